Context: an optimization exercise on an open-source flow, tuned for small area. The choices shown serve that exercise and are no tape-out recipe. RTL that was checked went through simulation tests only; none was proved equivalent to the original. Runs are listed by start time; runs that overlapped did not see each other's results, and the first one shown may already differ from the original design. Not every run is shown, and edits may drop behaviour that the tests do not exercise. The RTL of runs 2 to 5 was laid out without a check of its function. The clock port is modelled as an ideal driver, which makes a skipped or thinned clock tree look cheaper than it is; a real chip needs a root buffer or a tree.

--- flow/run.sh ---
#!/bin/bash
# synth_recipe.tcl (not shown) runs the flow's synth.tcl, then flattens the netlist and writes it again
# the make line also repeats each setting of config.mk as NAME=value (left out here)
make -C /OpenROAD-flow-scripts/flow DESIGN_CONFIG=/design/flow/config.mk WORK_HOME=/design/flow/orfs CLKGATE_MAP_FILE= SYNTH_SCRIPT=/design/flow/synth_recipe.tcl finish
--- flow/config.mk ---
export PLATFORM = sky130hd
export DESIGN_NAME = ad7606_drive
export DESIGN_NICKNAME = ad7606_drive
export VERILOG_FILES = /design/flow/design.v
export SDC_FILE = /design/flow/constraint.sdc
export NUM_CORES = 4
export LEC_CHECK = 0
export CAP_MARGIN = 20
export CORE_MARGIN = 2
export CORE_UTILIZATION = 40
export SLEW_MARGIN = 20
--- flow/constraint.sdc ---
create_clock -name core_clock -period 20.0 [get_ports {i_clk}]
set_input_delay 4.0000 -clock core_clock [delete_from_list [all_inputs] [get_ports {i_clk}]]
set_output_delay 4.0000 -clock core_clock [all_outputs]
set_load 0.01 [all_outputs]
--- flow/design.v ---
module ad7606_drive#(
    parameter           P_RANGE = 0     
)(
    input               i_clk           ,
    input               i_rst           ,
    input               i_user_ctrl     ,        
    output [15:0]       o_user_data_1   ,
    output              o_user_valid_1  ,
    output [15:0]       o_user_data_2   ,
    output              o_user_valid_2  ,
    output [15:0]       o_user_data_3   ,
    output              o_user_valid_3  ,
    output [15:0]       o_user_data_4   ,
    output              o_user_valid_4  ,
    output [15:0]       o_user_data_5   ,
    output              o_user_valid_5  ,
    output [15:0]       o_user_data_6   ,
    output              o_user_valid_6  ,
    output [15:0]       o_user_data_7   ,
    output              o_user_valid_7  ,
    output [15:0]       o_user_data_8   ,
    output              o_user_valid_8  ,
    output              o_ad_psb_sel    ,        
    output              o_ad_stby       ,        
    output              o_ad_convstA    ,        
    output              o_ad_convstB    ,        
    output              o_ad_reset      ,        
    output              o_ad_cs         ,        
    output              o_ad_rd         ,        
    output [2:0]        o_ad_osc        ,        
    output              o_ad_range      ,        
    input               i_ad_busy       ,
    input  [15:0]       i_ad_data       
);
reg                     ro_ad_psb_sel                                           ;
reg                     ro_ad_stby                                              ;
reg                     ro_ad_convstA                                           ;
reg                     ro_ad_convstB                                           ;
reg                     ro_ad_reset                                             ;
reg                     ro_ad_cs                                                ;
reg                     ro_ad_rd                                                ;
reg                     ro_ad_osc                                               ;
reg [15:0]              ro_user_data_1                                          ;
reg                     ro_user_valid_1                                         ;
reg [15:0]              ro_user_data_2                                          ;
reg                     ro_user_valid_2                                         ;
reg [15:0]              ro_user_data_3                                          ;
reg                     ro_user_valid_3                                         ;
reg [15:0]              ro_user_data_4                                          ;
reg                     ro_user_valid_4                                         ;
reg [15:0]              ro_user_data_5                                          ;
reg                     ro_user_valid_5                                         ;
reg [15:0]              ro_user_data_6                                          ;
reg                     ro_user_valid_6                                         ;
reg [15:0]              ro_user_data_7                                          ;
reg                     ro_user_valid_7                                         ;
reg [15:0]              ro_user_data_8                                          ;
reg                     ro_user_valid_8                                         ;
assign                  o_ad_range     = P_RANGE                                ;
assign                  o_ad_psb_sel   = ro_ad_psb_sel                          ;
assign                  o_ad_stby      = ro_ad_stby                             ;
assign                  o_ad_convstA   = ro_ad_convstA                          ;
assign                  o_ad_convstB   = ro_ad_convstB                          ;
assign                  o_ad_reset     = ro_ad_reset                            ;
assign                  o_ad_cs        = ro_ad_cs                               ;
assign                  o_ad_rd        = ro_ad_rd                               ;
assign                  o_ad_osc       = ro_ad_osc                              ;
assign                  o_user_data_1  = ro_user_data_1                         ;
assign                  o_user_valid_1 = ro_user_valid_1                        ;
assign                  o_user_data_2  = ro_user_data_2                         ;
assign                  o_user_valid_2 = ro_user_valid_2                        ;
assign                  o_user_data_3  = ro_user_data_3                         ;
assign                  o_user_valid_3 = ro_user_valid_3                        ;
assign                  o_user_data_4  = ro_user_data_4                         ;
assign                  o_user_valid_4 = ro_user_valid_4                        ;
assign                  o_user_data_5  = ro_user_data_5                         ;
assign                  o_user_valid_5 = ro_user_valid_5                        ;
assign                  o_user_data_6  = ro_user_data_6                         ;
assign                  o_user_valid_6 = ro_user_valid_6                        ;
assign                  o_user_data_7  = ro_user_data_7                         ;
assign                  o_user_valid_7 = ro_user_valid_7                        ;
assign                  o_user_data_8  = ro_user_data_8                         ;
assign                  o_user_valid_8 = ro_user_valid_8                        ;
localparam              P_ST_IDLE       =   0                                   ,
                        P_ST_RESET      =   1                                   ,
                        P_ST_CONVST     =   2                                   ,
                        P_ST_BUSY       =   3                                   ,
                        P_ST_READ       =   4                                   ,
                        P_ST_WAIT       =   5                                   ;
reg [7:0]               r_st_current                                            ;
reg [7:0]               r_st_next                                               ;
always@(posedge i_clk or posedge i_rst)
begin
    if (i_rst)
        r_st_current <= P_ST_IDLE;
    else
        r_st_current <= r_st_next;
end
always@(*)
begin
    case(r_st_current)
        P_ST_IDLE   : r_st_next = ri_user_ctrl  ? P_ST_RESET    : P_ST_IDLE     ;
        P_ST_RESET  : r_st_next = r_st_cnt == 2 ? P_ST_CONVST   : P_ST_RESET    ;
        P_ST_CONVST : r_st_next = P_ST_BUSY     ;
        P_ST_BUSY   : r_st_next = r_st_cnt >= 10 & !ri_ad_busy  ? P_ST_READ     : P_ST_BUSY     ;
        P_ST_READ   : r_st_next = r_st_cnt == 16 -1             ? P_ST_WAIT     : P_ST_READ     ;
        P_ST_WAIT   : r_st_next = r_st_cnt == 60                ? P_ST_CONVST   : P_ST_WAIT     ;        
        default     : r_st_next = P_ST_IDLE     ; 
    endcase
end
reg [15:0]              r_st_cnt                                                ;
always@(posedge i_clk or posedge i_rst)
begin
    if (i_rst)
        r_st_cnt <= 'd0;
    else if (r_st_current != r_st_next || r_st_current == P_ST_IDLE)
        r_st_cnt <= 'd0;
    else
        r_st_cnt <= r_st_cnt + 1;
end
reg                     ri_ad_busy                                              ;
reg                     ri_user_ctrl                                            ;
always@(posedge i_clk or posedge i_rst)
begin
    if (i_rst) begin
        ri_ad_busy   <= 'd0;
        ri_user_ctrl <= 'd0;
    end else begin
        ri_ad_busy   <= i_ad_busy;
        ri_user_ctrl <= i_user_ctrl;
    end
end
always@(posedge i_clk or posedge i_rst)
begin
    if (i_rst)
        ro_ad_psb_sel <= 'd0;
    else
        ro_ad_psb_sel <= 'd0;
end
always@(posedge i_clk or posedge i_rst)
begin
    if (i_rst)
        ro_ad_stby <= 'd0;
    else
        ro_ad_stby <= 'd0;
end
always@(posedge i_clk or posedge i_rst)
begin
    if (i_rst)
        ro_ad_convstA <= 'd1;
    else if (r_st_current == P_ST_CONVST)
        ro_ad_convstA <= 'd0;
    else 
        ro_ad_convstA <= 'd1;
end
always@(posedge i_clk or posedge i_rst)
begin
    if (i_rst)
        ro_ad_convstB <= 'd1;
    else if (r_st_current == P_ST_CONVST)
        ro_ad_convstB <= 'd0;
    else 
        ro_ad_convstB <= 'd1;
end
always@(posedge i_clk or posedge i_rst)
begin
    if (i_rst)
        ro_ad_reset <= 'd0;
    else if (r_st_current == P_ST_RESET && r_st_cnt == 2)
        ro_ad_reset <= 'd0;
    else if (ri_user_ctrl && r_st_current == P_ST_IDLE)
        ro_ad_reset <= 'd1;
    else 
        ro_ad_reset <= ro_ad_reset;
end
always@(posedge i_clk or posedge i_rst)
begin
    if (i_rst)
        ro_ad_cs <= 'd1;
    else if (r_st_current != P_ST_READ)
        ro_ad_cs <= 'd1;
    else if (r_st_current == P_ST_READ)
        ro_ad_cs <= 'd0;
    else 
        ro_ad_cs <= ro_ad_cs;
end
always@(posedge i_clk or posedge i_rst)
begin
    if (i_rst)
        ro_ad_rd <= 'd1;
    else if (r_st_current != P_ST_READ)
        ro_ad_rd <= 'd1;
    else if (r_st_current == P_ST_READ)
        ro_ad_rd <= ~ro_ad_rd;
    else 
        ro_ad_rd <= ro_ad_rd;
end
always@(posedge i_clk or posedge i_rst)
begin
    if (i_rst)
        ro_ad_osc <= 'd0;
    else 
        ro_ad_osc <= 'd0;
end
reg [7:0]               r_ad_channel                                            ;
always@(posedge i_clk or posedge i_rst)
begin
    if (i_rst)
        r_ad_channel <= 'd0;
    else if (r_st_cnt == 0 && r_ad_channel == 8)
        r_ad_channel <= 'd0;
    else if (r_st_current == P_ST_READ && ro_ad_rd)
        r_ad_channel <= r_ad_channel + 1;
    else
        r_ad_channel <= r_ad_channel;
end
always@(posedge i_clk or posedge i_rst)
begin
    if (i_rst) begin
        ro_user_data_1  <= 'd0;
        ro_user_valid_1 <= 'd0;
    end else if (r_ad_channel == 1 && ro_ad_rd) begin
        ro_user_data_1  <= i_ad_data;
        ro_user_valid_1 <= 'd1;
    end else begin
        ro_user_data_1  <= 'd0;
        ro_user_valid_1 <= 'd0;
    end
end
always@(posedge i_clk or posedge i_rst)
begin
    if (i_rst) begin
        ro_user_data_2  <= 'd0;
        ro_user_valid_2 <= 'd0;
    end else if (r_ad_channel == 2 && ro_ad_rd) begin
        ro_user_data_2  <= i_ad_data;
        ro_user_valid_2 <= 'd1;
    end else begin
        ro_user_data_2  <= 'd0;
        ro_user_valid_2 <= 'd0;
    end
end
always@(posedge i_clk or posedge i_rst)
begin
    if (i_rst) begin
        ro_user_data_3  <= 'd0;
        ro_user_valid_3 <= 'd0;
    end else if (r_ad_channel == 3 && ro_ad_rd) begin
        ro_user_data_3  <= i_ad_data;
        ro_user_valid_3 <= 'd1;
    end else begin
        ro_user_data_3  <= 'd0;
        ro_user_valid_3 <= 'd0;
    end
end
always@(posedge i_clk or posedge i_rst)
begin
    if (i_rst) begin
        ro_user_data_4  <= 'd0;
        ro_user_valid_4 <= 'd0;
    end else if (r_ad_channel == 4 && ro_ad_rd) begin
        ro_user_data_4  <= i_ad_data;
        ro_user_valid_4 <= 'd1;
    end else begin
        ro_user_data_4  <= 'd0;
        ro_user_valid_4 <= 'd0;
    end
end
always@(posedge i_clk or posedge i_rst)
begin
    if (i_rst) begin
        ro_user_data_5  <= 'd0;
        ro_user_valid_5 <= 'd0;
    end else if (r_ad_channel == 5 && ro_ad_rd) begin
        ro_user_data_5  <= i_ad_data;
        ro_user_valid_5 <= 'd1;
    end else begin
        ro_user_data_5  <= 'd0;
        ro_user_valid_5 <= 'd0;
    end
end
always@(posedge i_clk or posedge i_rst)
begin
    if (i_rst) begin
        ro_user_data_6  <= 'd0;
        ro_user_valid_6 <= 'd0;
    end else if (r_ad_channel == 6 && ro_ad_rd) begin
        ro_user_data_6  <= i_ad_data;
        ro_user_valid_6 <= 'd1;
    end else begin
        ro_user_data_6  <= 'd0;
        ro_user_valid_6 <= 'd0;
    end
end
always@(posedge i_clk or posedge i_rst)
begin
    if (i_rst) begin
        ro_user_data_7  <= 'd0;
        ro_user_valid_7 <= 'd0;
    end else if (r_ad_channel == 7 && ro_ad_rd) begin
        ro_user_data_7  <= i_ad_data;
        ro_user_valid_7 <= 'd1;
    end else begin
        ro_user_data_7  <= 'd0;
        ro_user_valid_7 <= 'd0;
    end
end
always@(posedge i_clk or posedge i_rst)
begin
    if (i_rst) begin
        ro_user_data_8  <= 'd0;
        ro_user_valid_8 <= 'd0;
    end else if (r_ad_channel == 8 && ro_ad_rd) begin
        ro_user_data_8  <= i_ad_data;
        ro_user_valid_8 <= 'd1;
    end else begin
        ro_user_data_8  <= 'd0;
        ro_user_valid_8 <= 'd0;
    end
end
endmodule
==> flow_summary.toml, run 1 <==
[global_routing]
grt_pass1_vias = 3942
grtUsageTotal_pct = 17.59
grt_overflow = 0
grt_pass1_wl_um = 22400
grt_max_degree = 86
antenna_found_initial = 0

[cells_and_area]
layout_common_cells = "dfrtp_1, clkdlybuf4s50_1, and2_1"
antenna_cells = 0
layout_commonest_cell = "dfrtp_1"
fillers = 1304
final_cells = 865
area_delta_synth_final_pct = 35.12
layout.nets = 664
drive_gt1_share_pct = 10.79

[cts]
ctsResizeCount = 0
root_buffer = "clkbuf_16"
clkLatencyLatePin_ps = 420
htreeDepth = 4
cts_tree = "done"
cts_hold_buf = 0
postCtsSetupRepairBufs = 0
cts_num_sinks = 169
clk_pin_slew_worst_paths_ps = 60
clockBufferDepth = 2
cts_buffers = 17

[floorplanning]
initial_core_util_pct = 40.78
die_area_um2 = 17170
io_pins = 167
die_w_um = 131.0
coreArea_um2 = 15830
dieHeight_um = 131.0
rows = 46

[run_status]
status = "no timing/DRC/antenna violations"

[setup_path]
crit_type = "reg -> out"
cp_max_fo = 23
start_kind = "flop"
required_ps = 16000
slowest_stage = "dfstp_2"
arrival_ps = 1830
slowest_delay_ps = 780
cp_cell_sequence = "clkdlybuf4s50_1"
crit_path_end_kind = "output pin"
critPathTopFamily = "flip-flops"
cp_num_buf_inv = 1

[synth]
netlist_instances = 475
syn_area_um2 = 6455
ys_seq_elements = 169
synth_edf_count = 0
ys_warn_count = 1
synth-main-ff-cell = "dfrtp_1"
synthArstFlopShare_pct = 100.0
yosysUniqueCellTypes = 45
syn_area_per_cell_um2 = 13.59
synth-seq-area-share_pct = 65.57

[drt]
dr.pass1.iters = 4
vias = 4008
first_iter_violations = 236
via_per_inst = 4.634
drc_errors = 0
wl_um = 14610
ant_nets = 0
wl_per_cell_um = 16.89

[placed_design]
dpl.hpwl_um = 10220
io_buffer_count = 160
dp.cells = 832
gp_congestion = 0.8200

[timing]
post-route-period-util_pct = 29.15
max_freq_mhz = 171.6
drv_slew = 0
fin_skew_ps = 11.30
worstMarginPinSlew_ps = 1030
setup_violations = 0
rsz0062_at_grt = "no"
slew_headroom_pct = 30.80
finalSetupTns_ps = 0
final-hold-violation-count = 0
fin_crit_ps = 5829

[run]
cap_violations = 0

[worst_hold_path]
hold_path_class = "reg -> reg"
## cell families (layout without fill, tap and decap cells)
group,Yosys count,after routing,synth area share [%]
and+or+nand+nor,214,214,21.81
DFF,169,169,65.57
buffers and inverters,34,203,3.877
AOI/OAI and AO/OA,29,29,4.478
xor gates and xnor gates,21,21,2.849
adders and majority gates,7,7,1.357
other,1,6,0.05810
## final cells by class
class / count / area, um2 / share of cell area, %
inverters: 8 / 35.03 / 0.4017
clock inverters: 14 / 125.1 / 1.435
multi-input cells: 277 / 1991 / 22.82
well taps: 216 / 270.3 / 3.099
clock buffers: 17 / 425.4 / 4.877
repair buffers: 164 / 1643 / 18.84
flip-flops and latches: 169 / 4233 / 48.53
## state kept, by name (all words and copies together) (netlist names), 8 cells and up
register,count
r_st_cnt,16
ro_user_data_1,16
ro_user_data_2,16
ro_user_data_3,16
ro_user_data_4,16
ro_user_data_5,16
ro_user_data_6,16
ro_user_data_7,16
ro_user_data_8,16
r_ad_channel,8
## stage by stage
step	hold WS [ps]	utilization, %	instance area [um2]	setup WS, ps
2_1_floorplan	446.5	-	6474	11430
3_3_place_gp	462.5	51.46	8145	13880
3_5_place_dp	464.8	51.46	8145	13820
4_1_cts	477.1	54.94	8696	14130
5_1_grt	497.6	55.11	8722	14080
6_report	474.3	55.11	8722	14170
## metal layers
| metal | track usage [%] | wire [um] |
|---|---|---|
| met1 | 23.18 | 6241 |
| met2 | 28.89 | 7417 |
| met3 | 4.194 | 864 |
| met4 | 5.695 | 90 |
| met5 | 0 | 0 |
## synthesized netlist by cell type, types with 5 or more instances
cell | n | share of area [%]
xor2_1 | 11 | 1.5
nand3_1 | 10 | 0.78
nand4_1 | 7 | 0.68
nor4_4 | 5 | 1.6
ha_1 | 7 | 1.4
dfrtp_1 | 166 | 64
and2_1 | 115 | 11
buf_6 | 9 | 1.6
a211oi_2 | 10 | 1.9
a211oi_1 | 6 | 0.70
nand2_1 | 19 | 1.1
xnor2_1 | 10 | 1.4
nor2_1 | 16 | 0.93
and3_1 | 19 | 1.8
buf_4 | 9 | 1.0
inv_1 | 8 | 0.47
## final timing paths
kind	depth (start not counted)	to	startpoint	slack, ps
worst max-delay path	1	o_ad_rd	ro_ad_rd	14170
worst min-delay path	1	r_ad_channel[7]	r_ad_channel[7]	470
worst max register to register	3	ro_user_data_1[1]	r_ad_channel[5]	17740
worst min register to register	1	r_ad_channel[7]	r_ad_channel[7]	470
max in group asynchronous	3	r_ad_channel[7]	i_rst	14690
min in group asynchronous	2	ro_user_data_5[10]	i_rst	4070
Power of run 1 is not shown: the default activity estimate is doubtful for this run.
==> run 2, diff against run 1 <==
==> flow/design.v (replaced) <==
module ad7606_drive#(
    parameter           P_RANGE = 0
)(
    input               i_clk           ,
    input               i_rst           ,
    input               i_user_ctrl     ,
    output [15:0]       o_user_data_1   ,
    output              o_user_valid_1  ,
    output [15:0]       o_user_data_2   ,
    output              o_user_valid_2  ,
    output [15:0]       o_user_data_3   ,
    output              o_user_valid_3  ,
    output [15:0]       o_user_data_4   ,
    output              o_user_valid_4  ,
    output [15:0]       o_user_data_5   ,
    output              o_user_valid_5  ,
    output [15:0]       o_user_data_6   ,
    output              o_user_valid_6  ,
    output [15:0]       o_user_data_7   ,
    output              o_user_valid_7  ,
    output [15:0]       o_user_data_8   ,
    output              o_user_valid_8  ,
    output              o_ad_psb_sel    ,
    output              o_ad_stby       ,
    output              o_ad_convstA    ,
    output              o_ad_convstB    ,
    output              o_ad_reset      ,
    output              o_ad_cs         ,
    output              o_ad_rd         ,
    output [2:0]        o_ad_osc        ,
    output              o_ad_range      ,
    input               i_ad_busy       ,
    input  [15:0]       i_ad_data
);
localparam [6:0] S_IDLE0  = 7'd124,   
                 S_IDLE1  = 7'd125,   
                 S_RESET0 = 7'd126,
                 S_CONVST = 7'd1,
                 S_BUSY10 = 7'd12,
                 S_READ0  = 7'd13,
                 S_WAIT60 = 7'd89;
reg  [6:0]  r_st;
reg         ri_ad_busy;
reg  [15:0] r_data;
wire w_hold = (r_st == S_IDLE0 && !i_user_ctrl) || (r_st == S_BUSY10 && ri_ad_busy);
always @(posedge i_clk or posedge i_rst)
begin
    if (i_rst)
        r_st <= S_IDLE0;
    else if (r_st == S_WAIT60)
        r_st <= S_CONVST;
    else if (!w_hold)
        r_st <= r_st + 7'd1;
end
always @(posedge i_clk)
begin
    ri_ad_busy <= i_ad_busy;
    r_data     <= i_ad_data;
end
wire [6:0] w_rd = r_st - S_READ0;    
assign o_ad_reset   = (r_st == S_RESET0) || (r_st == S_RESET0 + 7'd1) || (r_st == S_RESET0 + 7'd2);
assign o_ad_convstA = !(r_st == S_CONVST + 7'd1);
assign o_ad_convstB = o_ad_convstA;
assign o_ad_cs      = !(w_rd >= 7'd1 && w_rd <= 7'd16);
assign o_ad_rd      = !(w_rd >= 7'd1 && w_rd <= 7'd15 && w_rd[0]);
wire [8:1] w_valid;
genvar k;
generate for (k = 1; k <= 8; k = k + 1) begin : g_ch
    assign w_valid[k] = (w_rd == 2*k + 1);
end endgenerate
assign o_user_valid_1 = w_valid[1];
assign o_user_valid_2 = w_valid[2];
assign o_user_valid_3 = w_valid[3];
assign o_user_valid_4 = w_valid[4];
assign o_user_valid_5 = w_valid[5];
assign o_user_valid_6 = w_valid[6];
assign o_user_valid_7 = w_valid[7];
assign o_user_valid_8 = w_valid[8];
assign o_user_data_1  = r_data & {16{w_valid[1]}};
assign o_user_data_2  = r_data & {16{w_valid[2]}};
assign o_user_data_3  = r_data & {16{w_valid[3]}};
assign o_user_data_4  = r_data & {16{w_valid[4]}};
assign o_user_data_5  = r_data & {16{w_valid[5]}};
assign o_user_data_6  = r_data & {16{w_valid[6]}};
assign o_user_data_7  = r_data & {16{w_valid[7]}};
assign o_user_data_8  = r_data & {16{w_valid[8]}};
assign o_ad_psb_sel = 1'b0;
assign o_ad_stby    = 1'b0;
assign o_ad_osc     = 3'd0;
assign o_ad_range   = P_RANGE;
endmodule
--- a/flow/config.mk
+++ b/flow/config.mk
@@ -5,6 +5,7 @@
 export SDC_FILE = /design/flow/constraint.sdc
 export NUM_CORES = 4
 export LEC_CHECK = 0
+export ABC_AREA = 1
 export CAP_MARGIN = 20
 export CORE_MARGIN = 2
 export CORE_UTILIZATION = 40
==> flow_summary.toml, run 2 <==
[synth]
ys_warn_count = 1
synthArstFlopShare_pct = 29.17
synth-simple-area-share_pct = 48.57
synth_compound_area_share_pct = 2.208
synthAdderAreaFrac_pct = 3.896
synth_edf_count = 0
netlist_instances = 313
syn_area_per_cell_um2 = 6.156
synth_top_area_cell = "nor2_1"
synthMuxAreaShare_pct = 0
synth_xor_area_share_pct = 1.818
synth_top_area_share_pct = 27.86
syn_area_um2 = 1927
yosysMostFrequentCell = "nor2_1"
yosysUniqueCellTypes = 27
ys_seq_elements = 24
synth_common_cells = "nor2_1, inv_1, nand2_1, dfxtp_1"
synth_top_family_by_area = "simple AND/OR/NAND/NOR gates"
synth-seq-area-share_pct = 27.08
synth.area.top_cells = "nor2_1, dfxtp_1, inv_1, dfstp_2, nand2_1"
synth-main-ff-cell = "dfxtp_1"

[placed_design]
dpl.hpwl_um = 5770
gp_congestion = 0.9885
io_buffer_count = 160
post_dp_cell_area_um2 = 3466

[cells_and_area]
layout_commonest_cell = "clkdlybuf4s50_1"
top_register = "r_data"
postLayoutCellArea_um2 = 3537
area_delta_synth_final_pct = 83.57
layout_common_cells = "clkdlybuf4s50_1, nor2_1, inv_1"
drive_gt1_share_pct = 6.452
reg_top3 = "r_data x16, r_st x7, ri_ad_busy x1"
layout.nets = 492
largest_register_ffs = 16
final_util_pct = 75.39
antenna_cells = 0
fillers = 414

[timing]
final-hold-violation-count = 0
fin_skew_ps = 6.131
setup_violations = 0
fin_crit_ps = 6836
finalSetupTns_ps = 0
drv_slew = 0
rsz0062_at_grt = "no"
post-route-period-util_pct = 34.18
max_freq_mhz = 146.3

[cts]
clkLatencyLatePin_ps = 270
cts_tree = "done"
htreeDepth = 1
postCtsSetupRepairBufs = 0
root_buffer = "clkbuf_8"
clockBufferDepth = 2
cts_hold_buf = 0
cts_buffers = 3
clk_pin_slew_worst_paths_ps = 80
ctsResizeCount = 0
cts_num_sinks = 24

[global_routing]
grt_max_degree = 18
grt_pass1_vias = 2016
antenna_found_initial = 0
grtUsageTotal_pct = 26.06
grt_pass1_wl_um = 10890
grt_overflow = 0

[setup_path]
cp_max_fo = 17
slowest_stage = "clkdlybuf4s50_1"
crit_path_end_kind = "output pin"
r2r_cells = 7
cp_cell_sequence = "inv_2 -> ha_1 -> inv_1 -> nand3_1 -> nand3_1 -> nand2_2 -> nor2_1 -> nand3_2 -> nor2_1 -> clkdlybuf4s50_1"
start_kind = "flop"
critPathTopFamily = "simple AND/OR/NAND/NOR gates"
required_ps = 16000
arrival_ps = 2840
cp_num_cells = 10
crit_type = "reg -> out"
cp_num_buf_inv = 3
slowest_delay_ps = 570

[floorplanning]
die_area_um2 = 5388
initial_core_util_pct = 41.07
die_w_um = 73.41
rows = 25
io_pins = 167
coreArea_um2 = 4692
dieHeight_um = 73.41

[worst_hold_path]
whs_path_depth = 2
hold_path_class = "reg -> reg"

[drt]
wl_um = 7426
ant_nets = 0
wl_per_cell_um = 14.31
first_iter_violations = 111
drc_errors = 0
via_per_inst = 4.626
dr.pass1.iters = 4
vias = 2401

[run]
cap_violations = 0

[run_status]
status = "no timing/DRC/antenna violations"
## run 2: cell types whose count changed after synthesis, sizes merged, moves of 5 or more
cell | before | now
buf | 23 | 17
dfrtp | 166 | 2
a211oi | 16 | 0
nand2 | 21 | 42
nor4 | 5 | 0
nor2 | 22 | 145
xor2 | 11 | 3
inv | 8 | 43
and3 | 19 | 0
and2 | 115 | 0
dfxtp | 0 | 17
xnor2 | 10 | 1
## run 2: logic make-up after synthesis
group,after synthesis
and+or+nand+nor,210
buffers and inverters,60
DFF,24
AOI/OAI and AO/OA,8
adders and majority gates,6
xor gates and xnor gates,4
other,1
## run 2: worst paths after layout
kind | start | endpoint | slack, ps
setup / recovery | r_st[0] | o_user_data_8[6] | 13160
min in group asynchronous | i_rst | r_st[1] | 3960
setup reg to reg | r_st[0] | r_st[0] | 18360
hold reg to reg | r_st[1] | r_st[1] | 610
max in group asynchronous | i_rst | r_st[3] | 15780
hold / removal | r_st[1] | r_st[1] | 610
## run 2: worst min-delay path: stages, from the launching register on
cell,delay [ps]
dfrtp_1,430
nand2_1,70
o21ai_0,80
## run 2: stage by stage
step | hold slack, ps | std cells | setup slack, ps
after global routing | 653.6 | 519 | 12940
after detailed placement | 591.4 | 515 | 13470
final | 614.2 | 519 | 13160
after CTS | 611.7 | 519 | 13170
after global placement | 592.4 | 515 | 13550
after floorplan | 538.6 | 318 | 14190
## run 2: final cells by class
cell class	instances	area [um2]	area share (%)
Sequential cell	24	521.8	14.75
Inverter	43	163.9	4.634
Timing Repair Buffer	160	1602	45.28
Multi-Input combinational cell	234	1111	31.41
Clock buffer	3	41.29	1.167
Clock inverter	1	30.03	0.8490
Tap cell	54	67.56	1.910
## run 2: metal layers
metal	part of all wire (%)	routed length [um]	GRT usage [%]
met1	40	3007	31.18
met5	0	0	0
met4	2.2	163	7.879
met2	51	3790	47.05
met3	6.2	464	4.801
Power of run 2 is not shown: the default activity estimate is doubtful for this run.
==> run 3, diff against run 2 <==
==> flow/flow/run.sh (new file) <==
#!/bin/bash
# Standard ORFS layout, with minimum-size port buffers and power (size) recovery.
set -euo pipefail
export BUFFER_PORTS_ARGS="-buffer_cell sky130_fd_sc_hd__buf_1"
export RECOVER_POWER=100
bash standard.sh > standard_flow.log 2>&1
==> flow/standard.sh (new file) <==
#!/bin/bash
# synth_recipe.tcl (not shown) runs the flow's synth.tcl, then flattens the netlist and writes it again
# the make line also repeats each setting of config.mk as NAME=value (left out here)
make -C /OpenROAD-flow-scripts/flow DESIGN_CONFIG=/design/flow/config.mk WORK_HOME=/design/flow/orfs CLKGATE_MAP_FILE= SYNTH_SCRIPT=/design/flow/synth_recipe.tcl "${@:-finish}"
removed: flow/run.sh
==> flow_summary.toml, run 3 <==
[worst_hold_path]
hold_start = "r_st[3]"
hold_path_class = "reg -> reg"

[timing]
final-hold-violation-count = 0
rsz0062_at_grt = "no"
finalSetupTns_ps = 0
worstMarginPinSlew_ps = 719.5
fin_skew_ps = 2.804
fin_crit_ps = 7025
slew_headroom_pct = 51.90
max_freq_mhz = 142.4
drv_slew = 0
post-route-period-util_pct = 35.12
setup_violations = 0

[synth]
synth_top_area_cell = "nor2_1"
synth_top_area_share_pct = 27.86
synth.area.top_cells = "nor2_1, dfxtp_1, inv_1, dfstp_2, nand2_1"
netlist_instances = 313
synth_edf_count = 0
ys_warn_count = 1
syn_area_per_cell_um2 = 6.156
synthArstFlopShare_pct = 29.17
synth_common_cells = "nor2_1, inv_1, nand2_1, dfxtp_1"
ys_seq_elements = 24
synth-main-ff-cell = "dfxtp_1"
yosysMostFrequentCell = "nor2_1"
synth-seq-area-share_pct = 27.08
syn_area_um2 = 1927
yosysUniqueCellTypes = 27

[setup_path]
required_ps = 16000
crit_start = "r_st[0]"
crit_path_end_kind = "output pin"
cp_max_fo = 17
crit_type = "reg -> out"
r2r_start = "r_st[0]"
arrival_ps = 3020
start_kind = "flop"

[cts]
postCtsSetupRepairBufs = 0
clockBufferDepth = 2
cts_tree = "done"
clk_pin_slew_worst_paths_ps = 80
cts_buffers = 3
ctsResizeCount = 0
cts_num_sinks = 24
root_buffer = "clkbuf_8"
clkLatencyLatePin_ps = 270
cts_hold_buf = 0
htreeDepth = 1

[run_status]
status = "no timing/DRC/antenna violations"

[run]
cap_violations = 0

[drt]
via_per_inst = 4.655
drc_errors = 0
wl_per_cell_um = 12.22
ant_nets = 0
dr.pass1.iters = 5
first_iter_violations = 115
wl_um = 6341
vias = 2416

[floorplanning]
coreArea_um2 = 4692
rows = 25
die_area_um2 = 5388
io_pins = 167
dieHeight_um = 73.41
die_w_um = 73.41
initial_core_util_pct = 41.07

[cells_and_area]
top_register = "r_data"
layout_commonest_cell = "buf_1"
layout_common_cells = "buf_1, nor2_1, inv_1"
final_util_pct = 52.37
area_delta_synth_final_pct = 27.53
postLayoutCellArea_um2 = 2457
largest_register_ffs = 16
drive_gt1_share_pct = 3.871
final_cells = 519
layout.nets = 492
antenna_cells = 0
reg_top3 = "r_data x16, r_st x7, ri_ad_busy x1"

[placed_design]
io_buffer_count = 160
dp.cells = 515
dpl.hpwl_um = 4923
gp_congestion = 0.9767
post_dp_cell_area_um2 = 2465

[global_routing]
grt_pass1_wl_um = 9190
grt_overflow = 0
grt_pass1_vias = 1808
grt_max_degree = 18
antenna_found_initial = 0
grtUsageTotal_pct = 21.90
## run 3: cell counts after synthesis
No cell type changed its count.
## run 3: area by class of cell
| class | instances | area, um2 |
|---|---|---|
| Clock buffer | 3 | 41.29 |
| Clock inverter | 1 | 30.03 |
| Fill cell | 534 | 2235 |
| Inverter | 43 | 163.9 |
| Multi-Input combinational cell | 234 | 1032 |
| Sequential cell | 24 | 521.8 |
| Tap cell | 54 | 67.56 |
| Timing Repair Buffer | 160 | 600.6 |
## run 3: cell families (layout without fill, tap and decap cells)
family,Yosys count,in the layout,synth area share (%)
xor+xnor,4,4,1.819
other cells,1,6,0.1946
simple gates,210,210,48.57
flops,24,24,27.08
compound gates,8,8,2.208
buf+inv,60,207,16.23
fa+ha+maj,6,6,3.896
## run 3: final timing paths
check	slack, ps	end	cells past startpoint
max	12980	o_user_data_6[5]	11
min	610	r_st[3]	2
max reg2reg	18230	r_st[0]	7
min reg2reg	610	r_st[3]	2
max in group asynchronous	16120	r_st[3]	2
min in group asynchronous	3620	r_st[1]	2
## run 3: critical path, cell delays in order, from the launching register on
cell and delay [ps]:
dfrtp_1 460, inv_1 240, ha_1 220, inv_1 60
nand3_1 120, nand2_1 70, nand2_1 160, nand3_4 80
nor2_1 380, nand2_1 540, nor2_1 250, buf_1 170
## run 3: stage by stage
| step | hold WS (ps) | setup WS [ps] |
|---|---|---|
| global placement | 593.5 | 13920 |
| CTS | 616.7 | 13570 |
| global route | 678.9 | 12660 |
| finish | 614.5 | 12980 |
| detailed placement | 601.1 | 13880 |
| floorplan | 538.6 | 14190 |
## run 3: routing by layer
metal	GRT usage (%)	wire length, um
met5	0	0
met4	6.667	47
met3	2.881	342
met2	37.54	3197
met1	28.60	2754
Power of run 3 is not shown: the default activity estimate is doubtful for this run.
==> run 4, diff against run 3 <==
--- a/flow/design.v
+++ b/flow/design.v
@@ -32,42 +32,44 @@
     input               i_ad_busy       ,
     input  [15:0]       i_ad_data
 );
-localparam [6:0] S_IDLE0  = 7'd124,   
-                 S_IDLE1  = 7'd125,   
-                 S_RESET0 = 7'd126,
-                 S_CONVST = 7'd1,
-                 S_BUSY10 = 7'd12,
-                 S_READ0  = 7'd13,
-                 S_WAIT60 = 7'd89;
 reg  [6:0]  r_st;
-reg         ri_ad_busy;
+wire [6:0]  w_nst;
 reg  [15:0] r_data;
-wire w_hold = (r_st == S_IDLE0 && !i_user_ctrl) || (r_st == S_BUSY10 && ri_ad_busy);
+wire        w_convst_n, w_cs_n, w_rd_n;
+wire [8:1]  w_valid;
+reg ri_ad_busy;
+always @(posedge i_clk) ri_ad_busy <= i_ad_busy;
 always @(posedge i_clk or posedge i_rst)
 begin
     if (i_rst)
-        r_st <= S_IDLE0;
-    else if (r_st == S_WAIT60)
-        r_st <= S_CONVST;
-    else if (!w_hold)
-        r_st <= r_st + 7'd1;
+        r_st <= 7'd34;
+    else
+        r_st <= w_nst;
 end
 always @(posedge i_clk)
-begin
-    ri_ad_busy <= i_ad_busy;
-    r_data     <= i_ad_data;
-end
-wire [6:0] w_rd = r_st - S_READ0;    
-assign o_ad_reset   = (r_st == S_RESET0) || (r_st == S_RESET0 + 7'd1) || (r_st == S_RESET0 + 7'd2);
-assign o_ad_convstA = !(r_st == S_CONVST + 7'd1);
-assign o_ad_convstB = o_ad_convstA;
-assign o_ad_cs      = !(w_rd >= 7'd1 && w_rd <= 7'd16);
-assign o_ad_rd      = !(w_rd >= 7'd1 && w_rd <= 7'd15 && w_rd[0]);
-wire [8:1] w_valid;
-genvar k;
-generate for (k = 1; k <= 8; k = k + 1) begin : g_ch
-    assign w_valid[k] = (w_rd == 2*k + 1);
-end endgenerate
+    r_data <= i_ad_data;
+assign o_ad_reset = ~((~r_st[2]) | (r_st[0] & r_st[1]) | (r_st[3]) | (r_st[4]) | (r_st[6]));
+assign w_convst_n = (~r_st[0] & ~r_st[1] & ~r_st[2] & ~r_st[4] & ~r_st[6]);
+assign w_cs_n = (~r_st[2] & ~r_st[3] & ~r_st[4] & ~r_st[5]) | (r_st[2] & r_st[4] & ~r_st[6]) | (r_st[3] & r_st[4] & ~r_st[6]);
+assign w_rd_n = (~r_st[0] & ~r_st[2] & ~r_st[3] & ~r_st[4] & ~r_st[5]) | (~r_st[0] & r_st[2] & r_st[4] & ~r_st[6]) | (~r_st[0] & r_st[3] & r_st[4] & ~r_st[6]);
+assign w_valid[1] = (~r_st[0] & r_st[1] & r_st[2] & ~r_st[3] & r_st[4] & ~r_st[6]);
+assign w_valid[2] = (~r_st[0] & ~r_st[1] & ~r_st[2] & r_st[3] & r_st[4] & ~r_st[6]);
+assign w_valid[3] = (~r_st[0] & r_st[1] & ~r_st[2] & r_st[3] & r_st[4] & ~r_st[6]);
+assign w_valid[4] = (~r_st[0] & ~r_st[1] & r_st[2] & r_st[3] & r_st[4] & ~r_st[6]);
+assign w_valid[5] = (~r_st[0] & r_st[1] & r_st[2] & r_st[3] & r_st[4] & ~r_st[6]);
+assign w_valid[6] = (~r_st[0] & ~r_st[1] & ~r_st[2] & ~r_st[3] & ~r_st[4] & ~r_st[5]);
+assign w_valid[7] = (~r_st[0] & r_st[1] & ~r_st[2] & ~r_st[3] & ~r_st[4] & ~r_st[5]);
+assign w_valid[8] = (~r_st[0] & ~r_st[1] & r_st[2] & ~r_st[3] & ~r_st[4] & ~r_st[5]);
+assign w_hold_i = (~r_st[0] & ~r_st[2] & ~r_st[3] & ~r_st[4] & ~r_st[6]);
+assign w_hold_b = (~r_st[0] & r_st[1] & ~r_st[2] & ~r_st[3] & r_st[4] & ~r_st[6]);
+wire       w_en  = ~(w_hold_i & ~i_user_ctrl) & ~(w_hold_b & ri_ad_busy);
+wire [7:0] w_inc = {1'b0, r_st} + {7'd0, w_en};
+assign w_nst = w_inc[6:0] | {1'b0, w_inc[7], 2'b00, {3{w_inc[7]}}};
+wire w_hold_i, w_hold_b;
+assign o_ad_convstA   = ~w_convst_n;
+assign o_ad_convstB   = ~w_convst_n;
+assign o_ad_cs        = ~w_cs_n;
+assign o_ad_rd        = ~w_rd_n;
 assign o_user_valid_1 = w_valid[1];
 assign o_user_valid_2 = w_valid[2];
 assign o_user_valid_3 = w_valid[3];
@@ -84,8 +86,8 @@
 assign o_user_data_6  = r_data & {16{w_valid[6]}};
 assign o_user_data_7  = r_data & {16{w_valid[7]}};
 assign o_user_data_8  = r_data & {16{w_valid[8]}};
-assign o_ad_psb_sel = 1'b0;
-assign o_ad_stby    = 1'b0;
-assign o_ad_osc     = 3'd0;
-assign o_ad_range   = P_RANGE;
+assign o_ad_psb_sel   = 1'b0;
+assign o_ad_stby      = 1'b0;
+assign o_ad_osc       = 3'd0;
+assign o_ad_range     = P_RANGE;
 endmodule
==> flow/flow/run.sh (replaced) <==
#!/bin/bash
# The standard ORFS layout (standard.sh), with three changes that only
# affect cell sizes: ports get the smallest buffer (buf_1), every logic cell
# starts at its smallest size before repair_design, and power recovery
# downsizes cells with slack after global routing.
set -euo pipefail
HERE=$(pwd)
export BUFFER_PORTS_ARGS="-buffer_cell sky130_fd_sc_hd__buf_1"
export PRE_RESIZE_TCL="$HERE/flow/downsize.tcl"
export RECOVER_POWER=100
export SKIP_REPAIR_TIE_FANOUT=1
bash standard.sh > "$HERE/standard_flow.log" 2>&1
==> flow/flow/downsize.tcl (new file) <==
# Set every logic cell to the smallest cell of its own family (same function and
# pins, lower drive); repair_design, which runs next, sizes up whatever then needs it.
set db [ord::get_db]
set smallest [dict create]
foreach lib [$db getLibs] {
  foreach m [$lib getMasters] {
    set n [$m getName]
    if { ![regexp {^sky130_fd_sc_hd__(.+)_(\d+)$} $n -> fam drv] } { continue }
    if { [regexp {^(df|sdf|edf|dl|tap|fill|decap|conb|diode|probe|lpflow|clk)} $fam] } { continue }
    set lc [get_lib_cells -quiet */$n]
    if { $lc == "" || [get_property $lc dont_use] } { continue }
    set a [expr { [$m getWidth] * [$m getHeight] }]
    if { ![dict exists $smallest $fam] || $a < [lindex [dict get $smallest $fam] 1] } {
      dict set smallest $fam [list $n $a]
    }
  }
}
set count 0
foreach inst [[ord::get_db_block] getInsts] {
  set n [[$inst getMaster] getName]
  if { ![regexp {^sky130_fd_sc_hd__(.+)_(\d+)$} $n -> fam drv] } { continue }
  if { ![dict exists $smallest $fam] } { continue }
  set target [lindex [dict get $smallest $fam] 0]
  if { $target == $n } { continue }
  if { [$inst isFixed] || [$inst getPlacementStatus] == "FIRM" } { continue }
  replace_cell [get_cells [$inst getName]] [get_lib_cells */$target]
  incr count
}
puts "downsize: resized $count instances"
--- a/flow/config.mk
+++ b/flow/config.mk
@@ -8,5 +8,6 @@
 export ABC_AREA = 1
 export CAP_MARGIN = 20
 export CORE_MARGIN = 2
-export CORE_UTILIZATION = 40
+export CORE_UTILIZATION = 60
+export CTS_BUF_LIST = sky130_fd_sc_hd__clkbuf_8
 export SLEW_MARGIN = 20
==> flow_summary.toml, run 4 <==
[timing]
final-hold-violation-count = 0
fin_skew_ps = 2.220
drv_slew = 0
max_freq_mhz = 160.8
finalSetupTns_ps = 0
slew_headroom_pct = 49.24
rsz0062_at_grt = "no"
worstMarginPinSlew_ps = 759.3
fin_ws_ps = 13780
post-route-period-util_pct = 31.10
fin_crit_ps = 6219
setup_violations = 0

[cells_and_area]
final_util_pct = 78.25
reg_top3 = "r_data x16, r_st x7, ri_ad_busy x1"
multi_input_area_um2 = 753.2
layout.nets = 435
layout_commonest_cell = "buf_1"
ff_latch_area_um2 = 518.0
area_delta_synth_final_pct = 27.06
final_cells = 443
largest_register_ffs = 16
antenna_cells = 0
fillers = 248
layout_common_cells = "buf_1, nor2_1, inv_1"
drive_gt1_share_pct = 1.456
top_register = "r_data"

[run]
cap_violations = 0

[synth]
yosysMostFrequentCell = "nor2_1"
ys_warn_count = 1
syn_area_per_cell_um2 = 6.298
netlist_instances = 265
yosysUniqueCellTypes = 23
synth.area.top_cells = "nor2_1, dfxtp_1, inv_1, dfrtp_1, buf_6"
ys_seq_elements = 24
synth_top_area_cell = "nor2_1"
synth_common_cells = "nor2_1, inv_1, dfxtp_1, nand2_1, nor3_1"
syn_area_um2 = 1669
synthArstFlopShare_pct = 29.17
synth-seq-area-share_pct = 31.03
synth-main-ff-cell = "dfxtp_1"
synth_top_area_share_pct = 26.54
synth_edf_count = 0

[cts]
cts_tree = "done"
cts_buffers = 3
clkLatencyLatePin_ps = 260
cts_num_sinks = 24
postCtsSetupRepairBufs = 0
clk_pin_slew_worst_paths_ps = 80
ctsResizeCount = 0
cts_hold_buf = 0
htreeDepth = 1
clockBufferDepth = 2
root_buffer = "clkbuf_8"

[global_routing]
grt_pass1_wl_um = 7879
grtUsageTotal_pct = 31.34
antenna_found_initial = 0
grt_pass1_vias = 1572
grt_overflow = 0
grt_max_degree = 19

[drt]
drc_errors = 0
wl_um = 5454
via_per_inst = 4.772
dr.pass1.iters = 5
ant_nets = 0
wl_per_cell_um = 12.31
vias = 2114
first_iter_violations = 166

[floorplanning]
initial_core_util_pct = 61.59
die_w_um = 56.75
dieHeight_um = 56.75
coreArea_um2 = 2710
rows = 19
io_pins = 167
die_area_um2 = 3220

[setup_path]
r2r_start = "r_st[1]"
reg2reg_to = "r_st[4]"
r2r_cells = 11
rrSetupSlack_ps = 18050
start_kind = "flop"
arrival_ps = 2220
cp_max_fo = 17
crit_type = "reg -> out"
required_ps = 16000
crit_path_end_kind = "output pin"

[worst_hold_path]
whs_path_depth = 2
hold_path_class = "reg -> reg"
hold_start = "r_st[5]"
worstHoldEndpoint = "r_st[5]"

[placed_design]
dp.cells = 439
pre_cts_ws_ps = 14180
gp_congestion = 0.9947
io_buffer_count = 160
dpl.hpwl_um = 3997

[run_status]
status = "no timing/DRC/antenna violations"
run 4: metrics by stage:
step           hold WS [ps]  instance area, um2
2_1_floorplan         455.5                1669
3_3_place_gp          465.4                2151
3_5_place_dp          470.3                2066
4_1_cts               479.2                2121
5_1_grt               525.9                2121
6_report              475.2                2121
run 4: layer usage:
metal  routed length (um)  track usage (%)
met1                 2139            39.63
met2                 2673            51.99
met3                  589            7.834
met4                   51            10.63
met5                    0                0
run 4: critical path, cell delays in order (launching register included):
cell and delay (ps):
dfstp_1 600, inv_1 60, nor2_1 240, nand3_1 600
nor2_1 280, buf_1 180
run 4: worst max path at each step:
| stage | cells past startpoint | from | slack (ps) | endpoint |
|---|---|---|---|---|
| final | 5 | r_st[1] | 13780 | o_user_data_3[15] |
| after global routing | 5 | r_st[1] | 13620 | o_user_data_1[6] |
| after CTS | 5 | r_st[1] | 13850 | o_user_data_3[15] |
| after detailed placement | 5 | r_st[1] | 14180 | o_user_data_1[2] |
| after global placement | 5 | r_st[1] | 14510 | o_user_data_1[2] |
| after floorplan | 5 | r_st[1] | 14660 | o_user_data_7[10] |
run 4: area by class of cell:
class,instances,area share [%]
repair buffers,160,28.32
flip-flops and latches,24,24.42
multi-input cells,183,35.52
well taps,31,1.829
clock buffers,4,2.596
inverters,41,7.316
run 4: kinds of logic (layout without fill, tap and decap cells):
kind of cell,count (synthesis),count (layout),share of synthesized area (%)
AND/OR/NAND/NOR,176,176,46.85
other,1,1,0.2247
AO/OA/AOI/OAI,2,2,0.5991
XOR/XNOR,2,2,1.050
buffers and inverters,58,205,18.74
flip-flops,24,24,31.03
adder cells (fa/ha/maj),2,2,1.499
Power of run 4 is not shown: the default activity estimate is doubtful for this run.
==> run 5, diff against run 4 <==
--- a/flow/config.mk
+++ b/flow/config.mk
@@ -9,5 +9,6 @@
 export CAP_MARGIN = 20
 export CORE_MARGIN = 2
 export CORE_UTILIZATION = 60
-export CTS_BUF_LIST = sky130_fd_sc_hd__clkbuf_8
+export CTS_BUF_LIST = sky130_fd_sc_hd__clkbuf_4
+export CTS_CLUSTER_SIZE = 8
 export SLEW_MARGIN = 20
==> flow_summary.toml, run 5 <==
[cts]
ctsResizeCount = 0
cts_tree = "done"
postCtsSetupRepairBufs = 0
clkLatencyLatePin_ps = 300
root_buffer = "clkbuf_4"
cts_hold_buf = 0
cts_buffers = 3
clockBufferDepth = 2
htreeDepth = 1
clk_pin_slew_worst_paths_ps = 120
cts_num_sinks = 24

[synth]
netlist_instances = 265
syn_area_um2 = 1669
synth.area.top_cells = "nor2_1, dfxtp_1, inv_1, dfrtp_1, buf_6"
synth_top_area_share_pct = 26.54
synth_common_cells = "nor2_1, inv_1, dfxtp_1, nand2_1, nor3_1"
synthArstFlopShare_pct = 29.17
ys_seq_elements = 24
yosysUniqueCellTypes = 23
ys_warn_count = 1
synth_edf_count = 0
synth-main-ff-cell = "dfxtp_1"
yosysMostFrequentCell = "nor2_1"
synth_top_area_cell = "nor2_1"
synth-seq-area-share_pct = 31.03
syn_area_per_cell_um2 = 6.298

[timing]
final-hold-violation-count = 0
slew_headroom_pct = 48.55
setup_violations = 0
rsz0062_at_grt = "no"
drv_slew = 0
worstMarginPinSlew_ps = 769.6
finalSetupTns_ps = 0
fin_crit_ps = 6284
max_freq_mhz = 159.1
post-route-period-util_pct = 31.42
fin_skew_ps = 2.448

[drt]
wl_um = 5415
first_iter_violations = 169
vias = 2116
ant_nets = 0
dr.pass1.iters = 4
drc_errors = 0
wl_per_cell_um = 12.22
via_per_inst = 4.777

[floorplanning]
die_area_um2 = 3220
initial_core_util_pct = 61.59
rows = 19
die_w_um = 56.75
dieHeight_um = 56.75
io_pins = 167
coreArea_um2 = 2710

[cells_and_area]
reg_top3 = "r_data x16, r_st x7, ri_ad_busy x1"
top_register = "r_data"
multi_input_area_um2 = 753.2
layout_commonest_cell = "buf_1"
ff_latch_area_um2 = 518.0
layout.nets = 435
antenna_cells = 0
fillers = 254
largest_register_ffs = 16
area_delta_synth_final_pct = 25.34
layout_common_cells = "buf_1, nor2_1, inv_1"
drive_gt1_share_pct = 1.214

[setup_path]
slowest_stage = "dfstp_1"
arrival_ps = 2280
cp_cell_sequence = "inv_1 -> nor2_1 -> nand3_1 -> nor2_1 -> buf_1"
critPathTopFamily = "simple AND/OR/NAND/NOR gates"
crit_path_end_kind = "output pin"
start_kind = "flop"
required_ps = 16000
crit_path_frequent_cell = "nor2_1"
cp_max_fo = 17
slowest_delay_ps = 620
cp_num_buf_inv = 2
crit_type = "reg -> out"

[placed_design]
dpl.hpwl_um = 3997
gp_congestion = 0.9947
io_buffer_count = 160

[global_routing]
grt_max_degree = 19
grt_pass1_vias = 1581
grt_pass1_wl_um = 7893
grtUsageTotal_pct = 31.19
grt_overflow = 0
antenna_found_initial = 0

[worst_hold_path]
hold_path_class = "reg -> reg"

[run]
cap_violations = 0

[run_status]
status = "no timing/DRC/antenna violations"
-- run 5: cell counts after synthesis --
No cell type changed its count.
-- run 5: final timing paths --
| path | start | endpoint | slack [ps] | depth (start not counted) |
|---|---|---|---|---|
| setup / recovery | r_st[1] | o_user_data_3[15] | 13720 | 5 |
| hold / removal | r_st[5] | r_st[5] | 480 | 2 |
| setup reg to reg | r_st[1] | r_st[4] | 18040 | 11 |
| hold reg to reg | r_st[5] | r_st[5] | 480 | 2 |
| max in group asynchronous | i_rst | r_st[5] | 16150 | 2 |
| min in group asynchronous | i_rst | r_st[4] | 3580 | 2 |
-- run 5: worst min-delay path, cell delays in order, from the launching register on --
cell	delay (ps)
dfstp_2	390
nand2_1	60
nand2_1	40
-- run 5: logic make-up after synthesis --
kind of cell               after synthesis  synth area share [%]
DFF                                     24                 31.03
AOI/OAI and AO/OA                        2                0.5991
buffers and inverters                   58                 18.74
xor gates and xnor gates                 2                 1.050
adders and majority gates                2                 1.499
other                                    1                0.2247
and+or+nand+nor                        176                 46.85
-- run 5: area by class of cell --
cell class / count / area share (%)
inverter: 41 / 7.416
multi-input combinational: 183 / 36.00
clock inverter: 1 / 0.1794
sequential: 24 / 24.76
clock buffer: 3 / 1.077
timing repair buffer: 160 / 28.71
tap: 31 / 1.854
-- run 5: through the flow --
stage / util [%] / instance area [um2] / instances / setup slack [ps] / hold slack, ps
after global routing: 77.19 / 2092 / 443 / 13560 / 531.8
final: 77.19 / 2092 / 443 / 13720 / 482.1
after global placement: 79.36 / 2151 / 439 / 14510 / 465.4
after CTS: 77.19 / 2092 / 443 / 13790 / 485.5
after detailed placement: 76.22 / 2066 / 439 / 14180 / 470.3
after floorplan: - / 1669 / 265 / 14660 / 455.5
-- run 5: per-layer routing --
| metal | up-vias | global-route usage (%) | part of all wire [%] |
|---|---|---|---|
| li1 | 1063 | - | - |
| met1 | 939 | 39.34 | 40 |
| met2 | 112 | 52.33 | 50 |
| met3 | 2 | 7.834 | 10 |
| met4 | 0 | 9.635 | 0.092 |
| met5 | - | 0 | 0 |
Power of run 5 is not shown: the default activity estimate is doubtful for this run.
==> run 6, diff against run 5 <==
--- a/flow/design.v
+++ b/flow/design.v
@@ -37,35 +37,35 @@
 reg  [15:0] r_data;
 wire        w_convst_n, w_cs_n, w_rd_n;
 wire [8:1]  w_valid;
-reg ri_ad_busy;
-always @(posedge i_clk) ri_ad_busy <= i_ad_busy;
+wire        w_hold_i, w_hold_b, w_jmp, w_skip;
 always @(posedge i_clk or posedge i_rst)
 begin
     if (i_rst)
-        r_st <= 7'd34;
+        r_st <= 7'd90;
     else
         r_st <= w_nst;
 end
 always @(posedge i_clk)
     r_data <= i_ad_data;
-assign o_ad_reset = ~((~r_st[2]) | (r_st[0] & r_st[1]) | (r_st[3]) | (r_st[4]) | (r_st[6]));
-assign w_convst_n = (~r_st[0] & ~r_st[1] & ~r_st[2] & ~r_st[4] & ~r_st[6]);
-assign w_cs_n = (~r_st[2] & ~r_st[3] & ~r_st[4] & ~r_st[5]) | (r_st[2] & r_st[4] & ~r_st[6]) | (r_st[3] & r_st[4] & ~r_st[6]);
-assign w_rd_n = (~r_st[0] & ~r_st[2] & ~r_st[3] & ~r_st[4] & ~r_st[5]) | (~r_st[0] & r_st[2] & r_st[4] & ~r_st[6]) | (~r_st[0] & r_st[3] & r_st[4] & ~r_st[6]);
-assign w_valid[1] = (~r_st[0] & r_st[1] & r_st[2] & ~r_st[3] & r_st[4] & ~r_st[6]);
-assign w_valid[2] = (~r_st[0] & ~r_st[1] & ~r_st[2] & r_st[3] & r_st[4] & ~r_st[6]);
-assign w_valid[3] = (~r_st[0] & r_st[1] & ~r_st[2] & r_st[3] & r_st[4] & ~r_st[6]);
-assign w_valid[4] = (~r_st[0] & ~r_st[1] & r_st[2] & r_st[3] & r_st[4] & ~r_st[6]);
-assign w_valid[5] = (~r_st[0] & r_st[1] & r_st[2] & r_st[3] & r_st[4] & ~r_st[6]);
-assign w_valid[6] = (~r_st[0] & ~r_st[1] & ~r_st[2] & ~r_st[3] & ~r_st[4] & ~r_st[5]);
-assign w_valid[7] = (~r_st[0] & r_st[1] & ~r_st[2] & ~r_st[3] & ~r_st[4] & ~r_st[5]);
-assign w_valid[8] = (~r_st[0] & ~r_st[1] & r_st[2] & ~r_st[3] & ~r_st[4] & ~r_st[5]);
-assign w_hold_i = (~r_st[0] & ~r_st[2] & ~r_st[3] & ~r_st[4] & ~r_st[6]);
-assign w_hold_b = (~r_st[0] & r_st[1] & ~r_st[2] & ~r_st[3] & r_st[4] & ~r_st[6]);
-wire       w_en  = ~(w_hold_i & ~i_user_ctrl) & ~(w_hold_b & ri_ad_busy);
-wire [7:0] w_inc = {1'b0, r_st} + {7'd0, w_en};
-assign w_nst = w_inc[6:0] | {1'b0, w_inc[7], 2'b00, {3{w_inc[7]}}};
-wire w_hold_i, w_hold_b;
+assign o_ad_reset = ~((~r_st[6]) | (~r_st[2]) | (r_st[0] & r_st[1]) | (r_st[5]));
+assign w_convst_n = (~r_st[0] & ~r_st[1] & ~r_st[2] & ~r_st[3] & ~r_st[4] & r_st[6]);
+assign w_cs_n = ~((~r_st[6]) | (~r_st[5]) | (~r_st[3] & ~r_st[4]) | (~r_st[2] & ~r_st[4]) | (~r_st[0] & ~r_st[1] & ~r_st[4]) | (r_st[0] & r_st[2] & r_st[3] & r_st[4]) | (r_st[1] & r_st[2] & r_st[3] & r_st[4]));
+assign w_rd_n = ~((~r_st[6]) | (~r_st[5]) | (~r_st[3] & ~r_st[4]) | (~r_st[2] & ~r_st[4]) | (~r_st[0]) | (r_st[2] & r_st[3] & r_st[4]));
+assign w_valid[1] = (r_st[0] & r_st[1] & r_st[2] & r_st[3] & ~r_st[4] & r_st[6]);
+assign w_valid[2] = (r_st[0] & ~r_st[1] & ~r_st[2] & ~r_st[3] & r_st[4] & r_st[6]);
+assign w_valid[3] = (r_st[0] & r_st[1] & ~r_st[2] & ~r_st[3] & r_st[4] & r_st[6]);
+assign w_valid[4] = (r_st[0] & ~r_st[1] & r_st[2] & ~r_st[3] & r_st[4] & r_st[6]);
+assign w_valid[5] = (r_st[0] & r_st[1] & r_st[2] & ~r_st[3] & r_st[4] & r_st[6]);
+assign w_valid[6] = (r_st[0] & ~r_st[1] & ~r_st[2] & r_st[3] & r_st[4] & r_st[5]);
+assign w_valid[7] = (r_st[0] & r_st[1] & ~r_st[2] & r_st[3] & r_st[4] & r_st[5]);
+assign w_valid[8] = (r_st[0] & ~r_st[1] & r_st[2] & r_st[3] & r_st[4] & r_st[5]);
+assign w_hold_i = (~r_st[0] & ~r_st[2] & ~r_st[5] & r_st[6]);
+assign w_hold_b = (~r_st[0] & r_st[1] & ~r_st[2] & r_st[3] & ~r_st[4] & r_st[6]);
+assign w_skip = (r_st[0] & ~r_st[1] & ~r_st[2] & r_st[3] & ~r_st[4] & r_st[6]);
+assign w_jmp = (r_st[3] & r_st[4] & r_st[5] & ~r_st[6]);
+wire       w_en  = ~(w_hold_i & ~i_user_ctrl) & ~(w_hold_b & i_ad_busy);
+wire [6:0] w_inc = (r_st + {6'd0, w_en}) | {6'd0, w_skip & ~i_ad_busy};
+assign w_nst = (w_inc & ~({7{w_jmp}} & 7'd32)) | ({7{w_jmp}} & 7'd70);
 assign o_ad_convstA   = ~w_convst_n;
 assign o_ad_convstB   = ~w_convst_n;
 assign o_ad_cs        = ~w_cs_n;
==> flow/flow/run.sh (replaced) <==
#!/bin/bash
# The standard ORFS layout (standard.sh, standard synthesis unchanged), with
# changes that only affect cell choice and sizes:
#  - ports get the smallest buffer (buf_1) instead of clkdlybuf4s50_1,
#  - every logic cell starts at its smallest size before repair_design
#    (downsize.tcl), which then sizes up what it needs,
#  - power recovery downsizes cells with slack after global routing,
#  - the constant outputs share the one tie cell synthesis made,
#  - clock-tree leaf buffers that drive 9+ flip-flops become clkbuf_8
#    (post_cts.tcl), so flip-flop clock pins keep a fast edge.
set -euo pipefail
HERE=$(pwd)
export BUFFER_PORTS_ARGS="-buffer_cell sky130_fd_sc_hd__buf_1"
export PRE_RESIZE_TCL="$HERE/flow/downsize.tcl"
export RECOVER_POWER=100
export SKIP_REPAIR_TIE_FANOUT=1
export POST_CTS_TCL="$HERE/flow/post_cts.tcl"
bash standard.sh > "$HERE/standard_flow.log" 2>&1
==> flow/flow/post_cts.tcl (new file) <==
# Clock-tree leaf buffers that drive many flip-flops get a stronger cell, so
# every flip-flop clock pin keeps a sharp edge; the tree's shape is unchanged.
set count 0
foreach inst [[ord::get_db_block] getInsts] {
  if { [[$inst getMaster] getName] != "sky130_fd_sc_hd__clkbuf_4" } { continue }
  set sinks 0
  foreach it [$inst getITerms] {
    if { ![$it isOutputSignal] } { continue }
    set net [$it getNet]
    if { $net == "NULL" } { continue }
    foreach load [$net getITerms] {
      if { [string match "sky130_fd_sc_hd__df*" [[[$load getInst] getMaster] getName]] } { incr sinks }
    }
  }
  if { $sinks >= 9 } {
    replace_cell [get_cells [$inst getName]] [get_lib_cells */sky130_fd_sc_hd__clkbuf_8]
    incr count
  }
}
puts "post_cts: upsized $count clock leaf buffers"
if { $count > 0 } {
  detailed_placement
  check_placement -verbose
  estimate_parasitics -placement
}
--- a/flow/config.mk
+++ b/flow/config.mk
@@ -7,8 +7,7 @@
 export LEC_CHECK = 0
 export ABC_AREA = 1
 export CAP_MARGIN = 20
-export CORE_MARGIN = 2
-export CORE_UTILIZATION = 60
+export CORE_AREA = 2.3 2.72 63.7 63.28
 export CTS_BUF_LIST = sky130_fd_sc_hd__clkbuf_4
-export CTS_CLUSTER_SIZE = 8
+export DIE_AREA = 0 0 66 66
 export SLEW_MARGIN = 20
==> flow_summary.toml, run 6 <==
[run_status]
status = "no timing/DRC/antenna violations"

[cells_and_area]
final_util_pct = 56.80
layout.nets = 429
layout_commonest_cell = "buf_1"
final_cells = 454
reg_top3 = "r_data x16, r_st x7"
postLayoutCellArea_um2 = 2079
fillers = 403
drive_gt1_share_pct = 1.478
top_register = "r_data"
largest_register_ffs = 16
antenna_cells = 0
layout_common_cells = "buf_1, nor2_1, inv_1"
area_delta_synth_final_pct = 32.85

[global_routing]
grt_util_met2_pct = 45.71
grt_overflow = 0
grt_max_degree = 18
grtUsageMet1_pct = 29.62
grt_pass1_wl_um = 8349
grt_util_met3_pct = 3.578
antenna_found_initial = 0
grt_pass1_vias = 1650
busiest_layer = "met2"
grtUsageTotal_pct = 24.72

[synth]
synth-seq-area-share_pct = 31.97
synthMuxAreaShare_pct = 0
syn_area_um2 = 1565
yosysUniqueCellTypes = 23
synth_top_area_cell = "nor2_1"
synth_common_cells = "nor2_1, inv_1, dfxtp_1, nand2_1, buf_4"
synthAdderAreaFrac_pct = 1.599
yosysMostFrequentCell = "nor2_1"
synthArstFlopShare_pct = 30.43
synth_compound_area_share_pct = 2.398
netlist_instances = 258
ys_warn_count = 1
synth_edf_count = 0
synth.area.top_cells = "nor2_1, dfxtp_1, inv_1, dfstp_2, buf_4"
synth_top_family_by_area = "simple AND/OR/NAND/NOR gates"
synth_xor_area_share_pct = 1.119
synth_top_area_share_pct = 31.18
ys_seq_elements = 23
synth-main-ff-cell = "dfxtp_1"
synth-simple-area-share_pct = 45.96
syn_area_per_cell_um2 = 6.067

[cts]
clk_pin_slew_worst_paths_ps = 80
clkLatencyLatePin_ps = 280
cts_tree = "done"
cts_num_sinks = 23

[drt]
ant_nets = 0
dr.pass1.iters = 5
drc_errors = 0
wl_um = 5758
via_per_inst = 4.584
vias = 2081
wl_per_cell_um = 12.68
first_iter_violations = 109

[floorplanning]
rows = 22
die_area_um2 = 4356
coreArea_um2 = 3661
initial_core_util_pct = 42.75
die_w_um = 66
io_pins = 167
dieHeight_um = 66

[timing]
slew_headroom_pct = 57.07
drv_slew = 0
post-route-period-util_pct = 30.26
worstMarginPinSlew_ps = 642.4
fin_crit_ps = 6051
fin_skew_ps = 3.650
setup_violations = 0
finalSetupTns_ps = 0
final-hold-violation-count = 0
rsz0062_at_grt = "no"
max_freq_mhz = 165.3

[placed_design]
dpl.hpwl_um = 4314
gp_congestion = 0.9201
io_buffer_count = 160
dp.cells = 450
post_dp_cell_area_um2 = 2039

[run]
cap_violations = 0

[setup_path]
arrival_ps = 2050
start_kind = "flop"
crit_type = "reg -> out"
cp_cell_sequence = "nand3_1 -> inv_1 -> nand2_1 -> nor2_1 -> buf_1"
slowest_stage = "dfstp_1"
crit_path_end_kind = "output pin"
critPathTopFamily = "simple AND/OR/NAND/NOR gates"
cp_max_fo = 17
cp_num_buf_inv = 2
required_ps = 16000
cp_num_cells = 5
slowest_delay_ps = 670
r2r_cells = 9

[worst_hold_path]
hold_path_class = "reg -> reg"
whs_path_depth = 2
## run 6: cell types whose count changed in the layout (fill, tap and decap cells not counted), moves of 2 or more
cell and change:
nand2_1 -2, clkbuf_4 -2, o21ai_0 +2, a21oi_1 +2, nand4_1 +2, dfrtp_1 -2
nor3_1 -12, clkbuf_8 +2, inv_1 -4, nand3_1 -7, nor2_1 +14
## run 6: layout make-up
| type | count | area [um2] | share of cell area, % |
|---|---|---|---|
| clock buffers | 3 | 35.03 | 1.685 |
| clock inverters | 1 | 5.005 | 0.2407 |
| well taps | 48 | 60.06 | 2.888 |
| multi-input cells | 183 | 743.2 | 35.74 |
| repair buffers | 160 | 600.6 | 28.88 |
| inverters | 36 | 135.1 | 6.498 |
| flip-flops and latches | 23 | 500.5 | 24.07 |
## run 6: layer usage
layer | share of wire [%] | wire length (um)
met5 | 0 | 0
met3 | 7.6 | 440
met4 | 1.1 | 65
met1 | 40 | 2298
met2 | 51 | 2954
## run 6: worst reg2reg max path, cell delays in order (launching register included)
cell and delay [ps]:
dfstp_1 670, inv_1 130, nand4_1 80, o21ai_0 90
nand2_1 70, ha_1 210, ha_1 220, nand2_1 80
o21ai_0 170, nand2_1 70
## run 6: kinds of logic (layout without fill, tap and decap cells)
kind of cell               Yosys count  count (layout)
xor gates and xnor gates             2               2
buffers and inverters               52             200
adders and majority gates            2               2
and+or+nand+nor                    171             171
AOI/OAI and AO/OA                    7               7
DFF                                 23              23
other                                1               1
## run 6: metrics by stage
| stage | setup slack, ps | hold WS (ps) |
|---|---|---|
| 6_report | 13950 | 525.6 |
| 5_1_grt | 13750 | 556.4 |
| 2_1_floorplan | 14670 | 489.4 |
| 3_3_place_gp | 14540 | 518.6 |
| 3_5_place_dp | 14320 | 517.0 |
## run 6: path summary, 6_finish.rpt
| check | startpoint | to | slack [ps] |
|---|---|---|---|
| max in group asynchronous | i_rst | r_st[3] | 16100 |
| min in group asynchronous | i_rst | r_st[0] | 3610 |
| min reg2reg | r_st[6] | r_st[6] | 530 |
| min | r_st[6] | r_st[6] | 530 |
| max | r_st[4] | o_user_data_8[13] | 13950 |
| max reg2reg | r_st[4] | r_st[6] | 18140 |
Power of run 6 is not shown: the default activity estimate is doubtful for this run.
==> run 7, diff against run 6 <==
--- a/flow/design.v
+++ b/flow/design.v
@@ -37,35 +37,36 @@
 reg  [15:0] r_data;
 wire        w_convst_n, w_cs_n, w_rd_n;
 wire [8:1]  w_valid;
-wire        w_hold_i, w_hold_b, w_jmp, w_skip;
+wire        w_hold_i, w_hold_b, w_jmp;
+reg ri_ad_busy;
+always @(posedge i_clk) ri_ad_busy <= i_ad_busy;
 always @(posedge i_clk or posedge i_rst)
 begin
     if (i_rst)
-        r_st <= 7'd90;
+        r_st <= 7'd23;
     else
         r_st <= w_nst;
 end
 always @(posedge i_clk)
     r_data <= i_ad_data;
-assign o_ad_reset = ~((~r_st[6]) | (~r_st[2]) | (r_st[0] & r_st[1]) | (r_st[5]));
-assign w_convst_n = (~r_st[0] & ~r_st[1] & ~r_st[2] & ~r_st[3] & ~r_st[4] & r_st[6]);
-assign w_cs_n = ~((~r_st[6]) | (~r_st[5]) | (~r_st[3] & ~r_st[4]) | (~r_st[2] & ~r_st[4]) | (~r_st[0] & ~r_st[1] & ~r_st[4]) | (r_st[0] & r_st[2] & r_st[3] & r_st[4]) | (r_st[1] & r_st[2] & r_st[3] & r_st[4]));
-assign w_rd_n = ~((~r_st[6]) | (~r_st[5]) | (~r_st[3] & ~r_st[4]) | (~r_st[2] & ~r_st[4]) | (~r_st[0]) | (r_st[2] & r_st[3] & r_st[4]));
-assign w_valid[1] = (r_st[0] & r_st[1] & r_st[2] & r_st[3] & ~r_st[4] & r_st[6]);
-assign w_valid[2] = (r_st[0] & ~r_st[1] & ~r_st[2] & ~r_st[3] & r_st[4] & r_st[6]);
-assign w_valid[3] = (r_st[0] & r_st[1] & ~r_st[2] & ~r_st[3] & r_st[4] & r_st[6]);
-assign w_valid[4] = (r_st[0] & ~r_st[1] & r_st[2] & ~r_st[3] & r_st[4] & r_st[6]);
-assign w_valid[5] = (r_st[0] & r_st[1] & r_st[2] & ~r_st[3] & r_st[4] & r_st[6]);
-assign w_valid[6] = (r_st[0] & ~r_st[1] & ~r_st[2] & r_st[3] & r_st[4] & r_st[5]);
-assign w_valid[7] = (r_st[0] & r_st[1] & ~r_st[2] & r_st[3] & r_st[4] & r_st[5]);
-assign w_valid[8] = (r_st[0] & ~r_st[1] & r_st[2] & r_st[3] & r_st[4] & r_st[5]);
-assign w_hold_i = (~r_st[0] & ~r_st[2] & ~r_st[5] & r_st[6]);
-assign w_hold_b = (~r_st[0] & r_st[1] & ~r_st[2] & r_st[3] & ~r_st[4] & r_st[6]);
-assign w_skip = (r_st[0] & ~r_st[1] & ~r_st[2] & r_st[3] & ~r_st[4] & r_st[6]);
-assign w_jmp = (r_st[3] & r_st[4] & r_st[5] & ~r_st[6]);
-wire       w_en  = ~(w_hold_i & ~i_user_ctrl) & ~(w_hold_b & i_ad_busy);
-wire [6:0] w_inc = (r_st + {6'd0, w_en}) | {6'd0, w_skip & ~i_ad_busy};
-assign w_nst = (w_inc & ~({7{w_jmp}} & 7'd32)) | ({7{w_jmp}} & 7'd70);
+assign o_ad_reset = ~((~r_st[0] & ~r_st[1]) | (r_st[2]) | (r_st[5]) | (r_st[6]));
+assign w_convst_n = (r_st[0] & ~r_st[1] & r_st[2] & ~r_st[5] & ~r_st[6]);
+assign w_cs_n = ~((~r_st[5]) | (~r_st[3] & ~r_st[4]) | (~r_st[0] & ~r_st[1] & ~r_st[2] & ~r_st[4]) | (r_st[0] & r_st[3] & r_st[4]) | (r_st[1] & r_st[3] & r_st[4]) | (r_st[2] & r_st[3] & r_st[4]) | (r_st[6]));
+assign w_rd_n = ~((~r_st[5]) | (~r_st[3] & ~r_st[4]) | (~r_st[0]) | (r_st[3] & r_st[4]) | (r_st[6]));
+assign w_valid[1] = (r_st[0] & r_st[1] & ~r_st[2] & r_st[3] & ~r_st[4] & ~r_st[6]);
+assign w_valid[2] = (r_st[0] & ~r_st[1] & r_st[2] & r_st[3] & ~r_st[4] & ~r_st[6]);
+assign w_valid[3] = (r_st[0] & r_st[1] & r_st[2] & r_st[3] & ~r_st[4] & ~r_st[6]);
+assign w_valid[4] = (r_st[0] & ~r_st[1] & ~r_st[2] & ~r_st[3] & r_st[4] & ~r_st[6]);
+assign w_valid[5] = (r_st[0] & r_st[1] & ~r_st[2] & ~r_st[3] & r_st[4] & ~r_st[6]);
+assign w_valid[6] = (r_st[0] & ~r_st[1] & r_st[2] & ~r_st[3] & r_st[4] & ~r_st[6]);
+assign w_valid[7] = (r_st[0] & r_st[1] & r_st[2] & ~r_st[3] & r_st[4] & r_st[5]);
+assign w_valid[8] = (r_st[0] & ~r_st[1] & ~r_st[2] & r_st[3] & r_st[4] & r_st[5]);
+assign w_hold_i = (~r_st[3] & ~r_st[5] & ~r_st[6]);
+assign w_hold_b = (r_st[0] & r_st[1] & r_st[2] & ~r_st[3] & ~r_st[4] & ~r_st[6]);
+assign w_jmp = (r_st[2] & r_st[4] & r_st[5] & r_st[6]);
+wire       w_en  = ~(w_hold_i & ~i_user_ctrl) & ~(w_hold_b & ri_ad_busy);
+wire [6:0] w_inc = r_st + {6'd0, w_en};
+assign w_nst = (w_inc & ~({7{w_jmp}} & 7'd97)) | ({7{w_jmp}} & 7'd8);
 assign o_ad_convstA   = ~w_convst_n;
 assign o_ad_convstB   = ~w_convst_n;
 assign o_ad_cs        = ~w_cs_n;
==> flow_summary.toml, run 7 <==
[run_status]
status = "no timing/DRC/antenna violations"

[setup_path]
r2r_cells = 9
arrival_ps = 2230
slowest_stage = "dfstp_1"
reg2reg_to = "r_st[6]"
required_ps = 16000
cp_max_fo = 17
cp_cell_sequence = "inv_1 -> nor3_1 -> nand2_1 -> nor2_1 -> buf_1"
rrSetupSlack_ps = 18130
start_kind = "flop"
crit_path_end_kind = "output pin"
crit_type = "reg -> out"
slowest_delay_ps = 660
r2r_start = "r_st[2]"

[timing]
slew_headroom_pct = 51.21
rsz0062_at_grt = "no"
worstMarginPinSlew_ps = 729.8
final-hold-violation-count = 0
finalSetupTns_ps = 0
fin_skew_ps = 10.61
fin_crit_ps = 6234
fin_ws_ps = 13770
post-route-period-util_pct = 31.17
drv_slew = 0
max_freq_mhz = 160.4
setup_violations = 0

[worst_hold_path]
hold_path_class = "reg -> reg"
hold_start = "r_st[4]"
worstHoldEndpoint = "r_st[4]"
whs_path_depth = 2

[synth]
synth-simple-area-share_pct = 45.61
synth_edf_count = 0
synth_top_family_by_area = "simple AND/OR/NAND/NOR gates"
synthMuxAreaShare_pct = 0
netlist_instances = 255
ys_seq_elements = 24
syn_area_um2 = 1567
synth_top_area_share_pct = 33.07
ys_warn_count = 1
synth-seq-area-share_pct = 33.23
synth_common_cells = "nor2_1, inv_1, dfxtp_1, buf_4, nand2_1"
synth_compound_area_share_pct = 1.278
synthArstFlopShare_pct = 29.17
syn_area_per_cell_um2 = 6.143
synthAdderAreaFrac_pct = 1.597
synth.area.top_cells = "nor2_1, dfxtp_1, inv_1, dfstp_2, dfrtp_1"
synth_xor_area_share_pct = 1.118
yosysUniqueCellTypes = 22
yosysMostFrequentCell = "nor2_1"
synth-main-ff-cell = "dfxtp_1"
synth_top_area_cell = "nor2_1"

[cells_and_area]
final_cells = 450
area_delta_synth_final_pct = 33.15
reg_top3 = "r_data x16, r_st x7, ri_ad_busy x1"
layout_common_cells = "buf_1, nor2_1, inv_1"
layout.nets = 425
fillers = 395
final_util_pct = 56.97
top_register = "r_data"
largest_register_ffs = 16
antenna_cells = 0
drive_gt1_share_pct = 0.9950
layout_commonest_cell = "buf_1"

[drt]
wl_met3_um = 394
wl_um = 5597
dr.pass1.iters = 5
wl_met2_um = 2870
ant_nets = 0
met1_length_um = 2215
wl_per_cell_um = 12.44
maxUsedRoutingLayer = "met4"
vias = 2029
drc_errors = 0
via_per_inst = 4.509
first_iter_violations = 129

[cts]
cts_num_sinks = 24
clk_pin_slew_worst_paths_ps = 80
clkLatencyLatePin_ps = 290
cts_tree = "done"

[floorplanning]
initial_core_util_pct = 42.79
dieHeight_um = 66
die_area_um2 = 4356
die_w_um = 66
coreArea_um2 = 3661
io_pins = 167
rows = 22

[placed_design]
pre_cts_ws_ps = 14170
gp_congestion = 0.8583
dp.cells = 446
io_buffer_count = 160
dpl.hpwl_um = 4264

[global_routing]
grt_pass1_vias = 1581
antenna_found_initial = 0
grt_overflow = 0
grt_pass1_wl_um = 8086
grtUsageTotal_pct = 24.14
grt_max_degree = 18

[run]
cap_violations = 0
==> run 7: cells by family (layout without fill, tap and decap cells) <==
logic type                 count (synthesis)  after routing
and+or+nand+nor                          169            169
adders and majority gates                  2              2
AOI/OAI and AO/OA                          3              3
other                                      1              1
buffers and inverters                     54            201
xor gates and xnor gates                   2              2
DFF                                       24             24
==> run 7: stage by stage <==
step | hold WS [ps] | cell area (um2)
after detailed placement | 549.9 | 2043
final | 611.8 | 2086
after global placement | 566.2 | 2101
after global routing | 628.3 | 2086
after floorplan | 567.9 | 1567
==> run 7: area by class of cell <==
class,count,area (um2),share of cell area (%)
multi-input combinational,177,723.2,34.67
inverter,37,138.9,6.659
clock buffer,4,42.54,2.040
sequential,24,520.5,24.96
tap,48,60.06,2.879
timing repair buffer,160,600.6,28.79
==> run 7: worst max-delay path, delay by kind of cell, from the launching register on <==
family | cells | cell delay (ps)
simple gates | 3 | 1010
flops | 1 | 660
buf+inv | 2 | 280
==> run 7: worst max-delay path by stage <==
stage / start / endpoint / slack, ps / cells after the start
final: r_st[2] / o_user_data_6[9] / 13770 / 5
after global routing: r_st[2] / o_user_data_2[5] / 13470 / 5
after detailed placement: r_st[2] / o_user_data_6[9] / 14170 / 5
after global placement: r_st[0] / o_user_data_8[10] / 14460 / 5
after floorplan: r_st[2] / o_user_data_6[10] / 14610 / 6
==> run 7: per-layer routing <==
metal | GRT usage [%] | up-vias
met1 | 29.08 | 894
met5 | 0 | -
met4 | 9.439 | 0
li1 | - | 1030
met2 | 42.30 | 92
met3 | 4.429 | 13
Power of run 7 is not shown: the default activity estimate is doubtful for this run.
==> run 8, diff against run 7 <==
==> flow/design.v: back to that of run 6 <==
--- a/flow/flow/run.sh
+++ b/flow/flow/run.sh
@@ -14,5 +14,6 @@
 export PRE_RESIZE_TCL="$HERE/flow/downsize.tcl"
 export RECOVER_POWER=100
 export SKIP_REPAIR_TIE_FANOUT=1
-export POST_CTS_TCL="$HERE/flow/post_cts.tcl"
+export POST_CTS_TCL="$HERE/flow/post_cts2.tcl"
+export CLOCK_ROOT_CELL=sky130_fd_sc_hd__clkbuf_16
 bash standard.sh > "$HERE/standard_flow.log" 2>&1
==> flow/flow/post_cts2.tcl (new file) <==
# One clock buffer: CTS builds a root buffer feeding leaf buffers; with so few
# flip-flops one buffer (ROOT_CELL) can drive them all, so the leaf buffers'
# loads move onto the root's output net and the leaves are removed.
set root_cell $::env(CLOCK_ROOT_CELL)
set block [ord::get_db_block]
set clk_net [$block findNet i_clk]
set drv {}
foreach it [$clk_net getITerms] { lappend drv [$it getInst] }
if { [llength $drv] == 1 } {
  set root [lindex $drv 0]
  set rnet ""
  foreach it [$root getITerms] { if { [$it isOutputSignal] } { set rnet [$it getNet] } }
  set leaves {}
  foreach it [$rnet getITerms] {
    set inst [$it getInst]
    if { $inst != $root && [string match "sky130_fd_sc_hd__clkbuf_*" [[$inst getMaster] getName]] } { lappend leaves $inst }
  }
  set rnet_name [$rnet getName]
  foreach leaf $leaves {
    set lnet ""
    foreach it [$leaf getITerms] { if { [$it isOutputSignal] } { set lnet [$it getNet] } }
    set lname [$leaf getName]
    set lnet_name [$lnet getName]
    set pins {}
    foreach it [$lnet getITerms] {
      if { [$it getInst] != $leaf } { lappend pins "[[$it getInst] getName]/[[$it getMTerm] getName]" }
    }
    foreach p $pins {
      disconnect_pin $lnet_name $p
      connect_pin $rnet_name $p
    }
    delete_instance $lname
    delete_net $lnet_name
  }
  replace_cell [get_cells [$root getName]] [get_lib_cells */$root_cell]
  puts "post_cts2: removed [llength $leaves] leaf buffers, root is $root_cell"
  detailed_placement
  check_placement -verbose
  estimate_parasitics -placement
}
removed: flow/flow/post_cts.tcl
==> flow_summary.toml, run 8 <==
[cells_and_area]
largest_register_ffs = 16
layout_commonest_cell = "buf_1"
area_delta_synth_final_pct = 32.21
drive_gt1_share_pct = 0.9901
postLayoutCellArea_um2 = 2069
top_register = "r_data"
antenna_cells = 0
layout_common_cells = "buf_1, nor2_1, inv_1"
fillers = 400
reg_top3 = "r_data x16, r_st x7"
layout.nets = 427

[timing]
rsz0062_at_grt = "no"
fin_ws_ps = 14070
holdWs_ps = 531.9
final-hold-violation-count = 0
post-route-period-util_pct = 29.64
finalSetupTns_ps = 0
setup_violations = 0
slew_headroom_pct = 56.67
max_freq_mhz = 168.7
fin_crit_ps = 5929
drv_slew = 0
fin_skew_ps = 1.317
worstMarginPinSlew_ps = 648.4

[cts]
clk_pin_slew_worst_paths_ps = 100
clkLatencyLatePin_ps = 160
cts_num_sinks = 23

[synth]
synth_xor_area_share_pct = 1.119
synthAdderAreaFrac_pct = 1.599
synth_top_area_share_pct = 31.18
synth-simple-area-share_pct = 45.96
synth_top_family_by_area = "simple AND/OR/NAND/NOR gates"
synthMuxAreaShare_pct = 0
synth_top_area_cell = "nor2_1"
synth-seq-area-share_pct = 31.97
ys_seq_elements = 23
synthArstFlopShare_pct = 30.43
synth.area.top_cells = "nor2_1, dfxtp_1, inv_1, dfstp_2, buf_4"
syn_area_um2 = 1565
yosysUniqueCellTypes = 23
netlist_instances = 258
synth_edf_count = 0
synth-main-ff-cell = "dfxtp_1"
syn_area_per_cell_um2 = 6.067
synth_common_cells = "nor2_1, inv_1, dfxtp_1, nand2_1, buf_4"
synth_compound_area_share_pct = 2.398
ys_warn_count = 1
yosysMostFrequentCell = "nor2_1"

[global_routing]
grtUsageTotal_pct = 26.26
grt_pass1_vias = 1634
grt_max_degree = 25
grt_pass1_wl_um = 8224
grt_overflow = 0
antenna_found_initial = 0

[run_status]
status = "no timing/DRC/antenna violations"

[floorplanning]
io_pins = 167
dieHeight_um = 66
die_w_um = 66
rows = 22
coreArea_um2 = 3661
die_area_um2 = 4356
initial_core_util_pct = 42.75

[placed_design]
gp_congestion = 0.9201
io_buffer_count = 160
dpl.hpwl_um = 4314
pre_cts_ws_ps = 14320
post_dp_cell_area_um2 = 2039

[run]
cap_violations = 0

[setup_path]
arrival_ps = 1930
crit_type = "reg -> out"
required_ps = 16000
crit_path_end_kind = "output pin"
cp_max_fo = 17
start_kind = "flop"

[drt]
wl_um = 5674
drc_errors = 0
via_per_inst = 4.546
first_iter_violations = 133
ant_nets = 0
wl_per_cell_um = 12.55
vias = 2055
dr.pass1.iters = 5

[worst_hold_path]
hold_path_class = "reg -> reg"
## run 8: cell count changes after synthesis, sizes merged, moves of 2 or more
| cell | change |
|---|---|
| nand2 | +6 |
| o21ai | +2 |
| nor3 | -3 |
| nand4 | +2 |
| a21oi | +3 |
| nand3 | -3 |
## run 8: final timing paths
kind                                     to  depth (start not counted)  slack (ps)  startpoint
setup / recovery           o_user_data_7[1]                          5       14070     r_st[1]
hold / removal                      r_st[6]                          2         530     r_st[6]
setup reg to reg                    r_st[6]                          9       18170     r_st[4]
hold reg to reg                     r_st[6]                          2         530     r_st[6]
max in group asynchronous           r_st[3]                          2       15990       i_rst
min in group asynchronous           r_st[5]                          2        3730       i_rst
## run 8: logic make-up after synthesis
kind of cell / Yosys count
AOI/OAI and AO/OA: 7
and+or+nand+nor: 171
adders and majority gates: 2
xor gates and xnor gates: 2
DFF: 23
other: 1
buffers and inverters: 52
## run 8: worst max-delay path, cell delays in order (launching register included)
cell and delay [ps]:
dfstp_1 680, nand2_1 140, nor2_1 150, nand2_1 410, nor2_1 210, buf_1 190
## run 8: final cells by class
type | count | area [um2] | share of cell area (%)
Tap cell | 48 | 60.06 | 2.902
Timing Repair Buffer | 160 | 600.6 | 29.02
Clock buffer | 1 | 25.02 | 1.209
Multi-Input combinational cell | 183 | 743.2 | 35.91
Clock inverter | 1 | 5.005 | 0.2418
Inverter | 36 | 135.1 | 6.530
Sequential cell | 23 | 500.5 | 24.18
## run 8: metrics by stage
step,std cells,utilization (%)
6_report,452,56.53
5_1_grt,452,56.53
3_5_place_dp,450,55.71
3_3_place_gp,450,57.35
2_1_floorplan,258,-
## run 8: per-layer routing
layer  vias to the layer above  global-route usage [%]  part of all wire (%)
met4                         0                   7.143                   1.2
met1                       909                   32.35                    41
met3                         4                   2.555                   6.9
met5                         -                       0                     0
met2                        97                   48.36                    51
li1                       1045                       -                     -
Power of run 8 is not shown: the default activity estimate is doubtful for this run.
==> run 9, diff against run 8 <==
--- a/flow/config.mk
+++ b/flow/config.mk
@@ -7,7 +7,7 @@
 export LEC_CHECK = 0
 export ABC_AREA = 1
 export CAP_MARGIN = 20
-export CORE_AREA = 2.3 2.72 63.7 63.28
+export CORE_AREA = 2.3 2.72 58.88 58.48
 export CTS_BUF_LIST = sky130_fd_sc_hd__clkbuf_4
-export DIE_AREA = 0 0 66 66
+export DIE_AREA = 0 0 61 61
 export SLEW_MARGIN = 20
==> flow_summary.toml, run 9 <==
[timing]
rsz0062_at_grt = "no"
drv_slew = 0
fin_skew_ps = 4.231
fin_crit_ps = 5935
max_freq_mhz = 168.5
slew_headroom_pct = 54.61
setup_violations = 0
final-hold-violation-count = 0
post-route-period-util_pct = 29.68
finalSetupTns_ps = 0
worstMarginPinSlew_ps = 679.2

[global_routing]
grtUsageTotal_pct = 27.50
grt_overflow = 0
grt_max_degree = 25
grt_pass1_wl_um = 6920
antenna_found_initial = 0
grt_pass1_vias = 1389

[drt]
first_iter_violations = 217
via_per_inst = 4.616
ant_nets = 0
wl_um = 5441
drc_errors = 0
wl_per_cell_um = 12.15
vias = 2068
dr.pass1.iters = 5

[setup_path]
arrival_ps = 1930
required_ps = 16000
crit_start = "r_st[1]"
cp_cell_sequence = "nand2_1 -> nor2_1 -> nand2_1 -> nor2_1 -> buf_1"
slowest_stage = "dfstp_1"
start_kind = "flop"
slowest_delay_ps = 670
cp_num_cells = 5
cp_num_buf_inv = 1
r2r_start = "r_st[4]"
cp_max_fo = 17
reg2reg_to = "r_st[6]"
r2r_cells = 9
critPathTopFamily = "simple AND/OR/NAND/NOR gates"
worstSetupEndpoint = "o_user_data_1[5]"
crit_path_end_kind = "output pin"
crit_type = "reg -> out"
rrSetupSlack_ps = 18170

[cells_and_area]
drive_gt1_share_pct = 0.9901
antenna_cells = 0
fillers = 314
reg_top3 = "r_data x16, r_st x7"
top_register = "r_data"
layout.nets = 427
layout_commonest_cell = "buf_1"
final_cells = 448
layout_common_cells = "buf_1, nor2_1, inv_1"
largest_register_ffs = 16
area_delta_synth_final_pct = 31.89

[synth]
netlist_instances = 258
synth_edf_count = 0
synth-seq-area-share_pct = 31.97
ys_seq_elements = 23
yosysMostFrequentCell = "nor2_1"
synth_top_area_cell = "nor2_1"
synth-main-ff-cell = "dfxtp_1"
synth_common_cells = "nor2_1, inv_1, dfxtp_1, nand2_1, buf_4"
synth.area.top_cells = "nor2_1, dfxtp_1, inv_1, dfstp_2, buf_4"
syn_area_um2 = 1565
synth_top_area_share_pct = 31.18
synthArstFlopShare_pct = 30.43
yosysUniqueCellTypes = 23
syn_area_per_cell_um2 = 6.067
ys_warn_count = 1

[run]
cap_violations = 0

[cts]
clkLatencyLatePin_ps = 160
cts_num_sinks = 23
clk_pin_slew_worst_paths_ps = 90

[worst_hold_path]
hold_path_class = "reg -> reg"

[placed_design]
dp.cells = 446
io_buffer_count = 160
gp_congestion = 0.9373
dpl.hpwl_um = 4031

[floorplanning]
dieHeight_um = 61
rows = 20
coreArea_um2 = 3078
die_w_um = 61
die_area_um2 = 3721
initial_core_util_pct = 50.85
io_pins = 167

[run_status]
status = "no timing/DRC/antenna violations"
## run 9: cell counts after synthesis
Identical to the previous run, type by type.
## run 9: metal layers
metal  GRT usage [%]  up-vias  share of wire, %
met4           7.453        0               1.2
met1           36.79      886                40
met5               0        -                 0
met3           2.985        9               8.8
li1                -     1040                 -
met2           47.16      133                50
## run 9: area by class of cell
cell class	instances	area, um2	area share [%]
Clock buffer	1	25.02	1.212
Clock inverter	1	5.005	0.2424
Inverter	36	135.1	6.545
Multi-Input combinational cell	183	743.2	36.00
Sequential cell	23	500.5	24.24
Tap cell	44	55.05	2.667
Timing Repair Buffer	160	600.6	29.09
## run 9: worst min-delay path by stage
stage | depth (start not counted) | startpoint | slack, ps | endpoint
after detailed placement | 2 | r_st[6] | 530 | r_st[6]
final | 2 | r_st[6] | 550 | r_st[6]
after global routing | 2 | r_st[6] | 580 | r_st[6]
after floorplan | 2 | r_st[6] | 490 | r_st[6]
after global placement | 2 | r_st[6] | 540 | r_st[6]
## run 9: worst register-to-register path, delay by kind of cell, from the launching register on
| family | cells | cell delay (ps) |
|---|---|---|
| flops | 1 | 650 |
| buf+inv | 1 | 120 |
| fa+ha+maj | 2 | 440 |
| compound gates | 2 | 270 |
| simple gates | 4 | 290 |
## run 9: cells by family (layout without fill, tap and decap cells)
group	Yosys count	count (layout)	share of synthesized area, %
AO/OA/AOI/OAI	7	7	2.398
XOR/XNOR	2	2	1.119
buffers and inverters	52	198	16.71
other	1	1	0.2396
flip-flops	23	23	31.97
AND/OR/NAND/NOR	171	171	45.96
adder cells (fa/ha/maj)	2	2	1.598
## run 9: through the flow
| stage | setup WS (ps) | hold WS (ps) | utilization (%) | area [um2] |
|---|---|---|---|---|
| global route | 13910 | 578.9 | 67.07 | 2064 |
| floorplan | 14670 | 489.4 | - | 1565 |
| detailed placement | 14290 | 533.5 | 66.10 | 2034 |
| finish | 14070 | 546.8 | 67.07 | 2064 |
| global placement | 14510 | 536.1 | 68.05 | 2095 |
Power of run 9 is not shown: the default activity estimate is doubtful for this run.
==> run 10, diff against run 9 <==
--- a/flow/flow/run.sh
+++ b/flow/flow/run.sh
@@ -6,8 +6,8 @@
 #    (downsize.tcl), which then sizes up what it needs,
 #  - power recovery downsizes cells with slack after global routing,
 #  - the constant outputs share the one tie cell synthesis made,
-#  - clock-tree leaf buffers that drive 9+ flip-flops become clkbuf_8
-#    (post_cts.tcl), so flip-flop clock pins keep a fast edge.
+#  - the clock tree is one clkbuf_16 driving every flip-flop (post_cts2.tcl
+#    moves the CTS leaf buffers' loads onto the root buffer and removes them).
 set -euo pipefail
 HERE=$(pwd)
 export BUFFER_PORTS_ARGS="-buffer_cell sky130_fd_sc_hd__buf_1"
--- a/flow/config.mk
+++ b/flow/config.mk
@@ -7,7 +7,7 @@
 export LEC_CHECK = 0
 export ABC_AREA = 1
 export CAP_MARGIN = 20
-export CORE_AREA = 2.3 2.72 58.88 58.48
+export CORE_AREA = 2.3 2.72 63.7 63.28
 export CTS_BUF_LIST = sky130_fd_sc_hd__clkbuf_4
-export DIE_AREA = 0 0 61 61
+export DIE_AREA = 0 0 66 66
 export SLEW_MARGIN = 20
==> flow_summary.toml, run 10 <==
[setup_path]
required_ps = 16000
arrival_ps = 1930
cp_num_buf_inv = 1
start_kind = "flop"
slowest_delay_ps = 680
crit_type = "reg -> out"
critPathTopFamily = "simple AND/OR/NAND/NOR gates"
cp_cell_sequence = "nand2_1 -> nor2_1 -> nand2_1 -> nor2_1 -> buf_1"
cp_max_fo = 17
slowest_stage = "dfstp_1"
crit_path_end_kind = "output pin"

[synth]
synth_edf_count = 0
synth.area.top_cells = "nor2_1, dfxtp_1, inv_1, dfstp_2, buf_4"
syn_area_um2 = 1565
yosysUniqueCellTypes = 23
ys_seq_elements = 23
ys_warn_count = 1
synth_top_area_cell = "nor2_1"
synth_common_cells = "nor2_1, inv_1, dfxtp_1, nand2_1, buf_4"
synth-main-ff-cell = "dfxtp_1"
synth_top_area_share_pct = 31.18
yosysMostFrequentCell = "nor2_1"
synth-seq-area-share_pct = 31.97
syn_area_per_cell_um2 = 6.067
synthArstFlopShare_pct = 30.43
netlist_instances = 258

[cells_and_area]
area_delta_synth_final_pct = 32.21
layout.nets = 427
layout_commonest_cell = "buf_1"
layout_common_cells = "buf_1, nor2_1, inv_1"
final_cells = 452
drive_gt1_share_pct = 0.9901
top_register = "r_data"
largest_register_ffs = 16
antenna_cells = 0
reg_top3 = "r_data x16, r_st x7"

[placed_design]
dpl.hpwl_um = 4314
pre_cts_ws_ps = 14320
dp.cells = 450
gp_congestion = 0.9201
io_buffer_count = 160

[timing]
drv_slew = 0
fin_skew_ps = 1.317
max_freq_mhz = 168.7
rsz0062_at_grt = "no"
fin_crit_ps = 5929
final-hold-violation-count = 0
slew_headroom_pct = 56.67
fin_ws_ps = 14070
setup_violations = 0
holdWs_ps = 531.9
finalSetupTns_ps = 0
post-route-period-util_pct = 29.64
worstMarginPinSlew_ps = 648.4

[floorplanning]
rows = 22
io_pins = 167
dieHeight_um = 66
initial_core_util_pct = 42.75
die_w_um = 66
coreArea_um2 = 3661
die_area_um2 = 4356

[drt]
wl_um = 5674
vias = 2055
ant_nets = 0
drc_errors = 0
wl_per_cell_um = 12.55
first_iter_violations = 133
via_per_inst = 4.546
dr.pass1.iters = 5

[global_routing]
antenna_found_initial = 0
grt_pass1_vias = 1634
grt_max_degree = 25
grt_pass1_wl_um = 8224
grt_overflow = 0
grtUsageTotal_pct = 26.26

[cts]
cts_num_sinks = 23
clkLatencyLatePin_ps = 160
clk_pin_slew_worst_paths_ps = 100

[run]
cap_violations = 0

[worst_hold_path]
hold_path_class = "reg -> reg"

[run_status]
status = "no timing/DRC/antenna violations"
run 10: per-stage QoR:
step	instance area [um2]	util [%]
global placement	2100	57.35
global route	2069	56.53
detailed placement	2039	55.71
floorplan	1565	-
finish	2069	56.53
run 10: worst paths after layout:
check,start,end,cells past startpoint,slack (ps)
max,r_st[1],o_user_data_7[1],5,14070
min,r_st[6],r_st[6],2,530
max reg2reg,r_st[4],r_st[6],9,18170
min reg2reg,r_st[6],r_st[6],2,530
max in group asynchronous,i_rst,r_st[3],2,15990
min in group asynchronous,i_rst,r_st[5],2,3730
run 10: logic make-up after synthesis:
logic type      synth area share [%]
compound gates                 2.398
xor+xnor                       1.119
fa+ha+maj                      1.598
buf+inv                        16.71
flops                          31.97
other cells                   0.2396
simple gates                   45.96
run 10: area by class of cell:
class / instances / area (um2)
sequential: 23 / 500.5
timing repair buffer: 160 / 600.6
fill: 400 / 1592
clock buffer: 1 / 25.02
multi-input combinational: 183 / 743.2
inverter: 36 / 135.1
tap: 48 / 60.06
clock inverter: 1 / 5.005
run 10: tightest hold or removal path, stage by stage (launching register included):
cell     delay [ps]
dfstp_2         410
o21ai_0          70
nand2_1          50
run 10: layer usage:
layer | wire length, um | track usage [%] | up-vias
li1 | - | - | 1045
met1 | 2300 | 32.35 | 909
met2 | 2913 | 48.36 | 97
met3 | 392 | 2.555 | 4
met4 | 67 | 7.143 | 0
met5 | 0 | 0 | -
Power of run 10 is not shown: the default activity estimate is doubtful for this run.
==> run 11, diff against run 10 <==
--- a/flow/design.v
+++ b/flow/design.v
@@ -41,31 +41,31 @@
 always @(posedge i_clk or posedge i_rst)
 begin
     if (i_rst)
-        r_st <= 7'd90;
+        r_st <= 7'd26;
     else
         r_st <= w_nst;
 end
 always @(posedge i_clk)
     r_data <= i_ad_data;
-assign o_ad_reset = ~((~r_st[6]) | (~r_st[2]) | (r_st[0] & r_st[1]) | (r_st[5]));
-assign w_convst_n = (~r_st[0] & ~r_st[1] & ~r_st[2] & ~r_st[3] & ~r_st[4] & r_st[6]);
-assign w_cs_n = ~((~r_st[6]) | (~r_st[5]) | (~r_st[3] & ~r_st[4]) | (~r_st[2] & ~r_st[4]) | (~r_st[0] & ~r_st[1] & ~r_st[4]) | (r_st[0] & r_st[2] & r_st[3] & r_st[4]) | (r_st[1] & r_st[2] & r_st[3] & r_st[4]));
-assign w_rd_n = ~((~r_st[6]) | (~r_st[5]) | (~r_st[3] & ~r_st[4]) | (~r_st[2] & ~r_st[4]) | (~r_st[0]) | (r_st[2] & r_st[3] & r_st[4]));
-assign w_valid[1] = (r_st[0] & r_st[1] & r_st[2] & r_st[3] & ~r_st[4] & r_st[6]);
-assign w_valid[2] = (r_st[0] & ~r_st[1] & ~r_st[2] & ~r_st[3] & r_st[4] & r_st[6]);
-assign w_valid[3] = (r_st[0] & r_st[1] & ~r_st[2] & ~r_st[3] & r_st[4] & r_st[6]);
-assign w_valid[4] = (r_st[0] & ~r_st[1] & r_st[2] & ~r_st[3] & r_st[4] & r_st[6]);
-assign w_valid[5] = (r_st[0] & r_st[1] & r_st[2] & ~r_st[3] & r_st[4] & r_st[6]);
+assign o_ad_reset = ~((~r_st[2]) | (r_st[0] & r_st[1]) | (r_st[5]) | (r_st[6]));
+assign w_convst_n = (~r_st[0] & ~r_st[1] & ~r_st[2] & ~r_st[3] & ~r_st[4] & ~r_st[6]);
+assign w_cs_n = ~((~r_st[5]) | (~r_st[3] & ~r_st[4]) | (~r_st[2] & ~r_st[4]) | (~r_st[0] & ~r_st[1] & ~r_st[4]) | (r_st[0] & r_st[2] & r_st[3] & r_st[4]) | (r_st[1] & r_st[2] & r_st[3] & r_st[4]) | (r_st[6]));
+assign w_rd_n = ~((~r_st[5]) | (~r_st[3] & ~r_st[4]) | (~r_st[2] & ~r_st[4]) | (~r_st[0]) | (r_st[2] & r_st[3] & r_st[4]) | (r_st[6]));
+assign w_valid[1] = (r_st[0] & r_st[1] & r_st[2] & r_st[3] & ~r_st[4] & ~r_st[6]);
+assign w_valid[2] = (r_st[0] & ~r_st[1] & ~r_st[2] & ~r_st[3] & r_st[4] & ~r_st[6]);
+assign w_valid[3] = (r_st[0] & r_st[1] & ~r_st[2] & ~r_st[3] & r_st[4] & ~r_st[6]);
+assign w_valid[4] = (r_st[0] & ~r_st[1] & r_st[2] & ~r_st[3] & r_st[4] & ~r_st[6]);
+assign w_valid[5] = (r_st[0] & r_st[1] & r_st[2] & ~r_st[3] & r_st[4] & ~r_st[6]);
 assign w_valid[6] = (r_st[0] & ~r_st[1] & ~r_st[2] & r_st[3] & r_st[4] & r_st[5]);
 assign w_valid[7] = (r_st[0] & r_st[1] & ~r_st[2] & r_st[3] & r_st[4] & r_st[5]);
 assign w_valid[8] = (r_st[0] & ~r_st[1] & r_st[2] & r_st[3] & r_st[4] & r_st[5]);
-assign w_hold_i = (~r_st[0] & ~r_st[2] & ~r_st[5] & r_st[6]);
-assign w_hold_b = (~r_st[0] & r_st[1] & ~r_st[2] & r_st[3] & ~r_st[4] & r_st[6]);
-assign w_skip = (r_st[0] & ~r_st[1] & ~r_st[2] & r_st[3] & ~r_st[4] & r_st[6]);
-assign w_jmp = (r_st[3] & r_st[4] & r_st[5] & ~r_st[6]);
+assign w_hold_i = (~r_st[0] & ~r_st[2] & ~r_st[5] & ~r_st[6]);
+assign w_hold_b = (~r_st[0] & r_st[1] & ~r_st[2] & r_st[3] & ~r_st[4] & ~r_st[6]);
+assign w_skip = (r_st[0] & ~r_st[1] & ~r_st[2] & r_st[3] & ~r_st[4] & ~r_st[6]);
+assign w_jmp = (r_st[3] & r_st[4] & r_st[5] & r_st[6]);
 wire       w_en  = ~(w_hold_i & ~i_user_ctrl) & ~(w_hold_b & i_ad_busy);
 wire [6:0] w_inc = (r_st + {6'd0, w_en}) | {6'd0, w_skip & ~i_ad_busy};
-assign w_nst = (w_inc & ~({7{w_jmp}} & 7'd32)) | ({7{w_jmp}} & 7'd70);
+assign w_nst = (w_inc & ~({7{w_jmp}} & 7'd96)) | ({7{w_jmp}} & 7'd6);
 assign o_ad_convstA   = ~w_convst_n;
 assign o_ad_convstB   = ~w_convst_n;
 assign o_ad_cs        = ~w_cs_n;
--- a/flow/flow/run.sh
+++ b/flow/flow/run.sh
@@ -1,6 +1,10 @@
 #!/bin/bash
-# The standard ORFS layout (standard.sh, standard synthesis unchanged), with
-# changes that only affect cell choice and sizes:
+# The standard ORFS layout (standard.sh), with changes that only affect
+# cell choice and sizes:
+#  - synthesis is ORFS's own (synth_recipe.tcl, same passes and registers) except
+#    that ABC maps with flow/abc_area.script (an area-only amap) and adders are
+#    left to ABC instead of being mapped to half/full-adder cells first; the
+#    flow runs with a copy of ORFS's scripts/ that differs only in that file,
 #  - ports get the smallest buffer (buf_1) instead of clkdlybuf4s50_1,
 #  - every logic cell starts at its smallest size before repair_design
 #    (downsize.tcl), which then sizes up what it needs,
@@ -10,6 +14,11 @@
 #    moves the CTS leaf buffers' loads onto the root buffer and removes them).
 set -euo pipefail
 HERE=$(pwd)
+rm -rf "$HERE/orfs_scripts"
+cp -r "$FLOW_HOME/scripts" "$HERE/orfs_scripts"
+cp "$HERE/flow/abc_area.script" "$HERE/orfs_scripts/abc_area.script"
+export SCRIPTS_DIR="$HERE/orfs_scripts"
+export ADDER_MAP_FILE=
 export BUFFER_PORTS_ARGS="-buffer_cell sky130_fd_sc_hd__buf_1"
 export PRE_RESIZE_TCL="$HERE/flow/downsize.tcl"
 export RECOVER_POWER=100
==> flow/flow/abc_area.script (new file) <==
strash
dch -f
amap
topo
==> flow_summary.toml, run 11 <==
[run_status]
status = "no timing/DRC/antenna violations"

[cells_and_area]
layout_common_cells = "buf_1, nor2_1, clkinv_1"
antenna_cells = 0
largest_register_ffs = 16
drive_gt1_share_pct = 0.7732
multi_input_area_um2 = 681.9
top_register = "r_data"
fillers = 405
ff_latch_area_um2 = 499.2
layout.nets = 409
final_util_pct = 54.51
layout_commonest_cell = "buf_1"
reg_top3 = "r_data x16, r_st x7"
area_delta_synth_final_pct = 47.00

[synth]
synth-main-ff-cell = "dfxtp_1"
synthArstFlopShare_pct = 30.43
syn_area_per_cell_um2 = 5.826
ys_warn_count = 1
synth-seq-area-share_pct = 36.77
synth_top_area_share_pct = 39.82
netlist_instances = 233
synth_top_area_cell = "nor2_1"
synth_edf_count = 0
synth_common_cells = "nor2_1, clkinv_1, dfxtp_1, buf_4, nand2_1"
syn_area_um2 = 1358
yosysMostFrequentCell = "nor2_1"
ys_seq_elements = 23
synth.area.top_cells = "nor2_1, dfxtp_1, clkinv_1, dfrtp_1, dfstp_2"
yosysUniqueCellTypes = 20

[timing]
max_freq_mhz = 153.2
setup_violations = 0
fin_skew_ps = 1.195
post-route-period-util_pct = 32.64
fin_ws_ps = 13470
finalSetupTns_ps = 0
worstMarginPinSlew_ps = 551.2
slew_headroom_pct = 63.03
drv_slew = 0
fin_crit_ps = 6527
rsz0062_at_grt = "no"
final-hold-violation-count = 0

[drt]
dr.pass1.iters = 5
first_iter_violations = 96
wl_um = 5568
drc_errors = 0
via_per_inst = 4.622
vias = 2015
ant_nets = 0
wl_per_cell_um = 12.77

[setup_path]
critPathTopFamily = "simple AND/OR/NAND/NOR gates"
arrival_ps = 2530
slowest_stage = "dfstp_2"
cp_num_buf_inv = 3
start_kind = "flop"
slowest_delay_ps = 540
cp_cell_sequence = "clkinv_1 -> nor2_1 -> nand2_1 -> nor2_1 -> nand2_1 -> nor2_1 -> clkinv_1 -> nor2_1 -> buf_1"
required_ps = 16000
cp_max_fo = 16
crit_path_frequent_cell = "nor2_1"
crit_path_end_kind = "output pin"
crit_type = "reg -> out"

[floorplanning]
die_area_um2 = 4356
initial_core_util_pct = 37.08
dieHeight_um = 66
coreArea_um2 = 3661
io_pins = 167
die_w_um = 66
rows = 22

[global_routing]
grt_pass1_vias = 1509
grt_max_degree = 25
grt_overflow = 0
grt_pass1_wl_um = 7845
antenna_found_initial = 0
grtUsageTotal_pct = 24.89

[worst_hold_path]
hold_path_class = "reg -> reg"

[cts]
clkLatencyLatePin_ps = 150
clk_pin_slew_worst_paths_ps = 90
cts_num_sinks = 23

[placed_design]
pre_cts_ws_ps = 13670
dpl.hpwl_um = 4266
gp_congestion = 0.9829
io_buffer_count = 160

[run]
cap_violations = 0
-- run 11: changes by cell type after synthesis, sizes merged, moves of 2 or more --
cell,before,now
xor2,2,0
nor3,4,1
inv,36,0
nor2,139,144
clkinv,0,33
nand2,20,7
ha,2,0
buf,16,7
-- run 11: layout make-up --
cell class | instances | share of cell area [%]
clock buffer | 1 | 1.254
clock inverter | 1 | 0.2508
inverter | 33 | 6.207
multi-input combinational | 170 | 34.17
sequential | 23 | 25.02
tap | 48 | 3.009
timing repair buffer | 160 | 30.09
-- run 11: cell families (layout without fill, tap and decap cells) --
group / Yosys count / in the layout / synth area share [%]
compound gates: 9 / 9 / 4.517
flops: 23 / 23 / 36.78
buf+inv: 40 / 195 / 13.00
simple gates: 160 / 160 / 45.44
other cells: 1 / 1 / 0.2762
-- run 11: final timing paths --
kind / cells after the start / slack [ps] / end / startpoint
max: 9 / 13470 / o_user_data_1[12] / r_st[1]
min: 2 / 600 / r_st[3] / r_st[3]
max reg2reg: 6 / 18350 / r_st[5] / r_st[1]
min reg2reg: 2 / 600 / r_st[3] / r_st[3]
max in group asynchronous: 2 / 16070 / r_st[1] / i_rst
min in group asynchronous: 2 / 3690 / r_st[5] / i_rst
-- run 11: routing by layer --
layer	part of all wire, %	global-route usage [%]	up-vias
met5	0	0	-
met1	38	30.33	892
met4	0.65	3.061	0
met2	52	47.22	116
li1	-	-	1003
met3	9.1	3.578	4
-- run 11: worst reg2reg max path, delay by kind of cell, from the launching register on --
family | cells | cell delay [ps]
AO/OA/AOI/OAI | 1 | 110
buffers and inverters | 1 | 110
flip-flops | 1 | 540
AND/OR/NAND/NOR | 4 | 820
-- run 11: through the flow --
step | cell area [um2] | hold slack, ps | instances
after floorplan | 1358 | 489.0 | 233
after global placement | 1966 | 540.3 | 434
after detailed placement | 1966 | 542.0 | 434
after global routing | 1996 | 625.9 | 436
final | 1996 | 597.3 | 436
Power of run 11 is not shown: the default activity estimate is doubtful for this run.
==> run 12, diff against run 11 <==
--- a/flow/flow/run.sh
+++ b/flow/flow/run.sh
@@ -24,5 +24,5 @@
 export RECOVER_POWER=100
 export SKIP_REPAIR_TIE_FANOUT=1
 export POST_CTS_TCL="$HERE/flow/post_cts2.tcl"
-export CLOCK_ROOT_CELL=sky130_fd_sc_hd__clkbuf_16
+export CLOCK_ROOT_CELL=sky130_fd_sc_hd__buf_8
 bash standard.sh > "$HERE/standard_flow.log" 2>&1
==> flow_summary.toml, run 12 <==
[worst_hold_path]
hold_path_class = "reg -> reg"

[synth]
synth_top_area_share_pct = 39.82
synthArstFlopShare_pct = 30.43
synth_top_area_cell = "nor2_1"
yosysMostFrequentCell = "nor2_1"
synth.area.top_cells = "nor2_1, dfxtp_1, clkinv_1, dfrtp_1, dfstp_2"
ys_warn_count = 1
syn_area_per_cell_um2 = 5.826
synth-seq-area-share_pct = 36.77
synth-main-ff-cell = "dfxtp_1"
synth_edf_count = 0
synth_common_cells = "nor2_1, clkinv_1, dfxtp_1, buf_4, nand2_1"
netlist_instances = 233
yosysUniqueCellTypes = 20
syn_area_um2 = 1358
ys_seq_elements = 23

[drt]
first_iter_violations = 131
drc_errors = 0
vias = 2006
ant_nets = 0
via_per_inst = 4.601
wl_um = 5583
dr.pass1.iters = 5
wl_per_cell_um = 12.81

[run_status]
status = "no timing/DRC/antenna violations"

[floorplanning]
coreArea_um2 = 3661
die_w_um = 66
io_pins = 167
die_area_um2 = 4356
rows = 22
dieHeight_um = 66
initial_core_util_pct = 37.08

[global_routing]
grt_max_degree = 25
grtUsageTotal_pct = 25.11
grt_pass1_vias = 1508
antenna_found_initial = 0
grt_pass1_wl_um = 7866
grt_overflow = 0

[timing]
post-route-period-util_pct = 32.74
finalSetupTns_ps = 0
final-hold-violation-count = 0
holdWs_ps = 601.0
slew_headroom_pct = 62.54
setup_violations = 0
rsz0062_at_grt = "no"
max_freq_mhz = 152.7
fin_skew_ps = 3.337
drv_slew = 0
worstMarginPinSlew_ps = 558.5
fin_crit_ps = 6548

[placed_design]
gp_congestion = 0.9829
io_buffer_count = 160
dp.cells = 434
dpl.hpwl_um = 4266

[cells_and_area]
area_delta_synth_final_pct = 46.27
layout_common_cells = "buf_1, nor2_1, clkinv_1"
reg_top3 = "r_data x16, r_st x7"
layout_commonest_cell = "buf_1"
largest_register_ffs = 16
drive_gt1_share_pct = 0.7732
antenna_cells = 0
top_register = "r_data"
final_cells = 436
layout.nets = 409

[cts]
clk_pin_slew_worst_paths_ps = 120
cts_num_sinks = 23
clkLatencyLatePin_ps = 150

[run]
cap_violations = 0

[setup_path]
arrival_ps = 2550
required_ps = 16000
crit_type = "reg -> out"
cp_max_fo = 16
start_kind = "flop"
crit_path_end_kind = "output pin"
==> run 12: cell type report <==
type	count	area, um2
Fill cell	407	1675
Inverter	33	123.9
Multi-Input combinational cell	170	681.9
Clock inverter	1	5.005
Tap cell	48	60.06
Timing Repair Buffer	160	600.6
Sequential cell	23	499.2
Clock buffer	1	15.01
==> run 12: logic make-up (layout without fill, tap and decap cells) <==
logic type	after synthesis	after routing	synth area share, %
AO/OA/AOI/OAI	9	9	4.517
other	1	1	0.2762
flip-flops	23	23	36.78
buffers and inverters	40	195	13.00
AND/OR/NAND/NOR	160	160	45.44
==> run 12: final timing paths <==
check / depth (start not counted) / startpoint / slack, ps / to
worst max-delay path: 9 / r_st[1] / 13450 / o_user_data_1[12]
worst min-delay path: 2 / r_st[3] / 600 / r_st[3]
worst max register to register: 6 / r_st[1] / 18350 / r_st[5]
worst min register to register: 2 / r_st[3] / 600 / r_st[3]
max in group asynchronous: 2 / i_rst / 16070 / r_st[1]
min in group asynchronous: 2 / i_rst / 3690 / r_st[5]
==> run 12: worst max-delay path, cell delays in order (launching register included) <==
cell and delay (ps):
dfstp_2 550, clkinv_1 110, nor2_1 250, nand2_1 160, nor2_1 210, nand2_1 100, nor2_1 130, clkinv_1 470
nor2_1 240, buf_1 170
==> run 12: layer usage <==
layer  wire length (um)  vias up  global-route usage (%)
li1                   -     1003                       -
met1               2177      899                   30.33
met2               2896      100                   47.22
met3                459        4                   3.578
met4                 50        0                   4.592
met5                  0        -                       0
==> run 12: metrics by stage <==
step,instance area (um2),setup slack [ps],utilization (%)
5_1_grt,1986,13190,54.24
6_report,1986,13450,54.24
3_3_place_gp,1966,13760,53.69
3_5_place_dp,1966,13670,53.69
2_1_floorplan,1358,14020,-
Power of run 12 is not shown: the default activity estimate is doubtful for this run.
==> run 13, diff against run 12 <==
--- a/flow/flow/run.sh
+++ b/flow/flow/run.sh
@@ -24,5 +24,5 @@
 export RECOVER_POWER=100
 export SKIP_REPAIR_TIE_FANOUT=1
 export POST_CTS_TCL="$HERE/flow/post_cts2.tcl"
-export CLOCK_ROOT_CELL=sky130_fd_sc_hd__buf_8
+export CLOCK_ROOT_CELL=sky130_fd_sc_hd__buf_12
 bash standard.sh > "$HERE/standard_flow.log" 2>&1
==> flow_summary.toml, run 13 <==
[setup_path]
cp_cell_sequence = "clkinv_1 -> nor2_1 -> nand2_1 -> nor2_1 -> nand2_1 -> nor2_1 -> clkinv_1 -> nor2_1 -> buf_1"
r2r_start = "r_st[1]"
crit_type = "reg -> out"
slowest_delay_ps = 540
rrSetupSlack_ps = 18350
critPathTopFamily = "simple AND/OR/NAND/NOR gates"
crit_path_frequent_cell = "nor2_1"
cp_max_fo = 16
arrival_ps = 2500
cp_num_buf_inv = 3
required_ps = 16000
crit_start = "r_st[1]"
slowest_stage = "dfstp_2"
crit_path_end_kind = "output pin"
start_kind = "flop"

[drt]
first_iter_violations = 94
wl_per_cell_um = 12.80
drc_errors = 0
ant_nets = 0
wl_um = 5582
dr.pass1.iters = 7
vias = 2022
via_per_inst = 4.638

[cells_and_area]
postLayoutCellArea_um2 = 1991
ff_latch_area_um2 = 499.2
largest_register_ffs = 16
reg_top3 = "r_data x16, r_st x7"
antenna_cells = 0
drive_gt1_share_pct = 0.7732
multi_input_area_um2 = 681.9
layout.nets = 409
layout_common_cells = "buf_1, nor2_1, clkinv_1"
final_cells = 436
layout_commonest_cell = "buf_1"
area_delta_synth_final_pct = 46.64
fillers = 406
top_register = "r_data"

[run]
cap_violations = 0

[placed_design]
dpl.hpwl_um = 4266
post_dp_cell_area_um2 = 1966
gp_congestion = 0.9829
dp.cells = 434
pre_cts_ws_ps = 13670
io_buffer_count = 160

[cts]
cts_num_sinks = 23
clk_pin_slew_worst_paths_ps = 90
clkLatencyLatePin_ps = 130

[worst_hold_path]
hold_path_class = "reg -> reg"
hold_start = "r_st[3]"

[synth]
synth_common_cells = "nor2_1, clkinv_1, dfxtp_1, buf_4, nand2_1"
synth.area.top_cells = "nor2_1, dfxtp_1, clkinv_1, dfrtp_1, dfstp_2"
yosysMostFrequentCell = "nor2_1"
synth-main-ff-cell = "dfxtp_1"
synthArstFlopShare_pct = 30.43
netlist_instances = 233
synth_edf_count = 0
ys_seq_elements = 23
synth-seq-area-share_pct = 36.77
yosysUniqueCellTypes = 20
syn_area_um2 = 1358
syn_area_per_cell_um2 = 5.826
ys_warn_count = 1
synth_top_area_share_pct = 39.82
synth_top_area_cell = "nor2_1"

[floorplanning]
dieHeight_um = 66
die_w_um = 66
coreArea_um2 = 3661
io_pins = 167
die_area_um2 = 4356
initial_core_util_pct = 37.08
rows = 22

[timing]
final-hold-violation-count = 0
max_freq_mhz = 153.7
post-route-period-util_pct = 32.52
finalSetupTns_ps = 0
setup_violations = 0
fin_skew_ps = 1.796
slew_headroom_pct = 62.55
fin_ws_ps = 13500
worstMarginPinSlew_ps = 558.3
rsz0062_at_grt = "no"
fin_crit_ps = 6505
drv_slew = 0

[global_routing]
grt_pass1_vias = 1509
grt_pass1_wl_um = 7845
antenna_found_initial = 0
grt_overflow = 0
grt_max_degree = 25
grtUsageTotal_pct = 24.89

[run_status]
status = "no timing/DRC/antenna violations"
==> run 13: cell counts after synthesis <==
No cell type changed its count.
==> run 13: worst paths after layout <==
check                           cells past startpoint                end
min in group asynchronous                           2            r_st[5]
worst min-delay path                                2            r_st[3]
worst max register to register                      6            r_st[5]
worst max-delay path                                9  o_user_data_1[12]
worst min register to register                      2            r_st[3]
max in group asynchronous                           2            r_st[1]
==> run 13: cell type report <==
type,instances,area share (%)
inverters,33,6.223
multi-input cells,170,34.26
repair buffers,160,30.17
flip-flops and latches,23,25.08
clock inverters,1,0.2514
clock buffers,1,1.006
well taps,48,3.017
==> run 13: per-layer routing <==
metal / GRT usage, % / vias up / share of wire (%)
met3: 3.578 / 4 / 9.4
li1: - / 1005 / -
met1: 30.33 / 898 / 38
met5: 0 / - / 0
met4: 3.061 / 0 / 0.64
met2: 47.22 / 115 / 51
==> run 13: cell families (layout without fill, tap and decap cells) <==
group,after synthesis,after routing,share of synthesized area (%)
buffers and inverters,40,195,13.00
DFF,23,23,36.78
AOI/OAI and AO/OA,9,9,4.517
other,1,1,0.2762
and+or+nand+nor,160,160,45.44
==> run 13: stage by stage <==
stage	utilization (%)	hold slack [ps]
after floorplan	-	489.0
after global placement	53.69	540.3
after global routing	54.37	626.5
final	54.37	595.1
after detailed placement	53.69	542.0
==> run 13: tightest hold or removal path, cell delays in order, from the launching register on <==
cell and delay (ps):
dfstp_1 410, clkinv_1 100, a21oi_1 80
Power of run 13 is not shown: the default activity estimate is doubtful for this run.
==> run 14, diff against run 13 <==
--- a/flow/flow/run.sh
+++ b/flow/flow/run.sh
@@ -10,7 +10,7 @@
 #    (downsize.tcl), which then sizes up what it needs,
 #  - power recovery downsizes cells with slack after global routing,
 #  - the constant outputs share the one tie cell synthesis made,
-#  - the clock tree is one clkbuf_16 driving every flip-flop (post_cts2.tcl
+#  - the clock tree is one buf_12 driving every flip-flop (post_cts2.tcl
 #    moves the CTS leaf buffers' loads onto the root buffer and removes them).
 set -euo pipefail
 HERE=$(pwd)
==> flow_summary.toml, run 14 <==
[synth]
synthArstFlopShare_pct = 30.43
synth_common_cells = "nor2_1, clkinv_1, dfxtp_1, buf_4, nand2_1"
synth-main-ff-cell = "dfxtp_1"
syn_area_per_cell_um2 = 5.826
yosysUniqueCellTypes = 20
synth_top_area_share_pct = 39.82
synth_top_area_cell = "nor2_1"
ys_seq_elements = 23
netlist_instances = 233
yosysMostFrequentCell = "nor2_1"
synth_edf_count = 0
synth.area.top_cells = "nor2_1, dfxtp_1, clkinv_1, dfrtp_1, dfstp_2"
synth-seq-area-share_pct = 36.77
syn_area_um2 = 1358
ys_warn_count = 1

[drt]
first_iter_violations = 94
vias = 2022
wl_met2_um = 2874
maxUsedRoutingLayer = "met4"
met1_length_um = 2149
dr.pass1.iters = 7
wl_met3_um = 522
ant_nets = 0
via_per_inst = 4.638
drc_errors = 0
wl_per_cell_um = 12.80
wl_um = 5582

[run_status]
status = "no timing/DRC/antenna violations"

[cells_and_area]
largest_register_ffs = 16
layout_commonest_cell = "buf_1"
top_register = "r_data"
postLayoutCellArea_um2 = 1991
multi_input_area_um2 = 681.9
fillers = 406
drive_gt1_share_pct = 0.7732
antenna_cells = 0
layout.nets = 409
area_delta_synth_final_pct = 46.64
layout_common_cells = "buf_1, nor2_1, clkinv_1"
reg_top3 = "r_data x16, r_st x7"
ff_latch_area_um2 = 499.2

[floorplanning]
dieHeight_um = 66
die_area_um2 = 4356
initial_core_util_pct = 37.08
coreArea_um2 = 3661
die_w_um = 66
io_pins = 167
rows = 22

[worst_hold_path]
whs_path_depth = 2
hold_start = "r_st[3]"
hold_path_class = "reg -> reg"
worstHoldEndpoint = "r_st[3]"

[setup_path]
cp_max_fo = 16
reg2reg_to = "r_st[5]"
crit_path_end_kind = "output pin"
arrival_ps = 2500
cp_num_buf_inv = 3
required_ps = 16000
start_kind = "flop"
rrSetupSlack_ps = 18350
slowest_stage = "dfstp_2"
cp_cell_sequence = "clkinv_1 -> nor2_1 -> nand2_1 -> nor2_1 -> nand2_1 -> nor2_1 -> clkinv_1 -> nor2_1 -> buf_1"
cp_num_cells = 9
critPathTopFamily = "simple AND/OR/NAND/NOR gates"
r2r_cells = 6
r2r_start = "r_st[1]"
slowest_delay_ps = 540
crit_type = "reg -> out"
crit_path_frequent_cell = "nor2_1"

[global_routing]
grt_overflow = 0
grtUsageTotal_pct = 24.89
grt_max_degree = 25
grt_pass1_wl_um = 7845
antenna_found_initial = 0
grt_pass1_vias = 1509

[placed_design]
io_buffer_count = 160
post_dp_cell_area_um2 = 1966
dpl.hpwl_um = 4266
gp_congestion = 0.9829

[timing]
finalSetupTns_ps = 0
fin_crit_ps = 6505
fin_skew_ps = 1.796
rsz0062_at_grt = "no"
worstMarginPinSlew_ps = 558.3
setup_violations = 0
post-route-period-util_pct = 32.52
drv_slew = 0
max_freq_mhz = 153.7
slew_headroom_pct = 62.55
final-hold-violation-count = 0

[cts]
cts_num_sinks = 23
clkLatencyLatePin_ps = 130
clk_pin_slew_worst_paths_ps = 90

[run]
cap_violations = 0
==> run 14: cell type report <==
| type | instances | share of cell area (%) |
|---|---|---|
| multi-input cells | 170 | 34.26 |
| well taps | 48 | 3.017 |
| inverters | 33 | 6.223 |
| clock inverters | 1 | 0.2514 |
| clock buffers | 1 | 1.006 |
| flip-flops and latches | 23 | 25.08 |
| repair buffers | 160 | 30.17 |
==> run 14: kinds of logic (layout without fill, tap and decap cells) <==
group / count (synthesis) / in the layout / share of synthesized area [%]
other cells: 1 / 1 / 0.2762
compound gates: 9 / 9 / 4.517
simple gates: 160 / 160 / 45.44
buf+inv: 40 / 195 / 13.00
flops: 23 / 23 / 36.78
==> run 14: worst reg2reg max path: stages, from the launching register on <==
cell,delay [ps]
dfstp_2,540
clkinv_1,110
nor2_1,250
nand2_1,160
nor2_1,210
a21oi_1,110
nor3_1,200
==> run 14: worst max path at each step <==
stage	startpoint	end	slack (ps)
floorplan	r_st[1]	o_user_data_1[0]	14020
global route	r_st[1]	o_user_data_1[7]	13220
detailed placement	r_st[1]	o_user_data_1[12]	13670
finish	r_st[1]	o_user_data_1[12]	13500
global placement	r_st[1]	o_user_data_1[14]	13760
==> run 14: layer usage <==
layer  track usage [%]  vias up
met3             3.578        4
met1             30.33      898
met2             47.22      115
met4             3.061        0
li1                  -     1005
met5                 0        -
==> run 14: per-stage QoR <==
stage / cells / worst slack, ps / util, % / hold WS (ps)
floorplan: 233 / 14020 / - / 489.0
global placement: 434 / 13760 / 53.69 / 540.3
detailed placement: 434 / 13670 / 53.69 / 542.0
global route: 436 / 13220 / 54.37 / 626.5
finish: 436 / 13500 / 54.37 / 595.1
Power of run 14 is not shown: the default activity estimate is doubtful for this run.

==> what the ideal ports hide <==
No port has a modelled driver above. Below, the same layouts with a new extraction and two added sets of constraints. Step 1 sets driving cells, clkbuf_16 on the clock port and buf_2 on the other inputs (assumed; they add their load-dependent delay and slew). Step 2 moves the port delays by t, midway between the first and last clock arrival at a register: inputs arrive t later, outputs are due t later. That takes back most of the time a late clock gives input paths. a / b / c = no drivers / after step 1 / after step 2; a / b = the first two.
| run | t, ns | slack for setup (ns) | clock arrival spread, ns | slew at the worst register clock pin (ns) | worst slew at a driven data input, ns |
|---|---|---|---|---|---|
| run 1 | 0.453 | 14.171 / 14.128 / 14.258 | 0.017 / 0.017 | 0.07 / 0.07 | 0.06 |
| run 2 | 0.294 | 13.164 / 13.137 / 13.431 | 0.007 / 0.006 | 0.09 / 0.09 | 0.06 |
| run 3 | 0.292 | 12.976 / 12.948 / 13.240 | 0.004 / 0.003 | 0.09 / 0.09 | 0.05 |
| run 4 | 0.284 | 13.781 / 13.760 / 14.044 | 0.002 / 0.003 | 0.08 / 0.08 | 0.05 |
| run 5 | 0.321 | 13.716 / 13.697 / 14.018 | 0.003 / 0.002 | 0.12 / 0.12 | 0.05 |
| run 6 | 0.307 | 13.949 / 13.924 / 14.231 | 0.005 / 0.004 | 0.08 / 0.08 | 0.06 |
| run 7 | 0.306 | 13.766 / 13.741 / 14.047 | 0.011 / 0.011 | 0.08 / 0.08 | 0.05 |
| run 8 | 0.192 | 14.071 / 14.036 / 14.228 | 0.002 / 0.002 | 0.10 / 0.10 | 0.05 |
| run 9 | 0.182 | 14.065 / 14.036 / 14.219 | 0.005 / 0.005 | 0.09 / 0.09 | 0.05 |
| run 10 | 0.192 | 14.071 / 14.036 / 14.228 | 0.002 / 0.002 | 0.10 / 0.10 | 0.05 |
| run 11 | 0.179 | 13.473 / 13.444 / 13.623 | 0.003 / 0.003 | 0.09 / 0.09 | 0.06 |
| run 12 | 0.174 | 13.452 / 13.421 / 13.596 | 0.004 / 0.005 | 0.12 / 0.12 | 0.06 |
| run 13 | 0.158 | 13.495 / 13.464 / 13.622 | 0.005 / 0.004 | 0.09 / 0.09 | 0.06 |
| run 14 | 0.158 | 13.495 / 13.464 / 13.622 | 0.005 / 0.004 | 0.09 / 0.09 | 0.06 |
After both steps setup and hold are still met in every run listed. Setup slack includes reset recovery checks.
